Source: an optimization exercise on an open RTL-to-GDS flow (aim: a short achievable clock period and few clock cycles). Production flows keep margins and buffers that such runs may drop. RTL that was checked went through simulation tests only; none was proved equivalent to the original. Runs are listed by start time; runs that overlapped did not see each other's results, and the first one shown may already differ from the original design. Some runs may be left out. An edit can pass the tests and still lose a function that they never use. For runs 3 and 4, only the layout was checked, not whether the RTL still works. The clock cells of runs 6 and 7 come from the design's own scripts or RTL, not from TritonCTS. No driver is modelled on the clock port, so clock power and skew are understated where the tree is cut down; a real chip needs a root buffer or a tree. No activity file was given, so power comes from the tool's default toggle rates.

**design/flow/config.mk**
```make
export PLATFORM = sky130hd
export DESIGN_NAME = MIPS
export DESIGN_NICKNAME = MIPS
export VERILOG_FILES = /design/flow/design.v
export SDC_FILE = /design/flow/constraint.sdc
export NUM_CORES = 4
export LEC_CHECK = 0
export CAP_MARGIN = 20
export CORE_MARGIN = 2
export CORE_UTILIZATION = 40
export SLEW_MARGIN = 20
```
**design/flow/run.sh**
```bash
#!/bin/bash
# synth_recipe.tcl (not shown) runs the flow's synth.tcl, then flattens the netlist and writes it again
# the make line also repeats each setting of config.mk as NAME=value (left out here)
make -C /OpenROAD-flow-scripts/flow DESIGN_CONFIG=/design/flow/config.mk WORK_HOME=/design/flow/orfs CLKGATE_MAP_FILE= SYNTH_SCRIPT=/design/flow/synth_recipe.tcl finish
```
**design/flow/constraint.sdc**
```tcl
create_clock -name core_clock -period 14.0 [get_ports {clock}]
set_input_delay 2.8000 -clock core_clock [delete_from_list [all_inputs] [get_ports {clock}]]
set_output_delay 2.8000 -clock core_clock [all_outputs]
set_load 0.01 [all_outputs]
```
**design/flow/design.v**
```verilog
module alu(
			rega,
			regb,
			control,
			out_alu,
			cout,
			equal,
			zero,
			overflow
			);
parameter DATA_WIDTH = 16;
parameter OP_SIZE = 4;
localparam SHIFT_BITS = (DATA_WIDTH==32) ? 5 : 4;
    input 		[DATA_WIDTH-1:0] rega;
    input 		[DATA_WIDTH-1:0] regb;
	input 		[OP_SIZE-1:0] 	control;
    output reg 	[DATA_WIDTH-1:0]	out_alu;
    output reg 					cout;
	output reg 					zero;
	output reg					equal;
	output reg                  overflow;
	reg 		[DATA_WIDTH:0]	pre_out;
always @(rega or regb or control)
begin
	equal = (rega == regb) ? 1'b1 : 1'b0;
	overflow = 1'b0;
	pre_out = {1'b0, {DATA_WIDTH{1'b0}}};
	case (control)
		4'd0  : begin
					pre_out = ({1'b0, rega} + {1'b0, regb});
					overflow = (~(rega[DATA_WIDTH-1] ^ regb[DATA_WIDTH-1])) & (pre_out[DATA_WIDTH-1] ^ rega[DATA_WIDTH-1]);
				end
		4'd1  : begin
					pre_out = ({1'b0, rega} - {1'b0, regb});
					overflow = ((rega[DATA_WIDTH-1] ^ regb[DATA_WIDTH-1])) & (pre_out[DATA_WIDTH-1] ^ rega[DATA_WIDTH-1]);
				end
		4'd2  : pre_out = {1'b0, (rega & regb)};
		4'd3   : pre_out = {1'b0, (rega | regb)};
		4'd4  : pre_out = {1'b0, (rega ^ regb)};
		4'd5 : pre_out = {1'b0, (rega << regb[SHIFT_BITS-1:0])};
		4'd6 : pre_out = {1'b0, (rega >> regb[SHIFT_BITS-1:0])};
		4'd7  : pre_out = {1'b0, ({ {DATA_WIDTH-1{1'b0}}, ($signed(rega) < $signed(regb)) } )};
		4'd8  : pre_out = {1'b0, ~(rega | regb)};
		4'd9 : pre_out = {1'b0, ({ {DATA_WIDTH-1{1'b0}}, (rega < regb) } )};
		4'd10  : pre_out = {1'b0, (rega << regb[SHIFT_BITS-1:0])};
		4'd11 : pre_out = {1'b0, {DATA_WIDTH{1'b0}}};
		4'd12 : pre_out = {1'b0, $signed(rega) >>> regb[SHIFT_BITS-1:0]};
		4'd13 : begin
					pre_out = ({1'b0, rega} - {1'b0, regb});
					overflow = 1'b0;
				end
		4'd14 : begin
					pre_out = ({1'b0, rega} + {1'b0, regb});
					overflow = 1'b0;
				end
		4'd15  : pre_out = {1'b0, (rega >> regb[SHIFT_BITS-1:0])};
		default: begin
					pre_out = {1'b0, {DATA_WIDTH{1'b0}}};
					overflow = 1'b0;
				end
	endcase
end
always @(pre_out)
begin
		out_alu = pre_out[DATA_WIDTH-1:0];
		cout = pre_out[DATA_WIDTH];
		if (out_alu == {DATA_WIDTH{1'b0}})
			zero = 1'b1;
		else
			zero = 1'b0;
end		
endmodule
module regfile (
	clk, 
	w_data, 
	w_ena, 
	r1_data, 
	r2_data, 
	w_addr, 
	r1_addr, 
	r2_addr
	);
parameter MEM_WIDTH = 16;
parameter MEM_DEPTH = 31;
parameter ADDR_WIDTH = 5;  
input clk;
input w_ena;
input [MEM_WIDTH-1:0] w_data;
input [ADDR_WIDTH-1:0] w_addr, r1_addr;
input [ADDR_WIDTH-1:0] r2_addr;
output [MEM_WIDTH-1:0]r1_data;
output [MEM_WIDTH-1:0]r2_data;
reg [MEM_WIDTH-1:0]MEM[0:MEM_DEPTH];
assign r1_data = (r1_addr == 5'd0) ? {MEM_WIDTH{1'b0}} : MEM[r1_addr];
assign r2_data = (r2_addr == 5'd0) ? {MEM_WIDTH{1'b0}} : MEM[r2_addr];
always @(posedge clk)
begin
	if (w_ena)
		begin
			MEM[w_addr] <= w_data;
		end
end
endmodule
module decoder_mips (
						opcode,
						funct,
                        sa,
						rt_code,
						equalrsrt,
						rsmaior,
						rsmrt,
						rsneg,
						outsaida,
						ctrol,
						rt,
						slt_mux,
						zero_ext,
						jr_ctrl,
                        shift_imm,
                        shift_var,
                        shamt_ext,
                        jal
					);
input	[5:0]	opcode;
input	[5:0]	funct;  
input   [4:0]   sa;
input   [4:0]   rt_code;  
input           equalrsrt;
input           rsmaior;
input           rsmrt;  
input           rsneg;  
output	[7:0]	ctrol;  
output	[3:0]	outsaida;
output reg [31:0] rt;  
output reg slt_mux;  
output reg zero_ext;  
output reg jr_ctrl;  
output          shift_imm;
output          shift_var;
output [31:0]   shamt_ext;
output          jal;
reg jorf;
reg ctrl;
reg addorn;
reg rori;
reg instype;
reg reoral;
reg ref_w_ena;
reg d_mem_wena;
reg [3:0] outsaida_reg;
assign ctrol = {jorf, ctrl, addorn, rori, instype, reoral, ref_w_ena, d_mem_wena};
assign outsaida = outsaida_reg;
assign shift_imm = (opcode == 6'b000000) && ((funct == 6'b000000) || (funct == 6'b000010) || (funct == 6'b000011));
assign shift_var = (opcode == 6'b000000) && ((funct == 6'b000100) || (funct == 6'b000110) || (funct == 6'b000111));
assign shamt_ext = {27'd0, sa};
assign jal = (opcode == 6'b000011);
parameter ADD  = 4'd0;
parameter SUB  = 4'd1;
parameter AND  = 4'd2;
parameter OR   = 4'd3;
parameter XOR  = 4'd4;
parameter SLLV = 4'd5;
parameter SRLV = 4'd6;
parameter SLT  = 4'd7;
parameter NOR  = 4'd8;
parameter SLTU = 4'd9;
parameter SLL  = 4'd10;
parameter COMP = 4'd11;
parameter SRAV = 4'd12;
parameter SUBU = 4'd13;
parameter ADDU = 4'd14;
parameter SRL  = 4'd15;
parameter ADDI = 3'b000;
parameter ADDIU = 3'b001;
parameter SLTI = 3'b010;
parameter SLTIU = 3'b011;
parameter ANDI = 3'b100;
parameter ORI = 3'b101;
parameter XORI = 3'b110;
parameter LUI = 3'b111;
parameter BEQ = 2'b00;
parameter BNE = 2'b01;
parameter BLEZ = 2'b10;
parameter BGTZ = 2'b11;
always @(opcode or funct or rt_code or equalrsrt or rsmaior or rsmrt or rsneg)
begin
	rt = 32'd0;
    slt_mux = 1'b0;
    zero_ext = 1'b0;
    jr_ctrl = 1'b0;
	if(opcode[5] == 1'b1)
			begin
				if (opcode[3] == 1'b1)
					begin
						jorf = 1'b0;
						ctrl = 1'b0;
						addorn = 1'b0;
						rori = 1'b0;
						outsaida_reg = ADD;
						instype = 1'b0;
						reoral = 1'b0;
						ref_w_ena = 1'b0;
						d_mem_wena = 1'b1;
                        zero_ext = 1'b0;
					end
				else
					begin
						jorf = 1'b0;
						ctrl = 1'b0;
						addorn = 1'b0;
						rori = 1'b0;
						outsaida_reg = ADD;
						instype = 1'b1;
						reoral = 1'b0;
						ref_w_ena = 1'b1;
						d_mem_wena = 1'b0;
                        zero_ext = 1'b0;
					end
			end
	else
		begin
			if(opcode[3] == 1'b1)
				begin
					case(opcode[2:0])
						ADDI :	begin
									jorf = 1'b0;
									ctrl = 1'b0;
									addorn = 1'b0;
									rori = 1'b0;
									outsaida_reg = ADD;
									instype = 1'b1;
									reoral = 1'b1;
									ref_w_ena = 1'b1;
                                    slt_mux = 1'b0;
									d_mem_wena = 1'b0;
                                    zero_ext = 1'b0;
								end
						ADDIU : begin
									jorf = 1'b0;
									ctrl = 1'b0;
									addorn = 1'b0;
									rori = 1'b0;
									outsaida_reg = ADDU;
									instype = 1'b1;
									reoral = 1'b1;
									ref_w_ena = 1'b1;
                                    slt_mux = 1'b0;
									d_mem_wena = 1'b0;
                                    zero_ext = 1'b0;
								end
						ANDI :	begin
									jorf = 1'b0;
									ctrl = 1'b0;
									addorn = 1'b0;
									rori = 1'b0;
									outsaida_reg = AND;
									instype = 1'b1;
									reoral = 1'b1;
									ref_w_ena = 1'b1;
                                    slt_mux = 1'b0;
									d_mem_wena = 1'b0;
                                    zero_ext = 1'b1;
								end
						ORI : 	begin
									jorf = 1'b0;
									ctrl = 1'b0;
									addorn = 1'b0;
									rori = 1'b0;
									outsaida_reg = OR;
									instype = 1'b1;
									reoral = 1'b1;
									ref_w_ena = 1'b1;
                                    slt_mux = 1'b0;
									d_mem_wena = 1'b0;
                                    zero_ext = 1'b1;
								end
						XORI : 	begin
									jorf = 1'b0;
									ctrl = 1'b0;
									addorn = 1'b0;
									rori = 1'b0;
									outsaida_reg = XOR;
									instype = 1'b1;
									reoral = 1'b1;
									ref_w_ena = 1'b1;
                                    slt_mux = 1'b0;
									d_mem_wena = 1'b0;
                                    zero_ext = 1'b1;
								end
						LUI : 	begin
									jorf = 1'b0;
									ctrl = 1'b0;
									addorn = 1'b0;
									rori = 1'b0;
									outsaida_reg = ADD;
									instype = 1'b1;
									reoral = 1'b1;
									ref_w_ena = 1'b1;
                                    slt_mux = 1'b0;
									d_mem_wena = 1'b0;
                                    zero_ext = 1'b0;
								end
						SLTI : 	begin
									if (rsmaior == 1'b0)
									rt = 32'd1;
									else
									rt = 32'd0;
									jorf = 1'b0;
									ctrl = 1'b0;
									addorn = 1'b0;
									rori = 1'b0;
									outsaida_reg = 0;
									instype = 1'b1;
									reoral = 1'b1;  
									ref_w_ena = 1'b1;
                                    slt_mux = 1'b1;
									d_mem_wena = 1'b0;
                                    zero_ext = 1'b0;
								end
						SLTIU : begin
									if (rsmaior == 1'b0)
									rt = 32'd1;
									else
									rt = 32'd0;
									jorf = 1'b0;
									ctrl = 1'b0;
									addorn = 1'b0;
									rori = 1'b0;
									outsaida_reg = 0;
									instype = 1'b1;
									reoral = 1'b1;  
									ref_w_ena = 1'b1;
                                    slt_mux = 1'b1;
									d_mem_wena = 1'b0;
                                    zero_ext = 1'b0;
								end
					endcase
				end
			else if (opcode[2] == 1'b1)
				begin
					case(opcode[1:0])
						BEQ :	begin  
									rori = 1'b1;  
									outsaida_reg = COMP;  
									instype = 1'b1;
									reoral = 1'b1;  
									ref_w_ena = 1'b0;
									d_mem_wena = 1'b0;
                                    zero_ext = 1'b0;
								if (equalrsrt == 1'b1)
									begin
										addorn = 1'b0;
										ctrl = 1'b0;
										jorf = 1'b1;
									end
								else
									begin
										addorn = 1'b0;
										ctrl = 1'b0;
										jorf = 1'b0;
									end
								end
						BNE :	begin  
									rori = 1'b1;  
									outsaida_reg = COMP;  
									instype = 1'b1;
									reoral = 1'b1;  
									ref_w_ena = 1'b0;
									d_mem_wena = 1'b0;
                                    zero_ext = 1'b0;
								if (equalrsrt == 1'b0)
									begin
										addorn = 1'b0;
										ctrl = 1'b0;
										jorf = 1'b1;
									end
								else
									begin
										addorn = 1'b0;
										ctrl = 1'b0;
										jorf = 1'b0;
									end
								end
						BGTZ :	begin  
									rori = 1'b1;  
									outsaida_reg = COMP;  
									instype = 1'b1;
									reoral = 1'b1;  
									ref_w_ena = 1'b0;
									d_mem_wena = 1'b0;
                                    zero_ext = 1'b0;
								if (!equalrsrt && !rsneg)
									begin
										addorn = 1'b0;
										ctrl = 1'b0;
										jorf = 1'b1;
									end
								else
									begin
										addorn = 1'b0;
										ctrl = 1'b0;
										jorf = 1'b0;
									end
								end
						BLEZ : 	begin  
									rori = 1'b1;  
									outsaida_reg = COMP;  
									instype = 1'b1;
									reoral = 1'b1;  
									ref_w_ena = 1'b0;
									d_mem_wena = 1'b0;
                                    zero_ext = 1'b0;
								if (equalrsrt || rsneg)
									begin
										addorn = 1'b0;
										ctrl = 1'b0;
										jorf = 1'b1;
									end
								else
									begin
										addorn = 1'b0;
										ctrl = 1'b0;
										jorf = 1'b0;
									end
								end
					endcase
				end
			else if (opcode == 6'b000001)
				begin
					rori = 1'b1;
					outsaida_reg = COMP;
					instype = 1'b1;
					reoral = 1'b1;
					ref_w_ena = 1'b0;
					d_mem_wena = 1'b0;
                    zero_ext = 1'b0;
					addorn = 1'b0;
					ctrl = 1'b0;
					if (rt_code == 5'b00000)  
						begin
							if (rsneg)
								jorf = 1'b1;
							else
								jorf = 1'b0;
						end
					else  
						begin
							if (!rsneg)
								jorf = 1'b1;
							else
								jorf = 1'b0;
						end
				end
			else if (opcode[1:0] == 2'b0)
				begin
					if (funct == 6'b001000)
						begin
						jorf = 1'b1;
						ctrl = 1'b0;
						addorn = 1'b0;
						rori = 1'b0;
						outsaida_reg = 0;
						instype = 1'b0;
						reoral = 1'b0;
						ref_w_ena = 1'b0;
						d_mem_wena = 1'b0;
                        zero_ext = 1'b0;
                        jr_ctrl = 1'b1;
						end
					else if (funct == 6'b001001)
						begin
						jorf = 1'b1;
						ctrl = 1'b0;
						addorn = 1'b0;
						rori = 1'b0;
						outsaida_reg = 0;
						instype = 1'b0;
						reoral = 1'b0;
						ref_w_ena = 1'b0;
						d_mem_wena = 1'b0;
                        zero_ext = 1'b0;
                        jr_ctrl = 1'b1;
						end
					else if (funct == 6'b000000 || funct == 6'b000010 || funct == 6'b000011 || 
                             funct == 6'b000100 || funct == 6'b000110 || funct == 6'b000111)
						begin
							jorf = 1'b0;
							ctrl = 1'b0;
							addorn = 1'b1;
							rori = 1'b1;  
							if (funct == 6'b000000)      outsaida_reg = SLL;
							else if (funct == 6'b000010) outsaida_reg = SRL;
							else if (funct == 6'b000011) outsaida_reg = SRAV;
							else if (funct == 6'b000100) outsaida_reg = SLLV;
							else if (funct == 6'b000110) outsaida_reg = SRLV;
							else                         outsaida_reg = SRAV;
							instype = 1'b0;
							reoral = 1'b1;
							ref_w_ena = 1'b1;
							d_mem_wena = 1'b0;
                            zero_ext = 1'b0;
						end
					else
					begin
					if (funct == 6'b101010)
						begin
							jorf = 1'b0;
							ctrl = 1'b0;
							addorn = 1'b1;
							rori = 1'b1;
							outsaida_reg = SLT;
							instype = 1'b0;
							reoral = 1'b1;
							ref_w_ena = 1'b1;
                            slt_mux = 1'b0;
							d_mem_wena = 1'b0;
                            zero_ext = 1'b0;
						end
					else if (funct == 6'b101011)
						begin
							jorf = 1'b0;
							ctrl = 1'b0;
							addorn = 1'b1;
							rori = 1'b1;
							outsaida_reg = SLTU;
							instype = 1'b0;
							reoral = 1'b1;
							ref_w_ena = 1'b1;
                            slt_mux = 1'b0;
							d_mem_wena = 1'b0;
                            zero_ext = 1'b0;
						end
					else
					case (funct)
						6'b100000: 	begin  
									jorf = 1'b0;
									ctrl = 1'b0;
									addorn = 1'b1;
									rori = 1'b1;
									outsaida_reg = ADD;
									instype = 1'b0;
									reoral = 1'b1;
									ref_w_ena = 1'b1;
                                    slt_mux = 1'b0;
									d_mem_wena = 1'b0;
                                    zero_ext = 1'b0;
								end
						6'b100001:	begin  
									jorf = 1'b0;
									ctrl = 1'b0;
									addorn = 1'b1;
									rori = 1'b1;
									outsaida_reg = ADDU;
									instype = 1'b0;
									reoral = 1'b1;
									ref_w_ena = 1'b1;
                                    slt_mux = 1'b0;
									d_mem_wena = 1'b0;
                                    zero_ext = 1'b0;
								end
						6'b100010:	begin  
									jorf = 1'b0;
									ctrl = 1'b0;
									addorn = 1'b1;
									rori = 1'b1;
									outsaida_reg = SUB;
									instype = 1'b0;
									reoral = 1'b1;
									ref_w_ena = 1'b1;
                                    slt_mux = 1'b0;
									d_mem_wena = 1'b0;
                                    zero_ext = 1'b0;
								end
						6'b100011:	begin  
									jorf = 1'b0;
									ctrl = 1'b0;
									addorn = 1'b1;
									rori = 1'b1;
									outsaida_reg = SUBU;
									instype = 1'b0;
									reoral = 1'b1;
									ref_w_ena = 1'b1;
                                    slt_mux = 1'b0;
									d_mem_wena = 1'b0;
                                    zero_ext = 1'b0;
								end
						6'b100100:	begin  
									jorf = 1'b0;
									ctrl = 1'b0;
									addorn = 1'b1;
									rori = 1'b1;
									outsaida_reg = AND;
									instype = 1'b0;
									reoral = 1'b1;
									ref_w_ena = 1'b1;
                                    slt_mux = 1'b0;
									d_mem_wena = 1'b0;
                                    zero_ext = 1'b0;
								end
						6'b100101:	begin  
									jorf = 1'b0;
									ctrl = 1'b0;
									addorn = 1'b1;
									rori = 1'b1;
									outsaida_reg = OR;
									instype = 1'b0;
									reoral = 1'b1;
									ref_w_ena = 1'b1;
                                    slt_mux = 1'b0;
									d_mem_wena = 1'b0;
                                    zero_ext = 1'b0;
								end
						6'b100110:	begin  
									jorf = 1'b0;
									ctrl = 1'b0;
									addorn = 1'b1;
									rori = 1'b1;
									outsaida_reg = XOR;
									instype = 1'b0;
									reoral = 1'b1;
									ref_w_ena = 1'b1;
                                    slt_mux = 1'b0;
									d_mem_wena = 1'b0;
                                    zero_ext = 1'b0;
								end
						6'b100111:	begin  
									jorf = 1'b0;
									ctrl = 1'b0;
									addorn = 1'b1;
									rori = 1'b1;
									outsaida_reg = NOR;
									instype = 1'b0;
									reoral = 1'b1;
									ref_w_ena = 1'b1;
                                    slt_mux = 1'b0;
									d_mem_wena = 1'b0;
                                    zero_ext = 1'b0;
								end
						default: begin
									jorf = 1'b0;
									ctrl = 1'b0;
									addorn = 1'b1;
									rori = 1'b1;
									outsaida_reg = ADD;
									instype = 1'b0;
									reoral = 1'b1;
									ref_w_ena = 1'b1;
                                    slt_mux = 1'b0;
									d_mem_wena = 1'b0;
                                    zero_ext = 1'b0;
								end
					endcase
				end
			end
			else if (opcode[0] == 1'b1)
				begin
					jorf = 1'b1;
					ctrl = 1'b1;
					addorn = 1'b0;
					rori = 1'b0;
					outsaida_reg = 0;
					instype = 1'b0;
					reoral = 1'b0;
					ref_w_ena = 1'b0;
					d_mem_wena = 1'b0;
                    zero_ext = 1'b0;
				end
			else
				begin
					jorf = 1'b1;
					ctrl = 1'b1;
					addorn = 1'b0;
					rori = 1'b0;
					outsaida_reg = 0;
					instype = 1'b0;
					reoral = 1'b0;
					ref_w_ena = 1'b0;
					d_mem_wena = 1'b0;
                    zero_ext = 1'b0;
				end
		end
end
endmodule
module MIPS (
			clock,
			reset,
			imem_addr,
			imem_data,
			dmem_addr,
			dmem_wdata,
			dmem_we,
			dmem_rdata
			);
input clock;  
input reset;  
output [31:0] imem_addr;
input  [31:0] imem_data;
output [31:0] dmem_addr;
output [31:0] dmem_wdata;
output        dmem_we;
input  [31:0] dmem_rdata;
reg [31:0]program_counter;
reg [31:0]new_pc;
wire [31:0]instruction;
wire [31:0]sign_exted;
wire [31:0]rs_data;
wire [31:0]rt_data;
wire [31:0]regstb;
wire [31:0]rega_in;
wire [31:0]alu_out;
wire [31:0]readmem;
reg [31:0]writeback;
wire [31:0]writeback_comb;
wire [4:0]dest;
wire [31:0]new_jump_pc;
wire [31:0]imorsigex;
wire [0:0]zero_ext;
wire jr_ctrl;
wire rsneg;
wire [7:0] ctrol_bus;
wire [3:0] aluop;
wire [31:0] uc_data;
wire slt_mux;
wire jorf, ctrl, addorn, rori, instype, reoral, ref_w_ena, d_mem_wena;
assign {jorf, ctrl, addorn, rori, instype, reoral, ref_w_ena, d_mem_wena} = ctrol_bus;
reg equalrsrt;
reg rsmaior, rsmrt;
reg [31:0] np_jump;
wire [31:0] pc_jump;
wire alu_cout, alu_equal, alu_zero;
wire alu_overflow;
always @(posedge clock or negedge reset)
begin
	if(!reset)
		program_counter <= 32'd0;
	else
		program_counter <= np_jump;
end
assign imem_addr = program_counter;
assign instruction = imem_data;
always @(program_counter)
begin
	new_pc = program_counter + 32'd1;
end
always @(jorf, pc_jump, new_pc)
begin
	np_jump = jorf ? pc_jump : new_pc;
end
regfile #(.MEM_WIDTH(32)) REG_FILE (
				  .clk(clock), 
				  .w_data(writeback_comb),  
				  .w_ena(ref_w_ena_final), 
				  .r1_data(rs_data), 
				  .r2_data(rt_data), 
				  .w_addr(dest),
				  .r1_addr(instruction[25:21]), 
				  .r2_addr(instruction[20:16])
				);
assign sign_exted = (instruction[31:26] == 6'b001111) ? {instruction[15:0], 16'd0} :  
                    (zero_ext ? {16'd0, instruction[15:0]} 
                              : { {16{instruction[15]}}, instruction[15:0] }); 
decoder_mips INSTR_DEC (
						.opcode(instruction[31:26]),
						.funct(instruction[5:0]),
                        .sa(instruction[10:6]),
						.rt_code(instruction[20:16]),
						.equalrsrt(equalrsrt),
						.rsmaior(rsmaior),
						.rsmrt(rsmrt),
						.rsneg(rsneg),
						.outsaida(aluop),
						.ctrol(ctrol_bus),
						.rt(uc_data),
						.slt_mux(slt_mux),
						.zero_ext(zero_ext),
						.jr_ctrl(jr_ctrl),
                        .shift_imm(is_shift_special_imm),
                        .shift_var(is_shift_special_var),
                        .shamt_ext(shamt_ext),
                        .jal(jal)
						);
assign pc_jump = ctrl ? { {6'd0},instruction[25:0]} : (jr_ctrl ? rs_data : new_jump_pc);
wire is_shift_special_imm;
wire is_shift_special_var;
wire [31:0] shamt_ext;
assign regstb = is_shift_special_imm ? shamt_ext :
                (is_shift_special_var ? rs_data :
                 (rori ? rt_data : sign_exted));
assign rega_in = (is_shift_special_imm || is_shift_special_var) ? rt_data : rs_data;
alu #(.DATA_WIDTH(32)) ALU (
		  .rega(rega_in),
		  .regb(regstb),
		  .control(aluop),
		  .out_alu(alu_out),
		  .cout(alu_cout),
		  .equal(alu_equal),
		  .zero(alu_zero),
          .overflow(alu_overflow)
		);
wire jal;
assign dest = jal ? 5'd31 : (instype ? instruction[20:16] : instruction[15:11]) ;
assign new_jump_pc = addorn ? new_pc : (new_pc + sign_exted) ;
always @(rs_data, rt_data)
begin
	if ( rs_data == rt_data )
	equalrsrt = 1'b1;
	else
	equalrsrt = 1'b0;
end
assign rsneg = rs_data[31];
always @(rs_data, sign_exted)
begin
	if ( rs_data < sign_exted )
	rsmaior = 1'b0;
	else
	rsmaior = 1'b1;
end
always @(rs_data, rt_data)
begin
	if (rs_data < rt_data )
	rsmrt = 1'b1;
	else
	rsmrt = 1'b0;
end
assign dmem_addr = alu_out;
assign dmem_wdata = rt_data;
assign dmem_we = d_mem_wena;
assign readmem = dmem_rdata;
assign writeback_comb = jal ? new_pc : (slt_mux ? uc_data : (reoral ? alu_out : readmem));
wire signed_op_add_sub = (instruction[31:26] == 6'b000000) &&
                         ((instruction[5:0] == 6'b100000) || (instruction[5:0] == 6'b100010));
wire signed_op_addi    = (instruction[31:26] == 6'b001000);
wire ovf_trap_active   = (alu_overflow && (signed_op_add_sub || signed_op_addi));
wire ref_w_ena_final   = (ovf_trap_active ? 1'b0 : (ref_w_ena || jal));
always @(posedge clock or negedge reset)
begin
	if(!reset)
		writeback <= 32'd0;
	else
		writeback <= writeback_comb;
end
endmodule
```
==> results of run 1 <==
[through the flow]
| step | hold slack [ns] | util (%) | instances | total power [µW] |
|---|---|---|---|---|
| detailed placement | 0.6305 | 43.66 | 7250 | 7016 |
| global route | 0.6966 | 45.88 | 7454 | 10320 |
| finish | 0.6541 | 45.89 | 7458 | 10010 |
| global placement | 0.6326 | 43.65 | 7249 | 7000 |
| floorplan | 0.5874 | - | 4975 | 5721 |
| CTS | 0.6535 | 45.87 | 7453 | 9921 |
[cell usage in the layout, fill, tap and decap left out, types with 109 or more instances in the layout]
master | synthesis | layout
a21oi_1 | 249 | 240
edfxtp_1 | 1024 | 1024
nor2_1 | 327 | 292
nand2_1 | 293 | 293
inv_1 | 183 | 180
buf_4 | 70 | 253
ha_1 | 147 | 147
o21ai_0 | 179 | 177
mux4_2 | 481 | 481
clkdlybuf4s50_1 | 0 | 151
clkbuf_16 | 0 | 109
mux2i_1 | 369 | 369
[cells by family (layout without fill, tap and decap cells)]
family / after synthesis / count (layout)
AO/OA/AOI/OAI: 1139 / 1139
flip-flops: 1056 / 1056
AND/OR/NAND/NOR: 1053 / 1053
multiplexers: 927 / 927
buffers and inverters: 536 / 840
adder cells (fa/ha/maj): 151 / 151
XOR/XNOR: 113 / 113
other: 0 / 4
[per-layer routing]
metal / wire [µm] / part of all wire, % / vias to the layer above / global-route usage [%]
li1: - / - / 20440 / -
met1: 103400 / 38 / 25900 / 43.21
met2: 119400 / 43 / 3629 / 47.98
met3: 32680 / 12 / 758 / 7.439
met4: 19170 / 7.0 / 16 / 18.14
met5: 103 / 0.037 / - / 0
[cell usage after synthesis, types with 22 or more instances]
cell type / count
mux4_2: 481
a211oi_1: 68
nand2b_1: 36
buf_4: 70
a21o_1: 41
mux2i_1: 369
edfxtp_1: 1024
nor2_1: 327
buf_2: 98
xor2_1: 36
dfrtp_1: 32
o211ai_1: 59
a21oi_1: 249
ha_1: 147
inv_1: 183
mux2_2: 60
nand2_1: 293
o21a_1: 36
and3_1: 23
a31oi_1: 47
nand4_1: 37
nor3_1: 59
clkbuf_1: 131
or3_1: 22
nor2b_1: 41
xnor2_1: 77
o22ai_1: 78
o21ai_0: 179
nand3_1: 98
a22oi_1: 87
[worst paths after layout]
| check | depth (start not counted) | slack [ns] | end |
|---|---|---|---|
| max in group asynchronous | 1 | 11.32 | program_counter[29] |
| max | 21 | 0.73 | dmem_addr[25] |
| min reg2reg | 2 | 0.65 | program_counter[11] |
| max reg2reg | 24 | 5.25 | REG_FILE.MEM[20][11] |
| min | 2 | 0.65 | program_counter[11] |
| min in group asynchronous | 1 | 2.15 | program_counter[21] |
[sequential cells by signal (all words and copies together) (netlist names)]
name             flops
program_counter     32
REG_FILE.MEM      1024
[report_power, final]
group          switching [µW]  total [µW]  internal, µW
registers                 101        3820          3720
logic                    2060        3260          1200
clock network            1290        2940          1650
[critical path, cell delays in order]
cell             delay [ns]
clkbuf_8               0.37
buf_4                  0.64
mux4_2                 0.60
mux4_2                 0.48
nand2_1                0.09
nand3_1                0.64
mux2i_1                0.98
inv_1                  0.23
ha_1                   0.60
a21o_1                 0.21
a21oi_1                0.07
o221a_2                0.34
nand3_1                0.10
o21a_1                 0.29
o211ai_1               0.13
a211oi_1               0.26
buf_4                  0.17
nand4_1                0.27
o31a_1                 0.33
o22a_1                 0.25
clkdlybuf4s50_1        0.51
[area by class of cell]
class,instances,area [µm²]
fillers,14350,88080
repair buffers,449,4224
well taps,2175,2721
flip-flops and latches,1056,31550
clock inverters,84,828.3
multi-input cells,3383,31890
clock buffers,119,2765
diodes,4,10.01
inverters,188,706.9
==> results_dict.tcl, run 1 <==
set metrics [dict create \
    run_status "no timing/DRC/antenna violations" \
    ir_drop_mv 0.1055 \
    grt_pass1_wl_mm 379.9 \
    ys_top_cells_by_area "edfxtp_1 47%, mux4_2 17%, mux2i_1 5.6%" \
    hold_viol 0 \
    holdCritPathClass "reg2reg" \
    power_density_mw_per_mm2 134.1 \
    slew_headroom_pct 18.56 \
    std_cell_rows 148 \
    startpoint_type "input port" \
    synth-simple-area-share_pct 7.690 \
    first_global_vias 48030 \
    drv_cap 0 \
    cts_tree "done" \
    critPathArrivalTime_ns 10.47 \
    gp_congestion 1.054 \
    drtPass1Iterations 8 \
    drtIter0Drc 7889 \
    ys_ff_latch 1056 \
    synth_top_area_share_pct 46.91 \
    synth-edff-count 1024 \
    crit_path_start "imem_data[16]" \
    track_usage_pct 32.16 \
    nNetsFinal 5403 \
    yosysWarnings 4 \
    critPathKind "in2out" \
    synth_top_family_by_area "multiplexers" \
    synth_xor_xnor_area_share_pct 1.510 \
    netlist_area_mm2 0.06555 \
    synth_cell_types 117 \
    wl_per_cell_um 36.84 \
    viasPerCell 6.804 \
    syn-mean-instance-area_um2 13.18 \
    synth.yosys.seq_area_share_pct 48.13 \
    rsz0062_at_grt "false" \
    end_kind "output pin" \
    critPathRequiredTime_ns 11.20 \
    floorplan.initialDensity_pct 40.27 \
    ant_nets 0 \
    root_buffer "clkbuf_16" \
    final_area_mm2 0.07469 \
    cts.sinks 1056 \
    num_vias 50740 \
    cp_max_fo 34 \
    finalSetupViolCount 0 \
    synth_compound_area_share_pct 11.88 \
    port-buffer-count 162 \
    grt_overflow_total 0 \
    cts_resized 0 \
    async_flop_share_pct 3.030 \
    fin_crit_sh_pct 94.81 \
    grt_max_degree 87 \
    fp.dieW_um 408.8 \
    tns_ns 0 \
    die_y_um 408.8 \
    h-tree-depth 3 \
    mappedNetlistNets 5191 \
    synth.largest_area_cell "edfxtp_1" \
    drive_gt1_share_pct 22.01 \
    cts_post_setup_buffers_inserted 0 \
    antenna_found_initial 12 \
    clk_pin_slew_worst_paths_ns 0.06 \
    fmax_mhz 75.34 \
    io_pins 163 \
    dp_hpwl_mm 193.9 \
    synth_mux_area_share_pct 23.80 \
    slew_viol_final 0 \
    cts_inserted_buffers 109 \
    worst_pin_slew_ns 1.210 \
    min_period_ns 13.27 \
    synthCells 4975 \
    synth_fa_ha_area_share_pct 2.913 \
    core_area_mm2 0.1628 \
    min_from "program_counter[11]" \
    wirelength_mm 274.7 \
    clock_path_buffers 3 \
    crit-reg2reg-launch "REG_FILE.MEM[5][11]" \
    cellLeakagePower_uw 0.02600 \
    post-route-drc-count 0 \
    syn2layout_area_growth_pct 13.94 \
    placed_area_mm2 0.07107 \
    dp_slack_ns 0.9867 \
    die_area_mm2 0.1671 \
    skew_ns 0.09736 \
    setup_ws_ns 0.7266 \
    cts_hold_buf 0 \
    clkLatencyLatePin_ns 0.77 \
    synth_flop_cell "edfxtp_1" \
]
Testbench counts, summed over its fixed seeds: cycles 25,201.
==> run 2: changes to the inputs <==
==> design/flow/design.v (replaced) <==
module alu (
	input      [31:0] a,          
	input      [31:0] b,          
	input      [31:0] sv,         
	input      [4:0]  shamt,
	input             sub,        
	input             sh_right,
	input             sh_arith,
	input             sel_add,
	input             sel_and,
	input             sel_or,
	input             sel_xor,
	input             sel_nor,
	input             sel_sh,
	input             sel_slt,    
	input             sel_sltu,   
	input             sel_link,
	input      [31:0] link,
	output     [31:0] result,
	output     [31:0] sum,
	output            overflow
);
wire [31:0] bx = b ^ {32{sub}};
wire [32:0] s33 = {1'b0, a} + {1'b0, bx} + {32'd0, sub};
assign sum = s33[31:0];
assign overflow = (a[31] == bx[31]) && (sum[31] != a[31]);
wire lt_s = sum[31] ^ overflow;
wire lt_u = ~s33[32];
wire [31:0] sin;
genvar i;
generate for (i = 0; i < 32; i = i + 1) begin : rev_in
	assign sin[i] = sh_right ? sv[i] : sv[31-i];
end endgenerate
wire        fill = sh_arith & sv[31];
wire [31:0] sr = $signed({fill, sin}) >>> shamt;
wire [31:0] sres;
generate for (i = 0; i < 32; i = i + 1) begin : rev_out
	assign sres[i] = sh_right ? sr[i] : sr[31-i];
end endgenerate
assign result = ({32{sel_add}}  & sum)
              | ({32{sel_and}}  & (a & b))
              | ({32{sel_or}}   & (a | b))
              | ({32{sel_xor}}  & (a ^ b))
              | ({32{sel_nor}}  & ~(a | b))
              | ({32{sel_sh}}   & sres)
              | ({32{sel_link}} & link)
              | {31'd0, (sel_slt & lt_s) | (sel_sltu & lt_u)};
endmodule
module regfile (
	input             clk,
	input             w_ena,
	input      [4:0]  w_addr,
	input      [31:0] w_data,
	input      [4:0]  r1_addr,
	input      [4:0]  r2_addr,
	output     [31:0] r1_data,
	output     [31:0] r2_data
);
reg [31:0] MEM [1:31];
assign r1_data = (r1_addr == 5'd0) ? 32'd0 : MEM[r1_addr];
assign r2_data = (r2_addr == 5'd0) ? 32'd0 : MEM[r2_addr];
always @(posedge clk)
	if (w_ena && (w_addr != 5'd0))
		MEM[w_addr] <= w_data;
endmodule
module decoder_mips (
	input  [31:0] ir,
	output        uses_rs,
	output        uses_rt,
	output        writes,       
	output [4:0]  dest,
	output [31:0] imm,          
	output        b_imm,        
	output        sub,
	output        sh_right,
	output        sh_arith,
	output        sh_var,
	output        sel_add,
	output        sel_and,
	output        sel_or,
	output        sel_xor,
	output        sel_nor,
	output        sel_sh,
	output        sel_slt,
	output        sel_sltu,
	output        sel_link,
	output        ovf_chk,
	output        is_load,
	output        is_store,
	output        is_br,        
	output        br_eq,        
	output        br_ne,        
	output        br_neg,       
	output        br_pos,       
	output        is_j,         
	output        is_jr         
);
wire [5:0] op = ir[31:26];
wire [5:0] fn = ir[5:0];
wire       rtype = (op == 6'b000000);
wire f_shimm = rtype && (fn == 6'h00 || fn == 6'h02 || fn == 6'h03);
wire f_shvar = rtype && (fn == 6'h04 || fn == 6'h06 || fn == 6'h07);
wire f_jr    = rtype && (fn == 6'h08 || fn == 6'h09);
wire f_add   = rtype && (fn == 6'h20 || fn == 6'h21);
wire f_sub   = rtype && (fn == 6'h22 || fn == 6'h23);
wire f_and   = rtype && (fn == 6'h24);
wire f_or    = rtype && (fn == 6'h25);
wire f_xor   = rtype && (fn == 6'h26);
wire f_nor   = rtype && (fn == 6'h27);
wire f_slt   = rtype && (fn == 6'h2a);
wire f_sltu  = rtype && (fn == 6'h2b);
wire o_addi  = (op == 6'h08);
wire o_addiu = (op == 6'h09);
wire o_slti  = (op == 6'h0a) || (op == 6'h0b);
wire o_andi  = (op == 6'h0c);
wire o_ori   = (op == 6'h0d);
wire o_xori  = (op == 6'h0e);
wire o_lui   = (op == 6'h0f);
wire o_lw    = (op[5] == 1'b1) && (op[3] == 1'b0);
wire o_sw    = (op[5] == 1'b1) && (op[3] == 1'b1);
wire o_regim = (op == 6'h01);
wire o_b4    = (op[5:2] == 4'b0001);
wire o_j     = (op == 6'h02) || (op == 6'h03);
wire o_jal   = (op == 6'h03);
wire o_iarith = (op[5:3] == 3'b001);
assign is_load  = o_lw;
assign is_store = o_sw;
assign is_br    = o_b4 || o_regim;
assign br_eq    = o_b4 && (op[1:0] == 2'b00 || op[1:0] == 2'b10);
assign br_ne    = o_b4 && (op[1:0] == 2'b01 || op[1:0] == 2'b11);
assign br_neg   = (o_b4 && op[1:0] == 2'b10) || (o_regim && ir[20:16] == 5'd0);
assign br_pos   = (o_b4 && op[1:0] == 2'b11) || (o_regim && ir[20:16] != 5'd0);
assign is_j     = o_j;
assign is_jr    = f_jr;
assign uses_rs = !o_j && !f_shimm;
assign uses_rt = (rtype && !f_jr) || o_b4 || o_sw;
assign writes = (rtype && !f_jr) || o_iarith || o_lw || o_jal;
assign dest   = o_jal ? 5'd31 : (rtype ? ir[15:11] : ir[20:16]);
wire zext = o_andi || o_ori || o_xori;
assign imm = f_shimm ? {27'd0, ir[10:6]} :
             o_lui   ? {ir[15:0], 16'd0} :
             zext    ? {16'd0, ir[15:0]} :
                       {{16{ir[15]}}, ir[15:0]};
assign b_imm = !rtype;
assign sub      = f_sub || f_slt || f_sltu || o_slti;
assign sh_right = fn[1];
assign sh_arith = fn[0];
assign sh_var   = f_shvar;
assign sel_sh   = f_shimm || f_shvar;
assign sel_add  = f_add || f_sub || o_addi || o_addiu || o_lui || o_lw || o_sw ||
                  (rtype && !(f_shimm || f_shvar || f_jr || f_and || f_or || f_xor || f_nor || f_slt || f_sltu || f_sub || f_add));
assign sel_and  = f_and || o_andi;
assign sel_or   = f_or  || o_ori;
assign sel_xor  = f_xor || o_xori;
assign sel_nor  = f_nor;
assign sel_slt  = f_slt;
assign sel_sltu = f_sltu || o_slti;
assign sel_link = o_jal;
assign ovf_chk  = (rtype && (fn == 6'h20 || fn == 6'h22)) || o_addi;
endmodule
module MIPS (
	clock,
	reset,
	imem_addr,
	imem_data,
	dmem_addr,
	dmem_wdata,
	dmem_we,
	dmem_rdata
);
input         clock;
input         reset;
output [31:0] imem_addr;
input  [31:0] imem_data;
output [31:0] dmem_addr;
output [31:0] dmem_wdata;
output        dmem_we;
input  [31:0] dmem_rdata;
reg [31:0] pc;
reg        id_valid;
reg [31:0] id_ir;
reg [31:0] id_pc;
reg        ex_valid;
reg [31:0] ex_a, ex_b, ex_imm, ex_pc1, ex_tgt;
reg [4:0]  ex_dest;
reg        ex_writes, ex_ovf_chk, ex_load, ex_store;
reg        ex_b_imm, ex_sub, ex_sh_right, ex_sh_arith, ex_sh_var;
reg        ex_sel_add, ex_sel_and, ex_sel_or, ex_sel_xor, ex_sel_nor, ex_sel_sh,
           ex_sel_slt, ex_sel_sltu, ex_sel_link;
reg        ex_br, ex_br_eq, ex_br_ne, ex_br_neg, ex_br_pos, ex_jr, ex_pred;
reg        ex_fa_mem, ex_fa_wb, ex_fb_mem, ex_fb_wb;
reg        mem_we_r;           
reg [4:0]  mem_dest;
reg        mem_load;
reg [31:0] mem_res;
reg        st_we;
reg [31:0] st_addr, st_data;
reg        wb_we;
reg [4:0]  wb_dest;
reg [31:0] wb_val;
wire [4:0] id_rs = id_ir[25:21];
wire [4:0] id_rt = id_ir[20:16];
wire        d_uses_rs, d_uses_rt, d_writes, d_b_imm, d_sub, d_sh_right, d_sh_arith, d_sh_var;
wire        d_sel_add, d_sel_and, d_sel_or, d_sel_xor, d_sel_nor, d_sel_sh, d_sel_slt,
            d_sel_sltu, d_sel_link, d_ovf_chk, d_load, d_store;
wire        d_br, d_br_eq, d_br_ne, d_br_neg, d_br_pos, d_j, d_jr;
wire [4:0]  d_dest;
wire [31:0] d_imm;
decoder_mips INSTR_DEC (
	.ir(id_ir),
	.uses_rs(d_uses_rs), .uses_rt(d_uses_rt), .writes(d_writes), .dest(d_dest),
	.imm(d_imm), .b_imm(d_b_imm), .sub(d_sub), .sh_right(d_sh_right),
	.sh_arith(d_sh_arith), .sh_var(d_sh_var),
	.sel_add(d_sel_add), .sel_and(d_sel_and), .sel_or(d_sel_or), .sel_xor(d_sel_xor),
	.sel_nor(d_sel_nor), .sel_sh(d_sel_sh), .sel_slt(d_sel_slt), .sel_sltu(d_sel_sltu),
	.sel_link(d_sel_link), .ovf_chk(d_ovf_chk), .is_load(d_load), .is_store(d_store),
	.is_br(d_br), .br_eq(d_br_eq), .br_ne(d_br_ne), .br_neg(d_br_neg), .br_pos(d_br_pos),
	.is_j(d_j), .is_jr(d_jr)
);
wire [31:0] rf_rs, rf_rt;
regfile REG_FILE (
	.clk(clock),
	.w_ena(wb_we),
	.w_addr(wb_dest),
	.w_data(wb_val),
	.r1_addr(id_rs),
	.r2_addr(id_rt),
	.r1_data(rf_rs),
	.r2_data(rf_rt)
);
wire        byp_rs = wb_we && (wb_dest == id_rs) && (id_rs != 5'd0);
wire        byp_rt = wb_we && (wb_dest == id_rt) && (id_rt != 5'd0);
wire [31:0] id_a = byp_rs ? wb_val : rf_rs;
wire [31:0] id_b = byp_rt ? wb_val : rf_rt;
wire [31:0] id_pc1   = id_pc + 32'd1;
wire [31:0] id_btgt  = id_pc1 + {{16{id_ir[15]}}, id_ir[15:0]};
wire [31:0] id_jtgt  = {6'd0, id_ir[25:0]};
wire ex_ld_hit = ex_valid && ex_load && (ex_dest != 5'd0) &&
                 ((d_uses_rs && ex_dest == id_rs) || (d_uses_rt && ex_dest == id_rt));
wire [31:0] fa = ex_fa_mem && mem_we_r ? mem_res : (ex_fa_wb ? wb_val : ex_a);
wire [31:0] fb = ex_fb_mem && mem_we_r ? mem_res : (ex_fb_wb ? wb_val : ex_b);
wire [31:0] alu_res, alu_sum;
wire        alu_ovf;
alu ALU (
	.a(fa),
	.b(ex_b_imm ? ex_imm : fb),
	.sv(fb),
	.shamt(ex_sh_var ? fa[4:0] : ex_imm[4:0]),
	.sub(ex_sub),
	.sh_right(ex_sh_right),
	.sh_arith(ex_sh_arith),
	.sel_add(ex_sel_add), .sel_and(ex_sel_and), .sel_or(ex_sel_or), .sel_xor(ex_sel_xor),
	.sel_nor(ex_sel_nor), .sel_sh(ex_sel_sh), .sel_slt(ex_sel_slt), .sel_sltu(ex_sel_sltu),
	.sel_link(ex_sel_link),
	.link(ex_pc1),
	.result(alu_res),
	.sum(alu_sum),
	.overflow(alu_ovf)
);
wire br_equal = (fa == fb);
wire br_taken = (ex_br_eq && br_equal) ||
                (ex_br_ne && !br_equal && !(ex_br_pos && fa[31])) ||
                (ex_br_neg && fa[31]) ||
                (ex_br_pos && !ex_br_ne && !fa[31]);
wire        ex_redirect = ex_valid && (ex_jr || (ex_br && (br_taken != ex_pred)));
wire [31:0] ex_target   = ex_jr ? fa : (ex_pred ? ex_pc1 : ex_tgt);
wire stall       = id_valid && ex_ld_hit;
wire id_go       = id_valid && !stall && !ex_redirect;
wire id_pred     = d_br && id_ir[15];                  
wire id_redirect = id_go && (d_j || id_pred);
always @(posedge clock or negedge reset) begin
	if (!reset) begin
		pc       <= 32'd0;
		id_valid <= 1'b0;
		ex_valid <= 1'b0;
		mem_we_r <= 1'b0;
		st_we    <= 1'b0;
		wb_we    <= 1'b0;
	end else begin
		if (ex_redirect)      pc <= ex_target;
		else if (stall)       pc <= pc;
		else if (id_redirect) pc <= d_j ? id_jtgt : id_btgt;
		else                  pc <= pc + 32'd1;
		if (!stall || ex_redirect)
			id_valid <= !ex_redirect && !id_redirect;
		ex_valid <= id_go;
		mem_we_r <= ex_valid && ex_writes && !(ex_ovf_chk && alu_ovf);
		st_we    <= ex_valid && ex_store;
		wb_we    <= mem_we_r;
	end
end
always @(posedge clock) begin
	if (!stall) begin
		id_ir <= imem_data;
		id_pc <= pc;
	end
	ex_a        <= id_a;
	ex_b        <= id_b;
	ex_imm      <= d_imm;
	ex_pc1      <= id_pc1;
	ex_tgt      <= id_btgt;
	ex_dest     <= d_dest;
	ex_writes   <= d_writes && (d_dest != 5'd0);
	ex_ovf_chk  <= d_ovf_chk;
	ex_load     <= d_load;
	ex_store    <= d_store;
	ex_b_imm    <= d_b_imm;
	ex_sub      <= d_sub;
	ex_sh_right <= d_sh_right;
	ex_sh_arith <= d_sh_arith;
	ex_sh_var   <= d_sh_var;
	ex_sel_add  <= d_sel_add;
	ex_sel_and  <= d_sel_and;
	ex_sel_or   <= d_sel_or;
	ex_sel_xor  <= d_sel_xor;
	ex_sel_nor  <= d_sel_nor;
	ex_sel_sh   <= d_sel_sh;
	ex_sel_slt  <= d_sel_slt;
	ex_sel_sltu <= d_sel_sltu;
	ex_sel_link <= d_sel_link;
	ex_br       <= d_br;
	ex_br_eq    <= d_br_eq;
	ex_br_ne    <= d_br_ne;
	ex_br_neg   <= d_br_neg;
	ex_br_pos   <= d_br_pos;
	ex_jr       <= d_jr;
	ex_pred     <= id_pred;
	ex_fa_mem   <= ex_valid && ex_writes && (ex_dest == id_rs);
	ex_fa_wb    <= mem_we_r && (mem_dest == id_rs);
	ex_fb_mem   <= ex_valid && ex_writes && (ex_dest == id_rt);
	ex_fb_wb    <= mem_we_r && (mem_dest == id_rt);
	mem_dest <= ex_dest;
	mem_load <= ex_load;
	mem_res  <= alu_res;
	if (ex_valid && (ex_load || ex_store))
		st_addr <= alu_sum;
	if (ex_valid && ex_store)
		st_data <= fb;
	wb_dest <= mem_dest;
	wb_val  <= mem_load ? dmem_rdata : mem_res;
end
assign imem_addr  = pc;
assign dmem_addr  = st_addr;
assign dmem_wdata = st_data;
assign dmem_we    = st_we;
endmodule
==> run 2 against run 1 <==
Wire length shrank 11%. Core utilization shrank 0.19 points. Clock power is 43% higher. Largest power group unchanged. Sequential power is 54% higher. Via count fell by 8.2%. Combinational power shrank 15%.
==> results_dict.tcl, run 2 <==
set metrics [dict create \
    viasPerCell 6.213 \
    slew_headroom_pct 19.11 \
    wl_per_cell_um 32.54 \
    first_global_vias 45840 \
    top_register "REG_FILE.MEM" \
    min_period_ns 5.419 \
    startpoint_type "flip-flop" \
    finalSetupViolCount 0 \
    nFillCells 15580 \
    critPathRequiredTime_ns 14.67 \
    largest_reg_flops 992 \
    critPathArrivalTime_ns 6.09 \
    slew_viol_final 0 \
    cts_hold_buf 0 \
    cts_resized 0 \
    multi_input_area_mm2 0.03026 \
    antenna_found_initial 8 \
    fin_crit_sh_pct 38.70 \
    clock_path_buffers 3 \
    num_vias 46600 \
    ir_drop_mv 0.1389 \
    drtPass1Iterations 9 \
    ys_top_cells_by_area "edfxtp_1 47%, mux4_2 18%, dfxtp_1 7.7%" \
    cellLeakagePower_uw 0.02826 \
    async_flop_share_pct 2.577 \
    reg2regPathDepth 17 \
    final_common_cell "edfxtp_1" \
    synth_common_cells "1120 x edfxtp_1, 564 x mux4_2, 339 x mux2i_1, 300 x nand2_1, 279 x dfxtp_1" \
    syn2layout_area_growth_pct 13.36 \
    synth_top_area_share_pct 46.66 \
    final_cell_mix "1120 x edfxtp_1, 564 x mux4_2, 333 x mux2i_1" \
    port-buffer-count 162 \
    holdCritPathClass "reg2reg" \
    tns_ns 0 \
    synth.largest_area_cell "edfxtp_1" \
    synth_cell_types 93 \
    die_y_um 428.5 \
    post-route-util_pct 45.69 \
    holdPathStages 0 \
    synthMostInstantiatedCell "edfxtp_1" \
    grt_max_degree 113 \
    drive_gt1_share_pct 22.01 \
    netlist_area_mm2 0.07207 \
    synth_flop_cell "edfxtp_1" \
    std_cell_rows 155 \
    nNetsFinal 5225 \
    run_status "no timing/DRC/antenna violations" \
    hold_viol 0 \
    dp_hpwl_mm 158.0 \
    floorplan.initialDensity_pct 40.31 \
    synthCells 4926 \
    rsz0062_at_grt "false" \
    io_pins 163 \
    drtIter0Drc 5651 \
    clk_pin_slew_worst_paths_ns 0.06 \
    cts_post_setup_buffers_inserted 0 \
    gp_congestion 0.9933 \
    worst_pin_slew_ns 1.180 \
    power_density_mw_per_mm2 157.3 \
    root_buffer "clkbuf_16" \
    die_area_mm2 0.1836 \
    yosysWarnings 2 \
    synth.yosys.seq_area_share_pct 55.70 \
    fp.dieW_um 428.5 \
    post-route-drc-count 0 \
    wirelength_mm 244.0 \
    grt_pass1_wl_mm 344.9 \
    ys_ff_latch 1436 \
    regArea_mm2 0.04022 \
    mappedNetlistNets 5125 \
    drv_cap 0 \
    clkLatencyLatePin_ns 0.82 \
    grt_overflow_total 0 \
    skew_ns 0.04575 \
    ant_nets 0 \
    critPathKind "reg2reg" \
    cts.sinks 1436 \
    cp_max_fo 29 \
    cts_inserted_buffers 157 \
    cts_tree "done" \
    synth-edff-count 1120 \
    track_usage_pct 26.19 \
    end_kind "flip-flop" \
    core_area_mm2 0.1788 \
    syn-mean-instance-area_um2 14.63 \
    fmax_mhz 184.6 \
    h-tree-depth 4 \
]
## run 2: cell count changes after synthesis, moves of 50 or more
cell      previous run  this run
mux4_2             481       564
inv_1              183       133
buf_1               19        75
edfxtp_1          1024      1120
dfxtp_1              0       279
buf_2               98        16
o22ai_1             78        14
xnor2_1             77       138
nor2_1             327       261
a22oi_1             87         9
buf_4               70        18
clkbuf_1           131       221
## run 2: metal layers
| metal | vias to the layer above | routed length (µm) | global-route usage (%) |
|---|---|---|---|
| li1 | 19700 | - | - |
| met1 | 24130 | 96040 | 34.29 |
| met2 | 2255 | 117000 | 42.51 |
| met3 | 518 | 18070 | 4.335 |
| met4 | 6 | 12930 | 12.63 |
| met5 | - | 52 | 0 |
## run 2: power by group
group | switching (µW) | total (µW) | internal [µW]
registers | 614 | 5870 | 5260
logic | 1650 | 2780 | 1130
clock network | 1790 | 4200 | 2410
total | 4060 | 12900 | 8800
## run 2: path summary, 6_finish.rpt
path	startpoint	to	slack, ns
max	mem_we_r	mem_we_r	8.58
min	mem_dest[3]	wb_dest[3]	0.40
max reg2reg	mem_we_r	mem_we_r	8.58
min reg2reg	mem_dest[3]	wb_dest[3]	0.40
max in group asynchronous	reset	pc[11]	11.45
min in group asynchronous	reset	pc[29]	2.08
## run 2: layout make-up
class	instances	area share, %
Tap cell	2355	3.606
Sequential cell	1436	49.23
Inverter	134	0.6171
Timing Repair Buffer	281	3.173
Clock buffer	205	5.280
Antenna cell	2	0.006125
Multi-Input combinational cell	3016	37.03
Clock inverter	72	1.061
## run 2: logic make-up after synthesis
family / after synthesis / share of synthesized area [%]
buffers and inverters: 474 / 2.699
multiplexers: 1006 / 24.00
AND/OR/NAND/NOR: 877 / 5.548
adder cells (fa/ha/maj): 133 / 2.330
AO/OA/AOI/OAI: 815 / 7.479
flip-flops: 1436 / 55.70
XOR/XNOR: 185 / 2.248
## run 2: per-stage QoR
stage / cells / setup slack [ns] / instance area [µm²] / total power [µW] / hold WS (ns)
floorplan: 4926 / 9.275 / 72070 / 7380 / 0.3516
global placement: 7221 / 8.745 / 76470 / 8678 / 0.3893
detailed placement: 7221 / 8.693 / 76480 / 8692 / 0.3903
CTS: 7498 / 8.674 / 81660 / 12880 / 0.4004
global route: 7499 / 8.290 / 81700 / 13300 / 0.4134
finish: 7501 / 8.581 / 81710 / 12860 / 0.4017
## run 2: worst max-delay path, cell delays in order, from the launching register on
cell and delay [ns]:
dfrtp_1 0.36, buf_4 0.23, nand2_4 0.46, mux2i_1 0.79, nor2_1 0.09, a21oi_1 0.34
xnor2_1 0.12, ha_1 0.38, nand2_1 0.15, o21ai_0 0.51, a21o_1 0.21, a21o_1 0.11
a21oi_1 0.09, o31ai_1 0.28, a31oi_1 0.17, o21ai_1 0.64, xnor2_1 0.19, a31oi_1 0.11
Testbench counts for the RTL of run 2, summed over its fixed seeds: cycles 29,973.
==> run 3: changes to the inputs <==
--- a/design/flow/design.v
+++ b/design/flow/design.v
@@ -178,7 +178,10 @@
 input  [31:0] dmem_rdata;
 reg [31:0] pc;
+reg        btb_valid;          
+reg [31:0] btb_pc, btb_tgt;
 reg        id_valid;
 reg [31:0] id_ir;
 reg [31:0] id_pc;
+reg        id_btb;             
 reg        ex_valid;
 reg [31:0] ex_a, ex_b, ex_imm, ex_pc1, ex_tgt;
@@ -189,5 +192,5 @@
            ex_sel_slt, ex_sel_sltu, ex_sel_link;
 reg        ex_br, ex_br_eq, ex_br_ne, ex_br_neg, ex_br_pos, ex_jr, ex_pred;
-reg        ex_fa_mem, ex_fa_wb, ex_fb_mem, ex_fb_wb;
+reg        ex_fa_mem, ex_fb_mem;
 reg        mem_we_r;           
 reg [4:0]  mem_dest;
@@ -231,6 +234,9 @@
 wire        byp_rs = wb_we && (wb_dest == id_rs) && (id_rs != 5'd0);
 wire        byp_rt = wb_we && (wb_dest == id_rt) && (id_rt != 5'd0);
-wire [31:0] id_a = byp_rs ? wb_val : rf_rs;
-wire [31:0] id_b = byp_rt ? wb_val : rf_rt;
+wire        mfw_rs = mem_we_r && (mem_dest == id_rs);
+wire        mfw_rt = mem_we_r && (mem_dest == id_rt);
+wire [31:0] mem_val = mem_load ? dmem_rdata : mem_res;
+wire [31:0] id_a = mfw_rs ? mem_val : (byp_rs ? wb_val : rf_rs);
+wire [31:0] id_b = mfw_rt ? mem_val : (byp_rt ? wb_val : rf_rt);
 wire [31:0] id_pc1   = id_pc + 32'd1;
 wire [31:0] id_btgt  = id_pc1 + {{16{id_ir[15]}}, id_ir[15:0]};
@@ -238,6 +244,6 @@
 wire ex_ld_hit = ex_valid && ex_load && (ex_dest != 5'd0) &&
                  ((d_uses_rs && ex_dest == id_rs) || (d_uses_rt && ex_dest == id_rt));
-wire [31:0] fa = ex_fa_mem && mem_we_r ? mem_res : (ex_fa_wb ? wb_val : ex_a);
-wire [31:0] fb = ex_fb_mem && mem_we_r ? mem_res : (ex_fb_wb ? wb_val : ex_b);
+wire [31:0] fa = ex_fa_mem ? mem_res : ex_a;
+wire [31:0] fb = ex_fb_mem ? mem_res : ex_b;
 wire [31:0] alu_res, alu_sum;
 wire        alu_ovf;
@@ -258,4 +264,5 @@
 	.overflow(alu_ovf)
 );
+wire ex_wr_now = ex_valid && ex_writes && !(ex_ovf_chk && alu_ovf);
 wire br_equal = (fa == fb);
 wire br_taken = (ex_br_eq && br_equal) ||
@@ -268,8 +275,10 @@
 wire id_go       = id_valid && !stall && !ex_redirect;
 wire id_pred     = d_br && id_ir[15];                  
-wire id_redirect = id_go && (d_j || id_pred);
+wire id_redirect = id_go && (d_j || (id_pred && !id_btb));
+wire btb_hit     = btb_valid && (pc == btb_pc);
 always @(posedge clock or negedge reset) begin
 	if (!reset) begin
 		pc       <= 32'd0;
+		btb_valid <= 1'b0;
 		id_valid <= 1'b0;
 		ex_valid <= 1'b0;
@@ -281,9 +290,12 @@
 		else if (stall)       pc <= pc;
 		else if (id_redirect) pc <= d_j ? id_jtgt : id_btgt;
+		else if (btb_hit)     pc <= btb_tgt;
 		else                  pc <= pc + 32'd1;
+		if (id_valid && id_pred && !id_btb)
+			btb_valid <= 1'b1;
 		if (!stall || ex_redirect)
 			id_valid <= !ex_redirect && !id_redirect;
 		ex_valid <= id_go;
-		mem_we_r <= ex_valid && ex_writes && !(ex_ovf_chk && alu_ovf);
+		mem_we_r <= ex_wr_now;
 		st_we    <= ex_valid && ex_store;
 		wb_we    <= mem_we_r;
@@ -294,4 +306,9 @@
 		id_ir <= imem_data;
 		id_pc <= pc;
+		id_btb <= btb_hit;
+	end
+	if (id_valid && id_pred && !id_btb) begin
+		btb_pc  <= id_pc;
+		btb_tgt <= id_btgt;
 	end
 	ex_a        <= id_a;
@@ -326,8 +343,6 @@
 	ex_jr       <= d_jr;
 	ex_pred     <= id_pred;
-	ex_fa_mem   <= ex_valid && ex_writes && (ex_dest == id_rs);
-	ex_fa_wb    <= mem_we_r && (mem_dest == id_rs);
-	ex_fb_mem   <= ex_valid && ex_writes && (ex_dest == id_rt);
-	ex_fb_wb    <= mem_we_r && (mem_dest == id_rt);
+	ex_fa_mem   <= ex_wr_now && (ex_dest == id_rs);
+	ex_fb_mem   <= ex_wr_now && (ex_dest == id_rt);
 	mem_dest <= ex_dest;
 	mem_load <= ex_load;
@@ -338,5 +353,5 @@
 		st_data <= fb;
 	wb_dest <= mem_dest;
-	wb_val  <= mem_load ? dmem_rdata : mem_res;
+	wb_val  <= mem_val;
 end
 assign imem_addr  = pc;
==> design/flow/flow/run.sh (new file) <==
#!/bin/bash
# Standard ORFS layout (standard.sh, unchanged synthesis), with the
# resizer asked to keep a setup margin well beyond the default so that it
# keeps optimising paths that already meet the 14 ns clock.
set -uo pipefail
MARGIN=$(cat flow/margin.txt 2>/dev/null || echo 10)
bash standard.sh SETUP_SLACK_MARGIN=$MARGIN finish > flow_standard.log 2>&1
==> design/flow/flow/margin.txt (new file) <==
10
==> design/flow/standard.sh (new file) <==
#!/bin/bash
# synth_recipe.tcl (not shown) runs the flow's synth.tcl, then flattens the netlist and writes it again
# the make line also repeats each setting of config.mk as NAME=value (left out here)
make -C /OpenROAD-flow-scripts/flow DESIGN_CONFIG=/design/flow/config.mk WORK_HOME=/design/flow/orfs CLKGATE_MAP_FILE= SYNTH_SCRIPT=/design/flow/synth_recipe.tcl "${@:-finish}"
--- a/design/flow/config.mk
+++ b/design/flow/config.mk
@@ -6,4 +6,5 @@
 export NUM_CORES = 4
 export LEC_CHECK = 0
+export ABC_CLOCK_PERIOD_IN_PS = 3000
 export CAP_MARGIN = 20
 export CORE_MARGIN = 2
removed: design/flow/run.sh
==> run 3 against run 2 <==
Final area up 7.4%. Setup slack gained 1.0 ns. Combinational power increased by 24%. Maximum frequency is 24% higher. Power grew 10%. Synthesized cell count rose by 2.1%. Still clean. Clock power up 4%.
==> results_dict.tcl, run 3 <==
set metrics [dict create \
    post-route-util_pct 47.26 \
    io_pins 163 \
    drv_cap 0 \
    min_period_ns 4.380 \
    holdPathStages 0 \
    synth.yosys.seq_area_share_pct 56.27 \
    wl_per_cell_um 32.84 \
    track_usage_pct 26.52 \
    clk_pin_slew_worst_paths_ns 0.06 \
    dp_slack_ns 8.620 \
    largest_reg_flops 992 \
    grt_overflow_total 0 \
    slew_headroom_pct 21.77 \
    synth.largest_area_cell "edfxtp_1" \
    p_clk_share_pct 30.9 \
    crit_chain "buf_2" \
    reg2reg_to "mem_res[30]" \
    tns_ns 0 \
    synth-edff-count 1185 \
    root_buffer "clkbuf_16" \
    cts_inserted_buffers 160 \
    grt_pass1_wl_mm 360.4 \
    fp.dieW_um 436.4 \
    port-buffer-count 162 \
    power_switching_uw 4595 \
    cts_hold_buf 0 \
    clkLatencyLatePin_ns 0.82 \
    die_y_um 436.4 \
    final_cell_mix "1185 x edfxtp_1, 592 x mux4_2, 237 x dfxtp_1" \
    mappedNetlistNets 5226 \
    viasPerCell 6.275 \
    power_density_mw_per_mm2 161.5 \
    syn-mean-instance-area_um2 14.88 \
    synthCells 5027 \
    ant_nets 0 \
    nNetsFinal 5474 \
    wirelength_mm 259.1 \
    rsz0062_at_grt "true" \
    final_area_mm2 0.08772 \
    run_status "no timing/DRC/antenna violations" \
    top_register "REG_FILE.MEM" \
    placed_area_mm2 0.07928 \
    gp_congestion 0.9883 \
    cp_num_buf_inv 1 \
    synthMostInstantiatedCell "edfxtp_1" \
    cp_slowest_cell "edfxtp_1" \
    yosysWarnings 2 \
    drtIter0Drc 5962 \
    fin_crit_sh_pct 31.29 \
    core_area_mm2 0.1856 \
    skew_ns 0.05333 \
    ys_ff_latch 1500 \
    std_cell_rows 158 \
    hold_viol 0 \
    ir_drop_mv 0.1155 \
    clock_path_buffers 3 \
    cts_tree "done" \
    synth_cell_types 92 \
    critPathRequiredTime_ns 11.20 \
    startpoint_type "flip-flop" \
    antenna_found_initial 9 \
    h-tree-depth 4 \
    min_from "mem_dest[1]" \
    netlist_area_mm2 0.07478 \
    critPathKind "reg2out" \
    dp_hpwl_mm 159.6 \
    first_global_vias 47810 \
    total_power_uw 14170 \
    power_frac_seq_pct 44.8 \
    r2r_setup_slack_ns 9.78 \
    p_sw_share_pct 32.43 \
    synth_flop_cell "edfxtp_1" \
    slew_viol_final 0 \
    synth_common_cells "1185 x edfxtp_1, 592 x mux4_2, 277 x dfxtp_1, 275 x mux2i_1, 262 x nor2_1" \
    p_comb_share_pct 24.3 \
    final_common_cell "edfxtp_1" \
    fmax_mhz 228.3 \
    intPower_uw 9572 \
    drtPass1Iterations 9 \
    worst_pin_slew_ns 1.141 \
    post-route-drc-count 0 \
    syn2layout_area_growth_pct 17.31 \
    crit-reg2reg-launch "ex_fb_mem" \
    floorplan.initialDensity_pct 40.28 \
    async_flop_share_pct 2.533 \
    holdPathEnd "wb_dest[1]" \
    synth_top_area_share_pct 47.59 \
    cpLargestDelayFamily "flip-flops" \
    critPathArrivalTime_ns 1.58 \
    cts.sinks 1500 \
    cp_max_fo 1 \
    holdCritPathClass "reg2reg" \
    grt_max_degree 127 \
    num_vias 49520 \
    drive_gt1_share_pct 30.59 \
    cellLeakagePower_uw 0.03038 \
    cpPeakStageDelay_ns 0.54 \
    ys_top_cells_by_area "edfxtp_1 48%, mux4_2 18%, dfxtp_1 7.4%" \
    end_kind "output pin" \
    setup_ws_ns 9.620 \
    die_area_mm2 0.1904 \
    finalSetupViolCount 0 \
    reg2regPathDepth 17 \
]
## run 3: changes by cell type in the layout (fill, tap and decap cells not counted), sizes merged, moves of 14 or more
cell,before,now
a221oi,13,79
buf,120,363
clkbuf,205,223
clkdlybuf4s50,161,64
edfxtp,1120,1185
inv,140,166
mux2i,341,275
mux4,564,592
nand2,302,244
nand3,88,74
o21a,29,8
o21ai,152,110
xnor2,138,180
xor2,47,100
## run 3: layout make-up
class	count	area [µm²]
fill	15860	97910
sequential	1500	42200
multi-input combinational	3022	32510
clock buffer	220	4487
timing repair buffer	433	3872
tap	2480	3103
clock inverter	74	934.6
inverter	158	608.1
antenna	4	10.01
## run 3: worst max-delay path by stage
| stage | startpoint | end | slack (ns) | cells past startpoint |
|---|---|---|---|---|
| after global routing | st_data[16] | dmem_wdata[16] | 9.60 | 1 |
| after CTS | st_data[16] | dmem_wdata[16] | 9.57 | 1 |
| after detailed placement | ex_fb_mem | mem_we_r | 8.62 | 16 |
| final | st_data[0] | dmem_wdata[0] | 9.62 | 1 |
| after floorplan | ex_fa_mem | st_addr[29] | 10.00 | 16 |
| after global placement | ex_fb_mem | mem_we_r | 8.70 | 16 |
## run 3: worst reg2reg max path, stage by stage (launching register included)
cell	delay [ns]
dfxtp_4	0.40
buf_12	0.14
buf_12	0.10
mux2i_4	0.23
inv_2	0.08
mux2i_4	0.18
mux2_4	0.33
fa_2	0.36
a21o_1	0.25
a221oi_2	0.30
nor2_2	0.11
o211ai_1	0.32
a31oi_2	0.17
o41ai_2	0.34
o21ai_2	0.16
a31oi_1	0.19
xnor2_1	0.12
a221o_1	0.32
## run 3: metrics by stage
step                      std cells  hold WS (ns)
after global routing           7887        0.3817
after floorplan                5027        0.3516
after CTS                      7821        0.3770
after detailed placement       7420        0.3833
final                          7891        0.3875
after global placement         7420        0.3847
## run 3: cells by family after synthesis
family | share of synthesized area, %
DFF | 56.27
muxes | 23.00
AOI/OAI and AO/OA | 7.534
and+or+nand+nor | 5.065
buffers and inverters | 2.607
xor gates and xnor gates | 3.279
adders and majority gates | 2.245
## run 3: power by group through the flow
stage               combinational (µW)  clock [µW]  sequential, µW
finish                            3450        4370            6350
global route                      3650        4590            6400
CTS                               3210        4430            6330
detailed placement                2820           0            6490
global placement                  2810           0            6480
floorplan                         1880           0            6060
## run 3: repair_timing
item,4_1_cts,5_1_grt
gates cloned,5,2
pin swaps,50,74
setup endpoints to repair,299,235
setup buffers,102,64
hold endpoints to repair,0,0
resized for setup,664,141
## run 3: metal layers
| layer | global-route usage (%) | part of all wire, % | wire length, µm |
|---|---|---|---|
| met5 | 0 | 0.010 | 27 |
| met4 | 12.56 | 5.4 | 14010 |
| met3 | 4.576 | 8.4 | 21880 |
| met2 | 42.16 | 47 | 121900 |
| met1 | 35.46 | 39 | 101200 |
==> run 4: changes to the inputs <==
--- a/design/flow/design.v
+++ b/design/flow/design.v
@@ -22,20 +22,28 @@
 );
 wire [31:0] bx = b ^ {32{sub}};
-wire [32:0] s33 = {1'b0, a} + {1'b0, bx} + {32'd0, sub};
-assign sum = s33[31:0];
-assign overflow = (a[31] == bx[31]) && (sum[31] != a[31]);
-wire lt_s = sum[31] ^ overflow;
-wire lt_u = ~s33[32];
-wire [31:0] sin;
+wire [31:0] p0 = a ^ bx;
+wire [31:0] g0 = (a & bx) | {31'd0, p0[0] & sub};
+wire [31:0] g1, p1, g2, p2, g3, p3, g4, p4, g5, p5;
 genvar i;
-generate for (i = 0; i < 32; i = i + 1) begin : rev_in
-	assign sin[i] = sh_right ? sv[i] : sv[31-i];
-end endgenerate
-wire        fill = sh_arith & sv[31];
-wire [31:0] sr = $signed({fill, sin}) >>> shamt;
-wire [31:0] sres;
-generate for (i = 0; i < 32; i = i + 1) begin : rev_out
-	assign sres[i] = sh_right ? sr[i] : sr[31-i];
+generate for (i = 0; i < 32; i = i + 1) begin : ks
+	if (i >= 1)  begin assign g1[i] = g0[i] | (p0[i] & g0[i-1]);  assign p1[i] = p0[i] & p0[i-1];  end
+	else         begin assign g1[i] = g0[i];                        assign p1[i] = p0[i];            end
+	if (i >= 2)  begin assign g2[i] = g1[i] | (p1[i] & g1[i-2]);  assign p2[i] = p1[i] & p1[i-2];  end
+	else         begin assign g2[i] = g1[i];                        assign p2[i] = p1[i];            end
+	if (i >= 4)  begin assign g3[i] = g2[i] | (p2[i] & g2[i-4]);  assign p3[i] = p2[i] & p2[i-4];  end
+	else         begin assign g3[i] = g2[i];                        assign p3[i] = p2[i];            end
+	if (i >= 8)  begin assign g4[i] = g3[i] | (p3[i] & g3[i-8]);  assign p4[i] = p3[i] & p3[i-8];  end
+	else         begin assign g4[i] = g3[i];                        assign p4[i] = p3[i];            end
+	if (i >= 16) begin assign g5[i] = g4[i] | (p4[i] & g4[i-16]); assign p5[i] = p4[i] & p4[i-16]; end
+	else         begin assign g5[i] = g4[i];                        assign p5[i] = p4[i];            end
 end endgenerate
+wire [32:0] c = {g5, sub};           
+assign sum = p0 ^ c[31:0];
+assign overflow = c[31] ^ c[32];
+wire lt_s = sum[31] ^ overflow;
+wire lt_u = ~c[32];
+wire [31:0] sl = sv << shamt;
+wire [31:0] sr = $signed({sh_arith & sv[31], sv}) >>> shamt;
+wire [31:0] sres = sh_right ? sr : sl;
 assign result = ({32{sel_add}}  & sum)
               | ({32{sel_and}}  & (a & b))
@@ -185,12 +193,13 @@
 reg        id_btb;             
 reg        ex_valid;
-reg [31:0] ex_a, ex_b, ex_imm, ex_pc1, ex_tgt;
+reg [31:0] ex_a, ex_b, ex_t, ex_pc1, ex_tgt;
+reg [4:0]  ex_sa;
 reg [4:0]  ex_dest;
 reg        ex_writes, ex_ovf_chk, ex_load, ex_store;
-reg        ex_b_imm, ex_sub, ex_sh_right, ex_sh_arith, ex_sh_var;
+reg        ex_sub, ex_sh_right, ex_sh_arith, ex_sh_var;
 reg        ex_sel_add, ex_sel_and, ex_sel_or, ex_sel_xor, ex_sel_nor, ex_sel_sh,
            ex_sel_slt, ex_sel_sltu, ex_sel_link;
 reg        ex_br, ex_br_eq, ex_br_ne, ex_br_neg, ex_br_pos, ex_jr, ex_pred;
-reg        ex_fa_mem, ex_fb_mem;
+reg        ex_fa_mem, ex_fb_mem, ex_ft_mem;
 reg        mem_we_r;           
 reg [4:0]  mem_dest;
@@ -245,12 +254,13 @@
                  ((d_uses_rs && ex_dest == id_rs) || (d_uses_rt && ex_dest == id_rt));
 wire [31:0] fa = ex_fa_mem ? mem_res : ex_a;
-wire [31:0] fb = ex_fb_mem ? mem_res : ex_b;
+wire [31:0] fb = ex_fb_mem ? mem_res : ex_b;    
+wire [31:0] ft = ex_ft_mem ? mem_res : ex_t;    
 wire [31:0] alu_res, alu_sum;
 wire        alu_ovf;
 alu ALU (
 	.a(fa),
-	.b(ex_b_imm ? ex_imm : fb),
+	.b(fb),
 	.sv(fb),
-	.shamt(ex_sh_var ? fa[4:0] : ex_imm[4:0]),
+	.shamt(ex_sh_var ? fa[4:0] : ex_sa),
 	.sub(ex_sub),
 	.sh_right(ex_sh_right),
@@ -265,5 +275,5 @@
 );
 wire ex_wr_now = ex_valid && ex_writes && !(ex_ovf_chk && alu_ovf);
-wire br_equal = (fa == fb);
+wire br_equal = (fa == ft);
 wire br_taken = (ex_br_eq && br_equal) ||
                 (ex_br_ne && !br_equal && !(ex_br_pos && fa[31])) ||
@@ -313,6 +323,7 @@
 	end
 	ex_a        <= id_a;
-	ex_b        <= id_b;
-	ex_imm      <= d_imm;
+	ex_b        <= d_b_imm ? d_imm : id_b;
+	ex_t        <= id_b;
+	ex_sa       <= d_imm[4:0];
 	ex_pc1      <= id_pc1;
 	ex_tgt      <= id_btgt;
@@ -322,5 +333,4 @@
 	ex_load     <= d_load;
 	ex_store    <= d_store;
-	ex_b_imm    <= d_b_imm;
 	ex_sub      <= d_sub;
 	ex_sh_right <= d_sh_right;
@@ -344,12 +354,11 @@
 	ex_pred     <= id_pred;
 	ex_fa_mem   <= ex_wr_now && (ex_dest == id_rs);
-	ex_fb_mem   <= ex_wr_now && (ex_dest == id_rt);
+	ex_fb_mem   <= ex_wr_now && (ex_dest == id_rt) && !d_b_imm;
+	ex_ft_mem   <= ex_wr_now && (ex_dest == id_rt);
 	mem_dest <= ex_dest;
 	mem_load <= ex_load;
 	mem_res  <= alu_res;
-	if (ex_valid && (ex_load || ex_store))
-		st_addr <= alu_sum;
-	if (ex_valid && ex_store)
-		st_data <= fb;
+	st_addr  <= alu_sum;    
+	st_data  <= ft;
 	wb_dest <= mem_dest;
 	wb_val  <= mem_val;
--- a/design/flow/config.mk
+++ b/design/flow/config.mk
@@ -9,4 +9,7 @@
 export CAP_MARGIN = 20
 export CORE_MARGIN = 2
-export CORE_UTILIZATION = 40
+export CORE_UTILIZATION = 60
+export CTS_CLUSTER_DIAMETER = 80
+export CTS_CLUSTER_SIZE = 30
+export PLACE_DENSITY = 0.72
 export SLEW_MARGIN = 20
==> run 4 against run 3 <==
Wire length is 0.61% higher. Final area is 3.6% lower. Final cell count fell by 9.2%. Count of clock-buffer cells in the layout decreased by 132. Flip-flop and latch count rose by 5. Combinational power about the same. Sequential power fell by 0.6%. Largest cell class unchanged.
==> results_dict.tcl, run 4 <==
set metrics [dict create \
    cts.sinks 1505 \
    ys_top_cells_by_area "edfxtp_1 45%, mux4_2 16%, dfxtp_1 9.2%" \
    synth.yosys.seq_area_share_pct 54.95 \
    post-route-drc-count 0 \
    wl_per_cell_um 36.38 \
    ir_drop_mv 0.1479 \
    track_usage_pct 39.50 \
    synthMostInstantiatedCell "edfxtp_1" \
    holdWs_ns 0.3889 \
    regArea_mm2 0.04169 \
    drtIter0Drc 7922 \
    crit_end "imem_addr[2]" \
    r2r_setup_slack_ns 9.90 \
    synth.largest_area_cell "edfxtp_1" \
    crit_path_start "pc[2]" \
    cpLargestDelayFamily "flip-flops" \
    synth_top_area_share_pct 44.53 \
    num_vias 52390 \
    cp_num_buf_inv 1 \
    power_density_mw_per_mm2 147.2 \
    crit-reg2reg-launch "ex_fb_mem" \
    instances_no_fill 7166 \
    grt_pass1_wl_mm 362.8 \
    min_period_ns 4.182 \
    dp_hpwl_mm 156.5 \
    cts_hold_buf 0 \
    h-tree-depth 3 \
    wirelength_mm 260.7 \
    synth_flop_cell "edfxtp_1" \
    post-route-util_pct 67.45 \
    critPathRequiredTime_ns 11.20 \
    syn-mean-instance-area_um2 14.21 \
    die_area_mm2 0.1289 \
    synth-edff-count 1121 \
    cts_inserted_buffers 73 \
    crit_chain "buf_6" \
    core_area_mm2 0.1254 \
    slew_viol_final 0 \
    rsz0062_at_grt "true" \
    worst_pin_slew_ns 1.094 \
    syn2layout_area_growth_pct 11.89 \
    viasPerCell 7.311 \
    startpoint_type "flip-flop" \
    min_from "ex_load" \
    end_kind "output pin" \
    netlist_area_mm2 0.07560 \
    std_cell_rows 130 \
    tns_ns 0 \
    crit_cells 1 \
    synth_common_cells "1121 x edfxtp_1, 548 x mux4_2, 376 x mux2i_1, 346 x dfxtp_1, 321 x nand2_1" \
    ant_nets 0 \
    finalSetupViolCount 0 \
    largest_reg_flops 992 \
    nFillCells 8730 \
    critPathArrivalTime_ns 1.38 \
    fp.dieW_um 359.0 \
    critPathKind "reg2out" \
    clk_pin_slew_worst_paths_ns 0.11 \
    total_power_uw 12450 \
    reg2regPathDepth 23 \
    io_pins 163 \
    drtPass1Iterations 8 \
    grt_max_degree 127 \
    final_cell_mix "1121 x edfxtp_1, 548 x mux4_2, 339 x mux2i_1" \
    run_status "no timing/DRC/antenna violations" \
    ys_ff_latch 1505 \
    cp_max_fo 2 \
    cpPeakStageDelay_ns 0.50 \
    slew_headroom_pct 27.09 \
    grt_overflow_total 0 \
    yosysWarnings 2 \
    synth_cell_types 95 \
    cellLeakagePower_uw 0.02975 \
    clkLatencyLatePin_ns 0.75 \
    dp.cells 6870 \
    gp_congestion 1.042 \
    cts_tree "done" \
    port-buffer-count 162 \
    drive_gt1_share_pct 26.50 \
    nNetsFinal 5654 \
    fin_crit_sh_pct 29.87 \
    die_y_um 359.0 \
    holdCritPathClass "reg2reg" \
    floorplan.initialDensity_pct 60.29 \
    reg2reg_to "mem_res[8]" \
    mappedNetlistNets 5514 \
    final_common_cell "edfxtp_1" \
    root_buffer "clkbuf_16" \
    async_flop_share_pct 2.525 \
    hold_viol 0 \
    first_global_vias 49890 \
    synthCells 5320 \
    antenna_found_initial 11 \
    clock_path_buffers 3 \
    cp_slowest_cell "dfrtp_2" \
    skew_ns 0.06361 \
    drv_cap 0 \
    top_register "REG_FILE.MEM" \
    fmax_mhz 239.1 \
    multi_input_area_mm2 0.03338 \
]
[run 4: changes by cell type in the layout (fill, tap and decap cells not counted), sizes merged, moves of 64 or more]
cell and change:
nand2 +77, dfxtp +69, clkbuf -128, a211oi +73, edfxtp -64, mux2i +103
[run 4: worst min path at each step]
stage                to  slack [ns]  depth (start not counted)
2_1_floorplan  mem_load        0.33                          0
3_3_place_gp   mem_load        0.34                          0
3_5_place_dp   mem_load        0.35                          0
4_1_cts        mem_load        0.38                          0
5_1_grt        mem_load        0.40                          0
6_report       mem_load        0.39                          0
[run 4: cell type report]
| class | instances | share of cell area, % |
|---|---|---|
| Sequential cell | 1505 | 49.28 |
| Multi-Input combinational cell | 3283 | 39.46 |
| Timing Repair Buffer | 453 | 5.184 |
| Tap cell | 1650 | 2.441 |
| Clock buffer | 88 | 2.276 |
| Clock inverter | 40 | 0.6804 |
| Inverter | 144 | 0.6612 |
| Antenna cell | 3 | 0.008875 |
[run 4: stage by stage]
step	cell area, µm²	setup slack (ns)
finish	84590	9.818
global route	84580	9.783
CTS	83120	9.809
detailed placement	79210	8.515
global placement	79210	8.478
floorplan	75690	10.00
[run 4: metal layers]
| layer | GRT usage (%) | routed length (µm) | part of all wire (%) |
|---|---|---|---|
| met1 | 51.21 | 90070 | 35 |
| met2 | 60.24 | 117600 | 45 |
| met3 | 8.938 | 30920 | 12 |
| met4 | 26.37 | 22060 | 8.5 |
| met5 | 0 | 55 | 0.021 |
[run 4: kinds of logic (layout without fill, tap and decap cells)]
logic type / after synthesis / in the layout / synth area share, %
buffers and inverters: 532 / 725 / 2.751
adders and majority gates: 130 / 130 / 2.165
other: 0 / 3 / 0
DFF: 1505 / 1505 / 54.95
xor gates and xnor gates: 271 / 271 / 3.139
AOI/OAI and AO/OA: 955 / 955 / 8.742
and+or+nand+nor: 907 / 907 / 5.499
muxes: 1020 / 1020 / 22.76
[run 4: report_power, final]
| part | total [µW] | switching [µW] | internal (µW) | leakage (µW) |
|---|---|---|---|---|
| sequential | 6310 | 765 | 5550 | 0.0136 |
| clock | 2670 | 1560 | 1110 | 0.00120 |
| combinational | 3470 | 2000 | 1470 | 0.0149 |
| total | 12500 | 4320 | 8130 | 0.0298 |
[run 4: repair_timing]
item | 4_1_cts | 5_1_grt
setup endpoints to repair | 342 | 153
resized for setup | 609 | 167
pin swaps | 27 | 53
cloned | 8 | 6
setup buffers | 88 | 63
==> run 5: changes to the inputs <==
--- a/design/flow/design.v
+++ b/design/flow/design.v
@@ -186,4 +186,5 @@
 input  [31:0] dmem_rdata;
 reg [31:0] pc;
+reg [31:0] fetch_addr;         
 reg        btb_valid;          
 reg [31:0] btb_pc, btb_tgt;
@@ -287,4 +288,8 @@
 wire id_redirect = id_go && (d_j || (id_pred && !id_btb));
 wire btb_hit     = btb_valid && (pc == btb_pc);
+wire [31:0] pc_next = ex_redirect ? ex_target :
+                      stall       ? pc :
+                      id_redirect ? (d_j ? id_jtgt : id_btgt) :
+                      btb_hit     ? btb_tgt : pc + 32'd1;
 always @(posedge clock or negedge reset) begin
 	if (!reset) begin
@@ -294,12 +299,7 @@
 		ex_valid <= 1'b0;
 		mem_we_r <= 1'b0;
-		st_we    <= 1'b0;
 		wb_we    <= 1'b0;
 	end else begin
-		if (ex_redirect)      pc <= ex_target;
-		else if (stall)       pc <= pc;
-		else if (id_redirect) pc <= d_j ? id_jtgt : id_btgt;
-		else if (btb_hit)     pc <= btb_tgt;
-		else                  pc <= pc + 32'd1;
+		pc <= pc_next;
 		if (id_valid && id_pred && !id_btb)
 			btb_valid <= 1'b1;
@@ -308,9 +308,12 @@
 		ex_valid <= id_go;
 		mem_we_r <= ex_wr_now;
-		st_we    <= ex_valid && ex_store;
 		wb_we    <= mem_we_r;
 	end
 end
 always @(posedge clock) begin
+	fetch_addr <= reset ? pc_next : 32'd0;
+	st_we      <= reset && ex_valid && ex_store;
+end
+always @(posedge clock) begin
 	if (!stall) begin
 		id_ir <= imem_data;
@@ -364,5 +367,5 @@
 	wb_val  <= mem_val;
 end
-assign imem_addr  = pc;
+assign imem_addr  = fetch_addr;
 assign dmem_addr  = st_addr;
 assign dmem_wdata = st_data;
==> design/flow/flow/margin.txt (replaced) <==
10.3
--- a/design/flow/config.mk
+++ b/design/flow/config.mk
@@ -11,5 +11,5 @@
 export CORE_UTILIZATION = 60
 export CTS_CLUSTER_DIAMETER = 80
-export CTS_CLUSTER_SIZE = 30
+export CTS_CLUSTER_SIZE = 25
 export PLACE_DENSITY = 0.72
 export SLEW_MARGIN = 20
==> run 5 against run 4 <==
Still clean. Area after synthesis rose by 0.66%. Critical path depth did not move. Via count barely moved. Wire length rose by 2.2%. Global-route usage rose by 0.85 points. Core utilization rose by 1.8 points. Count of clock-buffer cells in the layout rose by 28. Critical path type unchanged.
==> results_dict.tcl, run 5 <==
set metrics [dict create \
    run_status "no timing/DRC/antenna violations" \
    skew_ns 0.03602 \
    synth.yosys.seq_area_share_pct 55.42 \
    clkLatencyLatePin_ns 0.74 \
    clk_pin_slew_worst_paths_ns 0.10 \
    cpLargestDelayFamily "flip-flops" \
    syn2layout_area_growth_pct 14.42 \
    root_buffer "clkbuf_16" \
    drtPass1Iterations 12 \
    synth.largest_area_cell "edfxtp_1" \
    synth_compound_area_share_pct 8.309 \
    synth-edff-count 1121 \
    total_power_uw 13120 \
    antenna_found_initial 12 \
    cellLeakagePower_uw 0.03053 \
    hold_viol 0 \
    critPathKind "reg2out" \
    synthCells 5323 \
    port-buffer-count 162 \
    synth_mux_area_share_pct 22.49 \
    ir_drop_mv 0.1424 \
    r2r_setup_slack_ns 9.97 \
    drtIter0Drc 7961 \
    slew_viol_final 0 \
    die_y_um 360.1 \
    power_density_mw_per_mm2 150.7 \
    cts.sinks 1537 \
    fmax_mhz 246.3 \
    netlist_area_mm2 0.07610 \
    grtUsageMet2_pct 61.85 \
    critPathArrivalTime_ns 1.26 \
    end_kind "output pin" \
    synthMostInstantiatedCell "edfxtp_1" \
    async_flop_share_pct 2.407 \
    synth_top_family_by_area "multiplexers" \
    use_met1_pct 53.18 \
    post-route-drc-count 0 \
    synth_xor_xnor_area_share_pct 3.142 \
    num_vias 52450 \
    placed_area_mm2 0.07970 \
    cp_slowest_cell "dfxtp_4" \
    synth_cell_types 94 \
    finalSetupViolCount 0 \
    critPathRequiredTime_ns 11.20 \
    holdWs_ns 0.3880 \
    ys_ff_latch 1537 \
    synth-simple-area-share_pct 5.771 \
    synth_flop_cell "edfxtp_1" \
    floorplan.initialDensity_pct 60.53 \
    cp_max_fo 1 \
    tns_ns 0 \
    first_global_vias 50660 \
    slew_headroom_pct 20.20 \
    cts_tree "done" \
    fp.dieW_um 360.1 \
    cpPeakStageDelay_ns 0.41 \
    top_register "REG_FILE.MEM" \
    holdCritPathClass "reg2reg" \
    io_pins 163 \
    reg2reg_to "pc[27]" \
    std_cell_rows 130 \
    viasPerCell 7.239 \
    dp_hpwl_mm 163.9 \
    fin_crit_sh_pct 29.00 \
    grt_max_degree 81 \
    gp_congestion 1.072 \
    crit_end "dmem_wdata[12]" \
    drv_cap 0 \
    final_common_cell "edfxtp_1" \
    synth_top_area_share_pct 44.23 \
    h-tree-depth 3 \
    final_area_mm2 0.08708 \
    grt-busiest-layer "met2" \
    track_usage_pct 40.35 \
    ant_nets 0 \
    min_period_ns 4.060 \
    wirelength_mm 266.3 \
    mappedNetlistNets 5520 \
    crit_chain "buf_6" \
    die_area_mm2 0.1297 \
    crit_cells 1 \
    crit_path_start "st_data[12]" \
    crit-reg2reg-launch "id_pc[0]" \
    rsz0062_at_grt "true" \
    syn-mean-instance-area_um2 14.30 \
    clock_path_buffers 3 \
    grt_overflow_total 0 \
    wl_per_cell_um 36.76 \
    ys_top_cells_by_area "edfxtp_1 44%, mux4_2 16%, dfxtp_1 10%" \
    startpoint_type "flip-flop" \
    synth_fa_ha_area_share_pct 2.173 \
    cp_num_buf_inv 1 \
    largest_reg_flops 992 \
    cts_inserted_buffers 79 \
    reg2regPathDepth 16 \
    drive_gt1_share_pct 30.04 \
    worst_pin_slew_ns 1.186 \
    met3_usage_pct 9.056 \
    grt_pass1_wl_mm 371.5 \
    synth_common_cells "1121 x edfxtp_1, 556 x mux4_2, 379 x dfxtp_1, 341 x mux2i_1, 319 x nand2_1" \
    core_area_mm2 0.1257 \
    yosysWarnings 2 \
    final_cell_mix "1121 x edfxtp_1, 556 x mux4_2, 309 x nand2_1" \
    nNetsFinal 5726 \
]
==> run 5: how the worst min path moves through the flow <==
stage / from / end / slack, ns / depth (start not counted)
3_3_place_gp: ex_load / mem_load / 0.38 / 0
6_report: ex_load / mem_load / 0.39 / 0
5_1_grt: ex_load / mem_load / 0.39 / 0
4_1_cts: ex_load / mem_load / 0.38 / 0
3_5_place_dp: ex_load / mem_load / 0.38 / 0
2_1_floorplan: ex_load / mem_load / 0.33 / 0
==> run 5: report_power, final <==
part           switching [µW]  internal [µW]
sequential                862           5680
combinational            2100           1680
clock                    1560           1250
==> run 5: layout make-up <==
class	instances	area (µm²)
Antenna cell	2	5.005
Clock buffer	116	2231
Clock inverter	29	419.2
Fill cell	8504	38650
Inverter	144	548.0
Multi-Input combinational cell	3270	34560
Sequential cell	1537	42360
Tap cell	1650	2064
Timing Repair Buffer	497	4897
==> run 5: logic make-up (layout without fill, tap and decap cells) <==
group / Yosys count / in the layout
muxes: 1000 / 1000
and+or+nand+nor: 949 / 949
AOI/OAI and AO/OA: 917 / 917
adders and majority gates: 131 / 131
xor gates and xnor gates: 273 / 273
DFF: 1537 / 1537
other: 0 / 2
buffers and inverters: 516 / 786
==> run 5: stage by stage <==
step | util (%) | cells | worst slack (ns)
after floorplan | - | 5323 | 10.22
after global placement | 63.38 | 6889 | 9.192
after detailed placement | 63.38 | 6890 | 9.109
after CTS | 67.62 | 7149 | 9.942
after global routing | 69.25 | 7243 | 9.855
final | 69.26 | 7245 | 9.940
==> run 5: layer usage <==
metal,share of wire [%],wire [µm],vias to the layer above
met5,0.035,93,-
met1,35,93550,26500
met3,12,32020,851
met2,45,121000,3775
li1,-,-,21300
met4,7.4,19680,16
==> run 5: timing repair <==
action | CTS | global route
setup buffers | 105 | 89
resized for setup | 801 | 254
gates cloned | 9 | 5
hold buffers | 0 | 0
pin swaps | 87 | 82
setup endpoints to repair | 403 | 306
Testbench counts for the RTL of run 5, summed over its fixed seeds: cycles 28,837.
==> run 6: changes to the inputs <==
--- a/design/flow/design.v
+++ b/design/flow/design.v
@@ -21,5 +21,5 @@
 	output            overflow
 );
-wire [31:0] bx = b ^ {32{sub}};
+wire [31:0] bx = b;
 wire [31:0] p0 = a ^ bx;
 wire [31:0] g0 = (a & bx) | {31'd0, p0[0] & sub};
@@ -55,4 +55,27 @@
               | {31'd0, (sel_slt & lt_s) | (sel_sltu & lt_u)};
 endmodule
+module ks_add32 (
+	input  [31:0] a,
+	input  [31:0] b,
+	output [31:0] s
+);
+wire [31:0] p0 = a ^ b;
+wire [31:0] g0 = a & b;
+wire [31:0] g1, p1, g2, p2, g3, p3, g4, p4, g5;
+genvar i;
+generate for (i = 0; i < 32; i = i + 1) begin : ks
+	if (i >= 1)  begin assign g1[i] = g0[i] | (p0[i] & g0[i-1]);  assign p1[i] = p0[i] & p0[i-1];  end
+	else         begin assign g1[i] = g0[i];                        assign p1[i] = p0[i];            end
+	if (i >= 2)  begin assign g2[i] = g1[i] | (p1[i] & g1[i-2]);  assign p2[i] = p1[i] & p1[i-2];  end
+	else         begin assign g2[i] = g1[i];                        assign p2[i] = p1[i];            end
+	if (i >= 4)  begin assign g3[i] = g2[i] | (p2[i] & g2[i-4]);  assign p3[i] = p2[i] & p2[i-4];  end
+	else         begin assign g3[i] = g2[i];                        assign p3[i] = p2[i];            end
+	if (i >= 8)  begin assign g4[i] = g3[i] | (p3[i] & g3[i-8]);  assign p4[i] = p3[i] & p3[i-8];  end
+	else         begin assign g4[i] = g3[i];                        assign p4[i] = p3[i];            end
+	if (i >= 16) begin assign g5[i] = g4[i] | (p4[i] & g4[i-16]); end
+	else         begin assign g5[i] = g4[i];                        end
+end endgenerate
+assign s = p0 ^ {g5[30:0], 1'b0};
+endmodule
 module regfile (
 	input             clk,
@@ -60,15 +83,32 @@
 	input      [4:0]  w_addr,
 	input      [31:0] w_data,
-	input      [4:0]  r1_addr,
-	input      [4:0]  r2_addr,
+	input             w_zero,
+	input      [31:0] r1_sel,
+	input      [31:0] r2_sel,
 	output     [31:0] r1_data,
-	output     [31:0] r2_data
+	output     [31:0] r2_data,
+	output            r1_zero,
+	output            r2_zero
 );
-reg [31:0] MEM [1:31];
-assign r1_data = (r1_addr == 5'd0) ? 32'd0 : MEM[r1_addr];
-assign r2_data = (r2_addr == 5'd0) ? 32'd0 : MEM[r2_addr];
-always @(posedge clk)
-	if (w_ena && (w_addr != 5'd0))
-		MEM[w_addr] <= w_data;
+reg  [31:0] R [1:31];
+reg  [31:1] Z;
+wire [31:0] t1 [0:31];
+wire [31:0] t2 [0:31];
+assign t1[0] = 32'd0;
+assign t2[0] = 32'd0;
+genvar i;
+generate for (i = 1; i < 32; i = i + 1) begin : rf
+	always @(posedge clk)
+		if (w_ena && (w_addr == i)) begin
+			R[i] <= w_data;
+			Z[i] <= w_zero;
+		end
+	assign t1[i] = t1[i-1] | (R[i] & {32{r1_sel[i]}});
+	assign t2[i] = t2[i-1] | (R[i] & {32{r2_sel[i]}});
+end endgenerate
+assign r1_zero = r1_sel[0] | |(Z & r1_sel[31:1]);
+assign r2_zero = r2_sel[0] | |(Z & r2_sel[31:1]);
+assign r1_data = t1[31];
+assign r2_data = t2[31];
 endmodule
 module decoder_mips (
@@ -192,10 +232,20 @@
 reg [31:0] id_ir;
 reg [31:0] id_pc;
+reg [31:0] id_pc1;             
 reg        id_btb;             
+reg        id_btb_ok;          
+reg [31:0] id_rs_oh, id_rt_oh;  
+reg        f_ex_rs, f_ex_rt;    
+reg        f_mem_rs, f_mem_rt;  
+reg        f_wb_rs, f_wb_rt;    
+reg        f_ldhit;             
+reg        f_brhit;             
 reg        ex_valid;
 reg [31:0] ex_a, ex_b, ex_t, ex_pc1, ex_tgt;
 reg [4:0]  ex_sa;
 reg [4:0]  ex_dest;
-reg        ex_writes, ex_ovf_chk, ex_load, ex_store;
+reg        ex_writes, ex_ovf_chk, ex_load, ex_store, ex_fastcmp;
+reg [31:0] ex_zp, ex_zo;
+reg        ex_eq;              
 reg        ex_sub, ex_sh_right, ex_sh_arith, ex_sh_var;
 reg        ex_sel_add, ex_sel_and, ex_sel_or, ex_sel_xor, ex_sel_nor, ex_sel_sh,
@@ -232,4 +282,7 @@
 );
 wire [31:0] rf_rs, rf_rt;
+wire        rf_z_rs, rf_z_rt;
+wire        wb_zero  = (wb_val == 32'd0);
+wire        mem_zero = (mem_res == 32'd0);
 regfile REG_FILE (
 	.clk(clock),
@@ -237,23 +290,24 @@
 	.w_addr(wb_dest),
 	.w_data(wb_val),
-	.r1_addr(id_rs),
-	.r2_addr(id_rt),
+	.w_zero(wb_zero),
+	.r1_sel(id_rs_oh),
+	.r2_sel(id_rt_oh),
 	.r1_data(rf_rs),
-	.r2_data(rf_rt)
+	.r2_data(rf_rt),
+	.r1_zero(rf_z_rs),
+	.r2_zero(rf_z_rt)
 );
-wire        byp_rs = wb_we && (wb_dest == id_rs) && (id_rs != 5'd0);
-wire        byp_rt = wb_we && (wb_dest == id_rt) && (id_rt != 5'd0);
-wire        mfw_rs = mem_we_r && (mem_dest == id_rs);
-wire        mfw_rt = mem_we_r && (mem_dest == id_rt);
+wire        mfw_rs = f_mem_rs && mem_we_r;
+wire        mfw_rt = f_mem_rt && mem_we_r;
 wire [31:0] mem_val = mem_load ? dmem_rdata : mem_res;
-wire [31:0] id_a = mfw_rs ? mem_val : (byp_rs ? wb_val : rf_rs);
-wire [31:0] id_b = mfw_rt ? mem_val : (byp_rt ? wb_val : rf_rt);
-wire [31:0] id_pc1   = id_pc + 32'd1;
-wire [31:0] id_btgt  = id_pc1 + {{16{id_ir[15]}}, id_ir[15:0]};
-wire [31:0] id_jtgt  = {6'd0, id_ir[25:0]};
-wire ex_ld_hit = ex_valid && ex_load && (ex_dest != 5'd0) &&
-                 ((d_uses_rs && ex_dest == id_rs) || (d_uses_rt && ex_dest == id_rt));
+wire [31:0] id_a  = mfw_rs ? mem_val : (f_wb_rs ? wb_val : rf_rs);
+wire [31:0] id_b  = mfw_rt ? mem_val : (f_wb_rt ? wb_val : rf_rt);
+wire [31:0] id_ca = mfw_rs ? mem_res : (f_wb_rs ? wb_val : rf_rs);
+wire [31:0] id_bx = (d_b_imm ? d_imm : id_b) ^ {32{d_sub}};
+wire [31:0] id_btgt;
+ks_add32 BTGT (.a(id_pc1), .b({{16{id_ir[15]}}, id_ir[15:0]}), .s(id_btgt));
+wire [31:0] id_jtgt = {6'd0, id_ir[25:0]};
 wire [31:0] fa = ex_fa_mem ? mem_res : ex_a;
-wire [31:0] fb = ex_fb_mem ? mem_res : ex_b;    
+wire [31:0] fb = ex_fb_mem ? (mem_res ^ {32{ex_sub}}) : ex_b;
 wire [31:0] ft = ex_ft_mem ? mem_res : ex_t;    
 wire [31:0] alu_res, alu_sum;
@@ -276,20 +330,76 @@
 );
 wire ex_wr_now = ex_valid && ex_writes && !(ex_ovf_chk && alu_ovf);
-wire br_equal = (fa == ft);
+wire br_equal = ex_eq;
+wire br_neg   = ex_a[31];
 wire br_taken = (ex_br_eq && br_equal) ||
-                (ex_br_ne && !br_equal && !(ex_br_pos && fa[31])) ||
-                (ex_br_neg && fa[31]) ||
-                (ex_br_pos && !ex_br_ne && !fa[31]);
+                (ex_br_ne && !br_equal && !(ex_br_pos && br_neg)) ||
+                (ex_br_neg && br_neg) ||
+                (ex_br_pos && !ex_br_ne && !br_neg);
 wire        ex_redirect = ex_valid && (ex_jr || (ex_br && (br_taken != ex_pred)));
 wire [31:0] ex_target   = ex_jr ? fa : (ex_pred ? ex_pc1 : ex_tgt);
-wire stall       = id_valid && ex_ld_hit;
+wire dep_ex_rs = f_ex_rs;
+wire dep_ex_rt = f_ex_rt;
+wire dep_ld_rs = mfw_rs && mem_load;
+wire dep_ld_rt = mfw_rt && mem_load;
+wire        fz  = (ex_zp[0] == ex_sub) && (ex_zo[30:0] == ex_zp[31:1]);
+wire z_rs = mfw_rs ? mem_zero : (f_wb_rs ? wb_zero : rf_z_rs);
+wire z_rt = mfw_rt ? mem_zero : (f_wb_rt ? wb_zero : rf_z_rt);
+wire n_rs = id_ca[31];
+wire same  = (id_rs == id_rt);
+wire rtz   = (id_rt == 5'd0);
+wire rsz   = (id_rs == 5'd0);
+wire id_eqtype = (d_br_eq || d_br_ne) && !d_br_neg && !d_br_pos;    
+wire id_regimm = !d_br_eq && !d_br_ne && (d_br_neg || d_br_pos);          
+wire rs_ok  = !dep_ld_rs && !dep_ex_rs;
+wire rs_okf = dep_ex_rs ? ex_fastcmp : !dep_ld_rs;
+wire rt_okf = dep_ex_rt ? ex_fastcmp : !dep_ld_rt;
+wire id_br_ok = id_regimm ? rs_ok :
+                same      ? 1'b1 :
+                rtz       ? (id_eqtype ? rs_okf : rs_ok) :
+                rsz       ? (id_eqtype && rt_okf) : 1'b0;
+wire id_eq    = same ? 1'b1 :
+                rtz  ? (dep_ex_rs ? fz : z_rs) :
+                       (dep_ex_rt ? fz : z_rt);
+wire id_neg   = n_rs;
+wire id_taken  = (d_br_eq && id_eq) ||
+                 (d_br_ne && !id_eq && !(d_br_pos && id_neg)) ||
+                 (d_br_neg && id_neg) ||
+                 (d_br_pos && !d_br_ne && !id_neg);
+wire id_back   = id_ir[15];
+wire id_tk     = id_br_ok ? id_taken : id_back;    
+wire stall       = id_valid && (f_ldhit || f_brhit);
 wire id_go       = id_valid && !stall && !ex_redirect;
-wire id_pred     = d_br && id_ir[15];                  
-wire id_redirect = id_go && (d_j || (id_pred && !id_btb));
-wire btb_hit     = btb_valid && (pc == btb_pc);
-wire [31:0] pc_next = ex_redirect ? ex_target :
-                      stall       ? pc :
-                      id_redirect ? (d_j ? id_jtgt : id_btgt) :
-                      btb_hit     ? btb_tgt : pc + 32'd1;
+wire id_redirect = id_go && (d_j || (d_br ? (id_tk ? !id_btb_ok : id_btb) : id_btb));
+wire btb_fill    = id_valid && d_br && id_back && !id_btb_ok;
+wire btb_hit     = btb_valid && (pc[11:0] == btb_pc[11:0]);
+wire btb_full    = btb_valid && (pc == btb_pc);
+wire [31:0] pc_inc = pc + 32'd1;
+wire        id_brgo  = id_valid && !stall && d_br;
+wire [31:0] pc_base  = stall                              ? pc :
+                       (id_valid && d_j)                  ? id_jtgt :
+                       (id_valid && id_btb && !d_br)      ? id_pc1 :
+                       btb_hit                            ? btb_tgt : pc_inc;
+wire [31:0] pc_if_tk = (id_brgo && !id_btb_ok) ? id_btgt : pc_base;
+wire [31:0] pc_if_nt = (id_brgo &&  id_btb) ? id_pc1  : pc_base;
+wire [31:0] pc_next  = ex_redirect ? ex_target : (id_tk ? pc_if_tk : pc_if_nt);
+wire [31:0] nx_ir = stall ? id_ir : imem_data;
+wire [4:0]  nx_rs = nx_ir[25:21];
+wire [4:0]  nx_rt = nx_ir[20:16];
+wire        nx_uses_rs, nx_uses_rt, nx_br, nx_br_eq, nx_br_ne, nx_br_neg, nx_br_pos;
+decoder_mips NEXT_DEC (
+	.ir(imem_data),
+	.uses_rs(nx_uses_rs), .uses_rt(nx_uses_rt), .writes(), .dest(),
+	.imm(), .b_imm(), .sub(), .sh_right(), .sh_arith(), .sh_var(),
+	.sel_add(), .sel_and(), .sel_or(), .sel_xor(), .sel_nor(), .sel_sh(), .sel_slt(),
+	.sel_sltu(), .sel_link(), .ovf_chk(), .is_load(), .is_store(),
+	.is_br(nx_br), .br_eq(nx_br_eq), .br_ne(nx_br_ne), .br_neg(nx_br_neg), .br_pos(nx_br_pos),
+	.is_j(), .is_jr()
+);
+wire nx_eqtype = (nx_br_eq || nx_br_ne) && !nx_br_neg && !nx_br_pos;
+wire nx_same   = (imem_data[25:21] == imem_data[20:16]);
+wire nx_rz     = (imem_data[25:21] == 5'd0) || (imem_data[20:16] == 5'd0);
+wire cur_fast  = d_sel_add && !d_ovf_chk && !d_load && !f_ex_rs && !(f_ex_rt && !d_b_imm);
+wire id_moves  = id_valid && !stall;                
+wire id_wr     = d_writes && (d_dest != 5'd0);
 always @(posedge clock or negedge reset) begin
 	if (!reset) begin
@@ -302,5 +412,5 @@
 	end else begin
 		pc <= pc_next;
-		if (id_valid && id_pred && !id_btb)
+		if (btb_fill)
 			btb_valid <= 1'b1;
 		if (!stall || ex_redirect)
@@ -317,14 +427,29 @@
 always @(posedge clock) begin
 	if (!stall) begin
-		id_ir <= imem_data;
-		id_pc <= pc;
-		id_btb <= btb_hit;
+		id_ir    <= imem_data;
+		id_pc    <= pc;
+		id_pc1   <= pc_inc;
+		id_btb   <= btb_hit;
+		id_btb_ok <= btb_full;
+		id_rs_oh <= 32'd1 << imem_data[25:21];
+		id_rt_oh <= 32'd1 << imem_data[20:16];
 	end
-	if (id_valid && id_pred && !id_btb) begin
+	f_ex_rs  <= id_moves && id_wr && (d_dest == nx_rs);
+	f_ex_rt  <= id_moves && id_wr && (d_dest == nx_rt);
+	f_mem_rs <= ex_valid && ex_writes && (ex_dest == nx_rs);
+	f_mem_rt <= ex_valid && ex_writes && (ex_dest == nx_rt);
+	f_wb_rs  <= mem_we_r && (mem_dest == nx_rs);
+	f_wb_rt  <= mem_we_r && (mem_dest == nx_rt);
+	f_brhit  <= id_moves && id_wr && nx_br && !(nx_same && (nx_br_eq || nx_br_ne)) &&
+	            ((d_dest == nx_rs) || (nx_uses_rt && d_dest == nx_rt)) &&
+	            !(nx_eqtype && nx_rz && cur_fast);
+	f_ldhit  <= id_moves && d_load && id_wr &&
+	            ((nx_uses_rs && d_dest == nx_rs) || (nx_uses_rt && d_dest == nx_rt));
+	if (btb_fill) begin
 		btb_pc  <= id_pc;
 		btb_tgt <= id_btgt;
 	end
 	ex_a        <= id_a;
-	ex_b        <= d_b_imm ? d_imm : id_b;
+	ex_b        <= id_bx;
 	ex_t        <= id_b;
 	ex_sa       <= d_imm[4:0];
@@ -332,8 +457,12 @@
 	ex_tgt      <= id_btgt;
 	ex_dest     <= d_dest;
-	ex_writes   <= d_writes && (d_dest != 5'd0);
+	ex_writes   <= id_wr;
 	ex_ovf_chk  <= d_ovf_chk;
 	ex_load     <= d_load;
 	ex_store    <= d_store;
+	ex_fastcmp  <= cur_fast;
+	ex_eq       <= (id_a == id_b);
+	ex_zp       <= id_a ^ id_bx;
+	ex_zo       <= id_a | id_bx;
 	ex_sub      <= d_sub;
 	ex_sh_right <= d_sh_right;
@@ -349,5 +478,5 @@
 	ex_sel_sltu <= d_sel_sltu;
 	ex_sel_link <= d_sel_link;
-	ex_br       <= d_br;
+	ex_br       <= d_br && !id_br_ok;
 	ex_br_eq    <= d_br_eq;
 	ex_br_ne    <= d_br_ne;
@@ -355,8 +484,8 @@
 	ex_br_pos   <= d_br_pos;
 	ex_jr       <= d_jr;
-	ex_pred     <= id_pred;
-	ex_fa_mem   <= ex_wr_now && (ex_dest == id_rs);
-	ex_fb_mem   <= ex_wr_now && (ex_dest == id_rt) && !d_b_imm;
-	ex_ft_mem   <= ex_wr_now && (ex_dest == id_rt);
+	ex_pred     <= id_tk;
+	ex_fa_mem   <= f_ex_rs && ex_wr_now;
+	ex_fb_mem   <= f_ex_rt && ex_wr_now && !d_b_imm;
+	ex_ft_mem   <= f_ex_rt && ex_wr_now;
 	mem_dest <= ex_dest;
 	mem_load <= ex_load;
==> design/flow/flow/run.sh (replaced) <==
#!/bin/bash
# Standard ORFS layout (standard.sh, unchanged synthesis), with
#  - the resizer asked to keep a setup margin well beyond the default, so that
#    it keeps optimising paths that already meet the 14 ns clock;
#  - a two-level clock tree built by flow/pre_cts.tcl in place of TritonCTS.
set -uo pipefail
MARGIN=$(cat flow/margin.txt 2>/dev/null || echo 10)
bash standard.sh SETUP_SLACK_MARGIN=$MARGIN PRE_CTS_TCL=$PWD/flow/pre_cts.tcl finish > flow_standard.log 2>&1
==> design/flow/flow/mytree.tcl (new file) <==
proc build_two_level_tree {ncol nrow rcol rrow {frac 0.0}} {
  set db [ord::get_db]
  set block [ord::get_db_block]
  set master [$db findMaster sky130_fd_sc_hd__clkbuf_16]
  set cnet [$block findNet clock]
  set bterm [$block findBTerm clock]
  # clock pin location
  set pin_x 0; set pin_y 0
  foreach bp [$bterm getBPins] {
    set bb [$bp getBBox]
    set pin_x [expr {([$bb xMin] + [$bb xMax]) / 2}]
    set pin_y [expr {([$bb yMin] + [$bb yMax]) / 2}]
  }
  set sinks {}
  foreach it [$cnet getITerms] {
    set inst [$it getInst]
    set loc [$inst getLocation]
    lappend sinks [list $it [lindex $loc 0] [lindex $loc 1]]
  }
  set n [llength $sinks]
  puts "mytree: $n sinks, pin at $pin_x $pin_y"
  # columns by x
  set sx [lsort -integer -index 1 $sinks]
  set percol [expr {double($n) / $ncol}]
  set leaves {}
  for {set c 0} {$c < $ncol} {incr c} {
    set lo [expr {int(round($c * $percol))}]
    set hi [expr {int(round(($c + 1) * $percol)) - 1}]
    set col [lsort -integer -index 2 [lrange $sx $lo $hi]]
    set m [llength $col]
    set perrow [expr {double($m) / $nrow}]
    for {set r 0} {$r < $nrow} {incr r} {
      set a [expr {int(round($r * $perrow))}]
      set b [expr {int(round(($r + 1) * $perrow)) - 1}]
      lappend leaves [list $c $r [lrange $col $a $b]]
    }
  }
  # leaf buffers
  set leafinfo {}
  set k 0
  foreach lf $leaves {
    lassign $lf c r grp
    set xs 0; set ys 0
    foreach s $grp { set xs [expr {$xs + [lindex $s 1]}]; set ys [expr {$ys + [lindex $s 2]}] }
    set g [llength $grp]
    set cx [expr {$xs / $g}]; set cy [expr {$ys / $g}]
    set inst [odb::dbInst_create $block $master "ctree_leaf_$k"]
    $inst setLocation $cx $cy
    $inst setPlacementStatus PLACED
    set net [odb::dbNet_create $block "ctree_leaf_net_$k"]
    $net setSigType CLOCK
    [$inst findITerm X] connect $net
    foreach s $grp {
      set it [lindex $s 0]
      $it disconnect
      $it connect $net
    }
    lappend leafinfo [list $c $r $inst $cx $cy]
    incr k
  }
  # root buffers: one per region of rcol x rrow leaf groups, placed by the pin
  set nreg [expr {($ncol / $rcol) * ($nrow / $rrow)}]
  set j 0
  for {set rc 0} {$rc < $ncol / $rcol} {incr rc} {
    for {set rr 0} {$rr < $nrow / $rrow} {incr rr} {
      # root sits a fraction frac of the way from the clock pin to its leaves
      set lx 0; set ly 0; set ln 0
      foreach li $leafinfo {
        lassign $li c r linst x y
        if {$c / $rcol == $rc && $r / $rrow == $rr} { set lx [expr {$lx + $x}]; set ly [expr {$ly + $y}]; incr ln }
      }
      set rx [expr {int($pin_x + $frac * ($lx / $ln - $pin_x))}]
      set ry [expr {int($pin_y + $frac * ($ly / $ln - $pin_y))}]
      set inst [odb::dbInst_create $block $master "ctree_root_$j"]
      $inst setLocation $rx $ry
      $inst setPlacementStatus PLACED
      set net [odb::dbNet_create $block "ctree_root_net_$j"]
      $net setSigType CLOCK
      [$inst findITerm X] connect $net
      [$inst findITerm A] connect $cnet
      foreach li $leafinfo {
        lassign $li c r linst
        if {$c / $rcol == $rc && $r / $rrow == $rr} { [$linst findITerm A] connect $net }
      }
      incr j
    }
  }
  puts "mytree: [llength $leafinfo] leaf buffers, $j root buffers"
}
==> design/flow/flow/pre_cts.tcl (new file) <==
# Sourced by ORFS's cts.tcl before clock tree synthesis (PRE_CTS_TCL).
# Builds a balanced two-level clock tree (see mytree.tcl) and turns the
# following clock_tree_synthesis call into a no-op; the rest of the CTS step
# (legalisation, setup and hold repair) runs as usual.
source [file join [file dirname [info script]] mytree.tcl]
build_two_level_tree 8 10 4 5 0.3
global_connect
rename clock_tree_synthesis {}
proc clock_tree_synthesis {args} {
  puts "clock tree already built by pre_cts.tcl"
}
--- a/design/flow/config.mk
+++ b/design/flow/config.mk
@@ -9,7 +9,5 @@
 export CAP_MARGIN = 20
 export CORE_MARGIN = 2
-export CORE_UTILIZATION = 60
-export CTS_CLUSTER_DIAMETER = 80
-export CTS_CLUSTER_SIZE = 25
-export PLACE_DENSITY = 0.72
+export CORE_UTILIZATION = 50
+export PLACE_DENSITY = 0.62
 export SLEW_MARGIN = 20
==> run 6 against run 5 <==
Area after synthesis is 2.7% higher. Largest power group unchanged. Clock power shrank 5%. Setup slack improved by 0.15 ns. Final cell count grew 20%. Critical path type unchanged. Sequential share of layout area increased by 4.1 points. Core utilization is 12 points lower. First-iteration DRC count is 69% higher. Combinational power shrank 5%. Wire length grew 38%. Critical path depth did not move.
==> results_dict.tcl, run 6 <==
set metrics [dict create \
    viasPerCell 7.705 \
    rsz0062_at_grt "true" \
    run_status "no timing/DRC/antenna violations" \
    synth_top_area_share_pct 47.59 \
    yosysWarnings 3 \
    r2r_setup_slack_ns 10.18 \
    clk_pin_slew_worst_paths_ns 0.11 \
    grt_max_degree 115 \
    worst_pin_slew_ns 1.241 \
    die_y_um 399.4 \
    num_vias 66870 \
    first_global_vias 61240 \
    io_pins 163 \
    crit_chain "buf_6" \
    floorplan.initialDensity_pct 50.22 \
    drive_gt1_share_pct 19.87 \
    async_flop_share_pct 2.141 \
    cp_slowest_cell "dfxtp_2" \
    drtIter0Drc 13480 \
    track_usage_pct 44.28 \
    final_area_mm2 0.08984 \
    gp_congestion 1.036 \
    ir_drop_mv 0.1629 \
    wl_per_cell_um 42.21 \
    die_area_mm2 0.1595 \
    synth_cell_types 96 \
    fmax_mhz 255.6 \
    mappedNetlistNets 6575 \
    reg2reg_to "ex_zp[27]" \
    reg2regPathDepth 11 \
    critPathRequiredTime_ns 11.20 \
    cpLargestDelayFamily "flip-flops" \
    drtPass1Iterations 10 \
    slew_viol_final 0 \
    power_density_mw_per_mm2 150.7 \
    skew_ns 0.07926 \
    ant_nets 0 \
    holdPathEnd "mem_load" \
    syn2layout_area_growth_pct 14.92 \
    synth-edff-count 1239 \
    synthMostInstantiatedCell "edfxtp_1" \
    cpPeakStageDelay_ns 0.38 \
    dp_hpwl_mm 215.5 \
    netlist_area_mm2 0.07818 \
    final_common_cell "edfxtp_1" \
    syn-mean-instance-area_um2 12.26 \
    clkLatencyLatePin_ns 0.63 \
    top_register "REG_FILE.R" \
    antenna_found_initial 12 \
    hold_viol 0 \
    tns_ns 0 \
    nNetsFinal 6802 \
    startpoint_type "flip-flop" \
    holdCritPathClass "reg2reg" \
    min_period_ns 3.913 \
    port-buffer-count 162 \
    largest_reg_flops 992 \
    critPathArrivalTime_ns 1.11 \
    crit-reg2reg-launch "f_wb_rt" \
    cp_num_buf_inv 1 \
    critPathKind "reg2out" \
    cp_max_fo 1 \
    cellLeakagePower_uw 0.03210 \
    synth.largest_area_cell "edfxtp_1" \
    end_kind "output pin" \
    synth_common_cells "1239 x edfxtp_1, 452 x dfxtp_1, 390 x nor2_1, 358 x a21oi_1" \
    cts_hold_buf 0 \
    synth_flop_cell "edfxtp_1" \
    post-route-drc-count 0 \
    final_cell_mix "1239 x edfxtp_1, 351 x nor2_1, 348 x buf_4" \
    synthCells 6379 \
    placed_area_mm2 0.08353 \
    ys_top_cells_by_area "edfxtp_1 48%, dfxtp_1 12%, a221oi_1 3.9%" \
    drv_cap 0 \
    core_area_mm2 0.1557 \
    std_cell_rows 145 \
    min_from "ex_load" \
    holdPathStages 0 \
    slew_headroom_pct 17.27 \
    grt_pass1_wl_mm 491.7 \
    fp.dieW_um 399.4 \
    ys_ff_latch 1728 \
    synth.yosys.seq_area_share_pct 60.35 \
    wirelength_mm 366.3 \
    finalSetupViolCount 0 \
    fin_crit_sh_pct 27.95 \
    grt_overflow_total 0 \
]
[run 6: cell types whose count changed in the layout (fill, tap and decap cells not counted), sizes merged, moves of 66 or more]
cell	before	now
nand2	319	231
mux2i	350	211
nand4	36	172
buf	424	560
inv	155	240
a22oi	8	344
a22o	21	333
a21oi	273	359
mux4	556	0
o32ai	1	67
dfxtp	379	452
edfxtp	1121	1239
nor2	279	391
a221oi	54	346
[run 6: power by group]
part / internal (µW) / leakage (µW) / switching (µW)
Sequential: 6420 / 0.0159 / 858
Clock: 1050 / 0.00104 / 1600
Combinational: 1390 / 0.0151 / 2210
[run 6: layout make-up]
type	count	area (µm²)
Fill cell	12730	65820
Multi-Input combinational cell	3964	31290
Antenna cell	16	40.04
Inverter	244	964.7
Sequential cell	1728	47350
Timing Repair Buffer	584	5512
Tap cell	2058	2575
Buffer	84	2102
[run 6: cells by family (layout without fill, tap and decap cells)]
group                    after synthesis  count (layout)  share of synthesized area (%)
XOR/XNOR                             287             287                          3.215
AO/OA/AOI/OAI                       1992            1992                          19.00
adder cells (fa/ha/maj)              130             130                          2.109
other                                  0              16                              0
multiplexers                         313             313                          4.171
AND/OR/NAND/NOR                     1242            1242                          7.732
buffers and inverters                687             912                          3.419
flip-flops                          1728            1728                          60.35
[run 6: worst max-delay path by stage]
| stage | startpoint | to | slack [ns] | cells after the start |
|---|---|---|---|---|
| after global routing | st_addr[31] | dmem_addr[31] | 10.09 | 1 |
| after global placement | wb_val[27] | fetch_addr[19] | 8.92 | 13 |
| final | st_addr[31] | dmem_addr[31] | 10.09 | 1 |
| after CTS | imem_data[2] | f_ldhit | 9.65 | 9 |
| after detailed placement | wb_val[27] | fetch_addr[19] | 8.88 | 13 |
| after floorplan | imem_data[5] | f_ldhit | 9.84 | 8 |
[run 6: timing repair]
item / 4_1_cts / 5_1_grt
endpoints found under the setup margin: 425 / 285
buffers inserted: 113 / 63
pin swaps: 164 / 46
cloned: 3 / 4
gates resized for setup: 671 / 600
[run 6: routing by layer]
metal / track usage, % / share of wire, % / up-vias
met1: 60.26 / 35 / 32540
met2: 57.71 / 38 / 7186
met3: 20.84 / 19 / 1679
li1: - / - / 25440
met5: 0.7869 / 0.097 / -
met4: 23.71 / 7.7 / 24
[run 6: through the flow]
step	setup slack, ns	power, µW	hold WS [ns]	utilization [%]	std cells
after floorplan	9.836	8760	0.3096	-	6379
after global placement	8.922	10350	0.3136	53.64	8390
after detailed placement	8.875	10380	0.3153	53.66	8391
after CTS	9.647	12600	0.3153	56.69	8591
after global routing	10.09	13840	0.3404	57.69	8662
final	10.09	13540	0.3318	57.71	8678
Testbench counts for the RTL of run 6, summed over its fixed seeds: cycles 27,785.
==> run 7: changes to the inputs <==
--- a/design/flow/config.mk
+++ b/design/flow/config.mk
@@ -9,5 +9,5 @@
 export CAP_MARGIN = 20
 export CORE_MARGIN = 2
-export CORE_UTILIZATION = 50
-export PLACE_DENSITY = 0.62
+export CORE_UTILIZATION = 42
+export PLACE_DENSITY = 0.55
 export SLEW_MARGIN = 20
==> run 7 against run 6 <==
Highest routed layer unchanged. Clock power is essentially flat. Register-to-register slack gained 0.02 ns. Hold slack gained 0.0012 ns. Critical path type unchanged.
==> results_dict.tcl, run 7 <==
set metrics [dict create \
    fin_crit_sh_pct 28.22 \
    power_density_mw_per_mm2 150.5 \
    largest_reg_flops 992 \
    run_status "no timing/DRC/antenna violations" \
    io_pins 163 \
    m1WireLength_mm 144.1 \
    clk_pin_slew_worst_paths_ns 0.11 \
    cp_num_buf_inv 1 \
    cp_slowest_cell "dfxtp_2" \
    mappedNetlistNets 6575 \
    clkLatencyLatePin_ns 0.63 \
    critPathRequiredTime_ns 11.20 \
    cts_hold_buf 0 \
    worst_pin_slew_ns 1.290 \
    viasPerCell 7.270 \
    synth_cell_types 96 \
    synth.largest_area_cell "edfxtp_1" \
    cp_max_fo 1 \
    num_vias 66470 \
    synth_common_cells "1239 x edfxtp_1, 452 x dfxtp_1, 390 x nor2_1, 358 x a21oi_1" \
    ant_nets 0 \
    grt_max_degree 78 \
    nNetsFinal 6831 \
    synth_top_area_share_pct 47.59 \
    wl_per_cell_um 42.81 \
    gp_congestion 0.9729 \
    drv_cap 0 \
    yosysWarnings 3 \
    critPathArrivalTime_ns 1.15 \
    fmax_mhz 253.1 \
    synthMostInstantiatedCell "edfxtp_1" \
    crit-reg2reg-launch "id_rt_oh[14]" \
    cpLargestDelayFamily "flip-flops" \
    slew_headroom_pct 13.97 \
    antenna_found_initial 26 \
    p_clk_share_pct 19.6 \
    synth.yosys.seq_area_share_pct 60.35 \
    grt_overflow_total 0 \
    drtIter0Drc 12670 \
    dp.cells 8852 \
    finalSetupViolCount 0 \
    power_switching_uw 4756 \
    met3_wirelength_mm 61.16 \
    min_from "ex_load" \
    topRoutingLayerUsed "met5" \
    netlist_area_mm2 0.07818 \
    async_flop_share_pct 2.141 \
    synth-edff-count 1239 \
    min_period_ns 3.951 \
    skew_ns 0.06798 \
    ys_top_cells_by_area "edfxtp_1 48%, dfxtp_1 12%, a221oi_1 3.9%" \
    std_cell_rows 158 \
    hold_viol 0 \
    drtPass1Iterations 7 \
    synth_flop_cell "edfxtp_1" \
    p_sw_share_pct 34.82 \
    setup_ws_ns 10.05 \
    total_power_uw 13660 \
    startpoint_type "flip-flop" \
    port-buffer-count 162 \
    crit_chain "buf_6" \
    die_y_um 435.4 \
    ir_drop_mv 0.1255 \
    rsz0062_at_grt "true" \
    final_cell_mix "1239 x edfxtp_1, 362 x dfxtp_1, 359 x buf_4" \
    die_area_mm2 0.1896 \
    intPower_uw 8904 \
    slew_viol_final 0 \
    fp.dieW_um 435.4 \
    holdCritPathClass "reg2reg" \
    grt_pass1_wl_mm 523.2 \
    tns_ns 0 \
    instances_no_fill 9143 \
    cellLeakagePower_uw 0.03228 \
    drive_gt1_share_pct 20.20 \
    dp_slack_ns 8.838 \
    first_global_vias 61860 \
    met2_length_mm 153.9 \
    core_area_mm2 0.1852 \
    post-route-drc-count 0 \
    critPathKind "reg2out" \
    floorplan.initialDensity_pct 42.20 \
    power_frac_seq_pct 51.8 \
    track_usage_pct 39.54 \
    syn2layout_area_growth_pct 16.09 \
    syn-mean-instance-area_um2 12.26 \
    synthCells 6379 \
    dp_hpwl_mm 239.1 \
    cpPeakStageDelay_ns 0.40 \
    top_register "REG_FILE.R" \
    crit_path_start "st_addr[30]" \
    end_kind "output pin" \
    p_comb_share_pct 28.6 \
    ys_ff_latch 1728 \
    wirelength_mm 391.4 \
    final_common_cell "edfxtp_1" \
]
## run 7: cell types whose count changed in the layout (fill, tap and decap cells not counted), sizes merged
cell           change
bufbuf             +2
clkbuf             -2
inv                +1
buf               +28
and2               +3
clkinvlp           -1
diode             +14
clkdlybuf4s15      -2
## run 7: layer usage
layer  track usage [%]  vias to the layer above
met5            0.9577                        -
met4             23.80                       22
met3             14.36                     1647
met2             53.91                     6408
met1             53.29                    32870
li1                  -                    25520
## run 7: power groups by stage
| stage | registers, µW | logic [µW] | clock network, µW |
|---|---|---|---|
| after floorplan | 6950 | 1810 | 0 |
| after global placement | 7120 | 3340 | 0 |
| after detailed placement | 7120 | 3360 | 0 |
| after CTS | 7130 | 3640 | 1960 |
| after global routing | 7110 | 4050 | 2820 |
| final | 7080 | 3900 | 2680 |
## run 7: through the flow
step | utilization, % | instance area (µm²) | hold slack (ns)
5_1_grt | 48.96 | 90700 | 0.3405
4_1_cts | 48.30 | 89470 | 0.3200
6_report | 49.00 | 90760 | 0.3331
3_3_place_gp | 45.54 | 84360 | 0.3146
2_1_floorplan | - | 79030 | 0.3096
3_5_place_dp | 45.55 | 84370 | 0.3200
## run 7: layout make-up
class	count	area [µm²]
fill	16420	94480
buffer	84	2102
tap	2480	3103
multi-input combinational	3967	31390
timing repair buffer	610	5832
antenna	30	75.07
inverter	244	944.7
sequential	1728	47310
## run 7: path summary, 6_finish.rpt
kind,end,slack (ns),cells past startpoint
worst min-delay path,mem_load,0.33,0
min in group asynchronous,wb_we,2.24,3
worst max-delay path,dmem_addr[30],10.05,1
max in group asynchronous,pc[31],11.20,4
worst min register to register,mem_load,0.33,0
worst max register to register,ex_zp[2],10.20,13
## run 7: cell families after synthesis
family,share of synthesized area (%)
AND/OR/NAND/NOR,7.732
buffers and inverters,3.419
flip-flops,60.35
AO/OA/AOI/OAI,19.00
multiplexers,4.171
XOR/XNOR,3.215
adder cells (fa/ha/maj),2.109
## run 7: what timing repair did
item,in CTS,in global routing
gates cloned,6,2
pin swaps,163,30
setup endpoints to repair,433,192
gates resized for setup,694,601
buffers inserted,134,35

static timing again, ports no longer ideal:
Ports are ideal in the flow. The routed layouts listed here were re-timed in OpenROAD.
Step 1 assumes that a clkbuf_16 drives the clock port and a buf_2 every other input.
Step 2 also shifts input and output timing later by t, the mid clock arrival at the registers, as if the neighbouring blocks saw the same clock.
Slacks: no drivers / after step 1 / after step 2; pairs: no drivers / after step 1.
| run | shift t [ns] | setup slack, ns | worst data-port slew with drivers (ns) |
|---|---|---|---|
| run 1 | 0.798 | 0.727 / 0.633 / 0.633 | 0.10 |
| run 2 | 0.893 | 8.581 / 8.581 / 8.581 | 0.06 |
| run 3 | 0.882 | 9.620 / 9.534 / 9.745 | 0.07 |
| run 4 | 0.794 | 9.818 / 9.742 / 9.175 | 0.09 |
| run 5 | 0.796 | 9.940 / 9.866 / 9.488 | 0.08 |
| run 6 | 0.682 | 10.087 / 9.992 / 9.615 | 0.08 |
| run 7 | 0.694 | 10.049 / 9.957 / 9.603 | 0.09 |
After both steps every run listed still meets setup and hold. For run 4, which loses most, drivers alone change the setup slack by -0.076 ns; drivers and shift together by -0.643 ns.
